From an optimization exercise on the open Yosys and OpenROAD flow, aimed at small area, a short achievable clock period and few clock cycles; shortcuts taken in it are not production practice. The RTL was checked by simulation tests, not by an equivalence proof against the original design. The runs stand in the order in which they began. Some may have run side by side, so a run need not build on the results above it, and the first need not be the original design. The series may have gaps, and a smaller design here may also do less where the tests do not look. Power is estimated from default activity; no workload was simulated.

File: design/flow/config.mk
export PLATFORM = sky130hd
export DESIGN_NAME = render_accelerator_module
export DESIGN_NICKNAME = render_accelerator_module
export VERILOG_FILES = /design/flow/design.v
export SDC_FILE = /design/flow/constraint.sdc
export NUM_CORES = 4
export LEC_CHECK = 0
export CAP_MARGIN = 20
export CORE_MARGIN = 2
export CORE_UTILIZATION = 40
export SLEW_MARGIN = 20
export SYNTH_MEMORY_MAX_BITS = 32768
File: design/flow/run.sh
#!/bin/bash
# synth_recipe.tcl (not shown) runs the flow's synth.tcl, then flattens the netlist and writes it again
# the make line also repeats each setting of config.mk as NAME=value (left out here)
make -C /OpenROAD-flow-scripts/flow DESIGN_CONFIG=/design/flow/config.mk WORK_HOME=/design/flow/orfs CLKGATE_MAP_FILE= SYNTH_SCRIPT=/design/flow/synth_recipe.tcl finish
File: design/flow/design.v
module dumb_cs(  
	input             clock_sink_clk,          
	input             reset_sink_reset,        
    input  [5:0]      select,
    output [15:0]     n0, n1, n2, n3, n4, n5, n6, n7, n8, n9, n10, n11, n12, n13, n14, n15, n16, n17, n18, n19, n20, n21, n22, n23
);
reg [15:0] num[23:0];
assign n0 = num[0];
assign n1 = num[1];
assign n2 = num[2];
assign n3 = num[3];
assign n4 = num[4];
assign n5 = num[5];
assign n6 = num[6];
assign n7 = num[7];
assign n8 = num[8];
assign n9 = num[9];
assign n10 = num[10];
assign n11 = num[11];
assign n12 = num[12];
assign n13 = num[13];
assign n14 = num[14];
assign n15 = num[15];
assign n16 = num[16];
assign n17 = num[17];
assign n18 = num[18];
assign n19 = num[19];
assign n20 = num[20];
assign n21 = num[21];
assign n22 = num[22];
assign n23 = num[23];
always @(posedge clock_sink_clk)begin
    if(reset_sink_reset)begin
                num[0]<=16'h0000;
                num[1]<=16'h0000;
                num[2]<=16'h0000;
                num[3]<=16'h0000;
                num[4]<=16'h0000;
                num[5]<=16'h0000;
                num[6]<=16'h0000;
                num[7]<=16'h0000;
                num[8]<=16'h0000;
                num[9]<=16'h0000;
                num[10]<=16'h0000;
                num[11]<=16'h0000;
                num[12]<=16'h0000;
                num[13]<=16'h0000;
                num[14]<=16'h0000;
                num[15]<=16'h0000;
                num[16]<=16'h0000;
                num[17]<=16'h0000;
                num[18]<=16'h0000;
                num[19]<=16'h0000;
                num[20]<=16'h0000;
                num[21]<=16'h0000;
                num[22]<=16'h0000;
                num[23]<=16'h0000;
    end else begin
        case (select)
            6'd0: begin
                num[0] <=16'h0000;
                num[1] <=16'h0000;
                num[2] <=16'h0000;
                num[3] <=16'h0000;
                num[4] <=16'h07E0;
                num[5] <=16'h0FF0;
                num[6] <=16'h1C38;
                num[7] <=16'h3C3C;
                num[8] <=16'h781C;
                num[9] <=16'h781E;
                num[10]<=16'h781E;
                num[11]<=16'h781E;
                num[12]<=16'h781E;
                num[13]<=16'h781E;
                num[14]<=16'h781E;
                num[15]<=16'h781E;
                num[16]<=16'h781E;
                num[17]<=16'h383C;
                num[18]<=16'h3C38;
                num[19]<=16'h1E78;
                num[20]<=16'h07E0;
                num[21]<=16'h0000;
                num[22]<=16'h0000;
                num[23]<=16'h0000;
            end
            6'd1: begin
                num[0] <=16'h0000;
                num[1] <=16'h0000;
                num[2] <=16'h0000;
                num[3] <=16'h0000;
                num[4] <=16'h00C0;
                num[5] <=16'h0FC0;
                num[6] <=16'h1FC0;
                num[7] <=16'h03C0;
                num[8] <=16'h03C0;
                num[9] <=16'h03C0;
                num[10]<=16'h03C0;
                num[11]<=16'h03C0;
                num[12]<=16'h03C0;
                num[13]<=16'h03C0;
                num[14]<=16'h03C0;
                num[15]<=16'h03C0;
                num[16]<=16'h03C0;
                num[17]<=16'h03C0;
                num[18]<=16'h03C0;
                num[19]<=16'h03E0;
                num[20]<=16'h1FFC;
                num[21]<=16'h0000;
                num[22]<=16'h0000;
                num[23]<=16'h0000;
            end
            6'd2:begin
                num[0] <=16'h0000;
                num[1] <=16'h0000;
                num[2] <=16'h0000;
                num[3] <=16'h0000;
                num[4] <=16'h07E0;
                num[5] <=16'h1EF8;
                num[6] <=16'h383C;
                num[7] <=16'h781C;
                num[8] <=16'h7C1C;
                num[9] <=16'h381C;
                num[10]<=16'h003C;
                num[11]<=16'h0038;
                num[12]<=16'h0070;
                num[13]<=16'h01E0;
                num[14]<=16'h0380;
                num[15]<=16'h0700;
                num[16]<=16'h0E06;
                num[17]<=16'h1C0E;
                num[18]<=16'h301C;
                num[19]<=16'h7FFC;
                num[20]<=16'h7FFC;
                num[21]<=16'h0000;
                num[22]<=16'h0000;
                num[23]<=16'h0000;
            end 
            6'd3:  begin
                num[0] <=16'h0000;
                num[1] <=16'h0000;
                num[2] <=16'h0000;
                num[3] <=16'h0000;
                num[4] <=16'h07E0;
                num[5] <=16'h1EF0;
                num[6] <=16'h3838;
                num[7] <=16'h383C;
                num[8] <=16'h383C;
                num[9] <=16'h003C;
                num[10]<=16'h0078;
                num[11]<=16'h03F0;
                num[12]<=16'h03F0;
                num[13]<=16'h0038;
                num[14]<=16'h001C;
                num[15]<=16'h001E;
                num[16]<=16'h381E;
                num[17]<=16'h781E;
                num[18]<=16'h783C;
                num[19]<=16'h3C78;
                num[20]<=16'h0FE0;
                num[21]<=16'h0000;
                num[22]<=16'h0000;
                num[23]<=16'h0000;
            end
            6'd4: begin
                num[0] <=16'h0000;
                num[1] <=16'h0000;
                num[2] <=16'h0000;
                num[3] <=16'h0000;
                num[4] <=16'h0070;
                num[5] <=16'h0070;
                num[6] <=16'h00F0;
                num[7] <=16'h01F0;
                num[8] <=16'h03F0;
                num[9] <=16'h0770;
                num[10]<=16'h0E70;
                num[11]<=16'h0C70;
                num[12]<=16'h1870;
                num[13]<=16'h3070;
                num[14]<=16'h7070;
                num[15]<=16'hFFFF;
                num[16]<=16'h0070;
                num[17]<=16'h0070;
                num[18]<=16'h0070;
                num[19]<=16'h00F8;
                num[20]<=16'h07FE;
                num[21]<=16'h0000;
                num[22]<=16'h0000;
                num[23]<=16'h0000;
            end
            6'd5: begin
                num[0] <=16'h0000;
                num[1] <=16'h0000;
                num[2] <=16'h0000;
                num[3] <=16'h0000;
                num[4] <=16'h1FFC;
                num[5] <=16'h1FFC;
                num[6] <=16'h3800;
                num[7] <=16'h3800;
                num[8] <=16'h3800;
                num[9] <=16'h3800;
                num[10]<=16'h3FF0;
                num[11]<=16'h3FF8;
                num[12]<=16'h383C;
                num[13]<=16'h101C;
                num[14]<=16'h001E;
                num[15]<=16'h001E;
                num[16]<=16'h381E;
                num[17]<=16'h781C;
                num[18]<=16'h783C;
                num[19]<=16'h3C78;
                num[20]<=16'h0FF0;
                num[21]<=16'h0000;
                num[22]<=16'h0000;
                num[23]<=16'h0000;
            end
            6'd6:begin
                num[0] <=16'h0000;
                num[1] <=16'h0000;
                num[2] <=16'h0000;
                num[3] <=16'h0000;
                num[4] <=16'h03F0;
                num[5] <=16'h0F38;
                num[6] <=16'h1C3C;
                num[7] <=16'h383C;
                num[8] <=16'h3800;
                num[9] <=16'h7800;
                num[10]<=16'h7BF0;
                num[11]<=16'h7FF8;
                num[12]<=16'h7C3C;
                num[13]<=16'h781E;
                num[14]<=16'h781E;
                num[15]<=16'h781E;
                num[16]<=16'h781E;
                num[17]<=16'h381E;
                num[18]<=16'h3C1C;
                num[19]<=16'h1E38;
                num[20]<=16'h07F0;
                num[21]<=16'h0000;
                num[22]<=16'h0000;
                num[23]<=16'h0000;
            end
            6'd7: begin
                num[0] <=16'h0000;
                num[1] <=16'h0000;
                num[2] <=16'h0000;
                num[3] <=16'h0000;
                num[4] <=16'h3FFE;
                num[5] <=16'h3FFE;
                num[6] <=16'h381C;
                num[7] <=16'h7018;
                num[8] <=16'h7030;
                num[9] <=16'h0070;
                num[10]<=16'h00E0;
                num[11]<=16'h00E0;
                num[12]<=16'h01C0;
                num[13]<=16'h01C0;
                num[14]<=16'h0380;
                num[15]<=16'h0380;
                num[16]<=16'h0780;
                num[17]<=16'h0780;
                num[18]<=16'h0780;
                num[19]<=16'h0780;
                num[20]<=16'h0780;
                num[21]<=16'h0000;
                num[22]<=16'h0000;
                num[23]<=16'h0000;
            end
            6'd8: begin
                num[0] <=16'h0000;
                num[1] <=16'h0000;
                num[2] <=16'h0000;
                num[3] <=16'h0000;
                num[4] <=16'h07E0;
                num[5] <=16'h1E78;
                num[6] <=16'h381C;
                num[7] <=16'h701E;
                num[8] <=16'h701E;
                num[9] <=16'h781C;
                num[10]<=16'h3E3C;
                num[11]<=16'h1FF0;
                num[12]<=16'h1FF0;
                num[13]<=16'h3CF8;
                num[14]<=16'h783C;
                num[15]<=16'h701E;
                num[16]<=16'h701E;
                num[17]<=16'h701E;
                num[18]<=16'h701C;
                num[19]<=16'h3C38;
                num[20]<=16'h0FF0;
                num[21]<=16'h0000;
                num[22]<=16'h0000;
                num[23]<=16'h0000;
            end
            6'd9: begin
                num[0] <=16'h0000;
                num[1] <=16'h0000;
                num[2] <=16'h0000;
                num[3] <=16'h0000;
                num[4] <=16'h0FE0;
                num[5] <=16'h1EF8;
                num[6] <=16'h3838;
                num[7] <=16'h781C;
                num[8] <=16'h701E;
                num[9] <=16'h701E;
                num[10]<=16'h701E;
                num[11]<=16'h781E;
                num[12]<=16'h783E;
                num[13]<=16'h3FFE;
                num[14]<=16'h0FDE;
                num[15]<=16'h001C;
                num[16]<=16'h003C;
                num[17]<=16'h1838;
                num[18]<=16'h3C78;
                num[19]<=16'h3CF0;
                num[20]<=16'h1FC0;
                num[21]<=16'h0000;
                num[22]<=16'h0000;
                num[23]<=16'h0000;
            end                      
            6'd10: begin             
                num[0] <=16'h0000;
                num[1] <=16'h0000;
                num[2] <=16'h0000;
                num[3] <=16'h0000;
                num[4] <=16'h03C0;
                num[5] <=16'h03C0;
                num[6] <=16'h03C0;
                num[7] <=16'h07E0;
                num[8] <=16'h07E0;
                num[9] <=16'h0EE0;
                num[10]<=16'h0EF0;
                num[11]<=16'h0CF0;
                num[12]<=16'h1C70;
                num[13]<=16'h1C70;
                num[14]<=16'h1FF8;
                num[15]<=16'h3838;
                num[16]<=16'h3838;
                num[17]<=16'h303C;
                num[18]<=16'h701C;
                num[19]<=16'h701E;
                num[20]<=16'hFC7F;
                num[21]<=16'h0000;
                num[22]<=16'h0000;
                num[23]<=16'h0000;
            end
            6'd11: begin             
                num[0] <=16'h0000;
                num[1] <=16'h0000;
                num[2] <=16'h0000;
                num[3] <=16'h0000;
                num[4] <=16'hFFE0;
                num[5] <=16'h7FF8;
                num[6] <=16'h383C;
                num[7] <=16'h381E;
                num[8] <=16'h381E;
                num[9] <=16'h381C;
                num[10]<=16'h383C;
                num[11]<=16'h3FF8;
                num[12]<=16'h3FF8;
                num[13]<=16'h381C;
                num[14]<=16'h381E;
                num[15]<=16'h380F;
                num[16]<=16'h380F;
                num[17]<=16'h380E;
                num[18]<=16'h381E;
                num[19]<=16'h387C;
                num[20]<=16'hFFF0;
                num[21]<=16'h0000;
                num[22]<=16'h0000;
                num[23]<=16'h0000;
            end
            6'd12: begin             
                num[0] <=16'h0000;
                num[1] <=16'h0000;
                num[2] <=16'h0000;
                num[3] <=16'h0000;
                num[4] <=16'h03FE;
                num[5] <=16'h0F3E;
                num[6] <=16'h1C0E;
                num[7] <=16'h3806;
                num[8] <=16'h7807;
                num[9] <=16'h7800;
                num[10]<=16'hF000;
                num[11]<=16'hF000;
                num[12]<=16'hF000;
                num[13]<=16'hF000;
                num[14]<=16'hF000;
                num[15]<=16'h7000;
                num[16]<=16'h7807;
                num[17]<=16'h7806;
                num[18]<=16'h3C0C;
                num[19]<=16'h1F3C;
                num[20]<=16'h07F0;
                num[21]<=16'h0000;
                num[22]<=16'h0000;
                num[23]<=16'h0000;
            end
            6'd13: begin             
                num[0] <=16'h0000;
                num[1] <=16'h0000;
                num[2] <=16'h0000;
                num[3] <=16'h0000;
                num[4] <=16'hFF80;
                num[5] <=16'h7FF0;
                num[6] <=16'h3838;
                num[7] <=16'h381C;
                num[8] <=16'h381E;
                num[9] <=16'h381E;
                num[10]<=16'h380E;
                num[11]<=16'h380F;
                num[12]<=16'h380F;
                num[13]<=16'h380F;
                num[14]<=16'h380E;
                num[15]<=16'h381E;
                num[16]<=16'h381E;
                num[17]<=16'h381C;
                num[18]<=16'h383C;
                num[19]<=16'h38F0;
                num[20]<=16'hFFC0;
                num[21]<=16'h0000;
                num[22]<=16'h0000;
                num[23]<=16'h0000;
            end
            6'd14: begin             
                num[0] <=16'h0000;
                num[1] <=16'h0000;
                num[2] <=16'h0000;
                num[3] <=16'h0000;
                num[4] <=16'hFFFC;
                num[5] <=16'h7FFC;
                num[6] <=16'h3C0E;
                num[7] <=16'h3C06;
                num[8] <=16'h3C00;
                num[9] <=16'h3C30;
                num[10]<=16'h3C30;
                num[11]<=16'h3FF0;
                num[12]<=16'h3FF0;
                num[13]<=16'h3C30;
                num[14]<=16'h3C30;
                num[15]<=16'h3C00;
                num[16]<=16'h3C00;
                num[17]<=16'h3C07;
                num[18]<=16'h3C0E;
                num[19]<=16'h3C1E;
                num[20]<=16'hFFFC;
                num[21]<=16'h0000;
                num[22]<=16'h0000;
                num[23]<=16'h0000;
            end
            6'd15: begin             
                num[0] <=16'h0000;
                num[1] <=16'h0000;
                num[2] <=16'h0000;
                num[3] <=16'h0000;
                num[4] <=16'hFFFE;
                num[5] <=16'h7FFE;
                num[6] <=16'h3C0E;
                num[7] <=16'h3C07;
                num[8] <=16'h3C00;
                num[9] <=16'h3C18;
                num[10]<=16'h3C38;
                num[11]<=16'h3C78;
                num[12]<=16'h3FF8;
                num[13]<=16'h3C38;
                num[14]<=16'h3C38;
                num[15]<=16'h3C00;
                num[16]<=16'h3C00;
                num[17]<=16'h3C00;
                num[18]<=16'h3C00;
                num[19]<=16'h3C00;
                num[20]<=16'hFF00;
                num[21]<=16'h0000;
                num[22]<=16'h0000;
                num[23]<=16'h0000;
            end
            6'd16: begin             
                num[0] <=16'h0000;
                num[1] <=16'h0000;
                num[2] <=16'h0000;
                num[3] <=16'h0000;
                num[4] <=16'h07F8;
                num[5] <=16'h0F7C;
                num[6] <=16'h1C1C;
                num[7] <=16'h381C;
                num[8] <=16'h780C;
                num[9] <=16'h7000;
                num[10]<=16'hF000;
                num[11]<=16'hF000;
                num[12]<=16'hF000;
                num[13]<=16'hF07F;
                num[14]<=16'hF07E;
                num[15]<=16'hF01C;
                num[16]<=16'h701C;
                num[17]<=16'h781C;
                num[18]<=16'h381C;
                num[19]<=16'h1E3C;
                num[20]<=16'h0FF0;
                num[21]<=16'h0000;
                num[22]<=16'h0000;
                num[23]<=16'h0000;
            end
            6'd17: begin             
                num[0] <=16'h0000;
                num[1] <=16'h0000;
                num[2] <=16'h0000;
                num[3] <=16'h0000;
                num[4] <=16'hFC7F;
                num[5] <=16'h7C3E;
                num[6] <=16'h781C;
                num[7] <=16'h781C;
                num[8] <=16'h781C;
                num[9] <=16'h781C;
                num[10]<=16'h781C;
                num[11]<=16'h781C;
                num[12]<=16'h7FFC;
                num[13]<=16'h781C;
                num[14]<=16'h781C;
                num[15]<=16'h781C;
                num[16]<=16'h781C;
                num[17]<=16'h781C;
                num[18]<=16'h781C;
                num[19]<=16'h781C;
                num[20]<=16'hFE7F;
                num[21]<=16'h0000;
                num[22]<=16'h0000;
                num[23]<=16'h0000;
            end
            6'd18: begin             
                num[0] <=16'h0000;
                num[1] <=16'h0000;
                num[2] <=16'h0000;
                num[3] <=16'h0000;
                num[4] <=16'h3FFC;
                num[5] <=16'h1FF8;
                num[6] <=16'h03C0;
                num[7] <=16'h03C0;
                num[8] <=16'h03C0;
                num[9] <=16'h03C0;
                num[10]<=16'h03C0;
                num[11]<=16'h03C0;
                num[12]<=16'h03C0;
                num[13]<=16'h03C0;
                num[14]<=16'h03C0;
                num[15]<=16'h03C0;
                num[16]<=16'h03C0;
                num[17]<=16'h03C0;
                num[18]<=16'h03C0;
                num[19]<=16'h03C0;
                num[20]<=16'h3FFC;
                num[21]<=16'h0000;
                num[22]<=16'h0000;
                num[23]<=16'h0000;
            end
            6'd19: begin             
                num[0] <=16'h0000;
                num[1] <=16'h0000;
                num[2] <=16'h0000;
                num[3] <=16'h0000;
                num[4] <=16'h0FFF;
                num[5] <=16'h07FE;
                num[6] <=16'h00F0;
                num[7] <=16'h00F0;
                num[8] <=16'h00F0;
                num[9] <=16'h00F0;
                num[10]<=16'h00F0;
                num[11]<=16'h00F0;
                num[12]<=16'h00F0;
                num[13]<=16'h00F0;
                num[14]<=16'h00F0;
                num[15]<=16'h00F0;
                num[16]<=16'h00F0;
                num[17]<=16'h00F0;
                num[18]<=16'h00F0;
                num[19]<=16'h00F0;
                num[20]<=16'h70F0;
                num[21]<=16'hF8E0;
                num[22]<=16'h7BC0;
                num[23]<=16'h3F00;
            end
            6'd20: begin             
                num[0] <=16'h0000;
                num[1] <=16'h0000;
                num[2] <=16'h0000;
                num[3] <=16'h0000;
                num[4] <=16'hFE7E;
                num[5] <=16'h7E7E;
                num[6] <=16'h3838;
                num[7] <=16'h3860;
                num[8] <=16'h38E0;
                num[9] <=16'h39C0;
                num[10]<=16'h3B80;
                num[11]<=16'h3F80;
                num[12]<=16'h3FC0;
                num[13]<=16'h3DE0;
                num[14]<=16'h38E0;
                num[15]<=16'h38F0;
                num[16]<=16'h3870;
                num[17]<=16'h3878;
                num[18]<=16'h383C;
                num[19]<=16'h383E;
                num[20]<=16'hFE7F;
                num[21]<=16'h0000;
                num[22]<=16'h0000;
                num[23]<=16'h0000;
            end
            6'd21: begin             
                num[0] <=16'h0000;
                num[1] <=16'h0000;
                num[2] <=16'h0000;
                num[3] <=16'h0000;
                num[4] <=16'h7F00;
                num[5] <=16'h7E00;
                num[6] <=16'h3C00;
                num[7] <=16'h3C00;
                num[8] <=16'h3C00;
                num[9] <=16'h3C00;
                num[10]<=16'h3C00;
                num[11]<=16'h3C00;
                num[12]<=16'h3C00;
                num[13]<=16'h3C00;
                num[14]<=16'h3C00;
                num[15]<=16'h3C00;
                num[16]<=16'h3C00;
                num[17]<=16'h3C07;
                num[18]<=16'h3C06;
                num[19]<=16'h3C1E;
                num[20]<=16'hFFFE;
                num[21]<=16'h0000;
                num[22]<=16'h0000;
                num[23]<=16'h0000;
            end
            6'd22: begin             
                num[0] <=16'h0000;
                num[1] <=16'h0000;
                num[2] <=16'h0000;
                num[3] <=16'h0000;
                num[4] <=16'hF01F;
                num[5] <=16'hF81F;
                num[6] <=16'h783E;
                num[7] <=16'h783E;
                num[8] <=16'h7C3E;
                num[9] <=16'h7C7E;
                num[10]<=16'h7C7E;
                num[11]<=16'h7E7E;
                num[12]<=16'h6EFE;
                num[13]<=16'h6EDE;
                num[14]<=16'h6EDE;
                num[15]<=16'h67DE;
                num[16]<=16'h67DE;
                num[17]<=16'h679E;
                num[18]<=16'h679E;
                num[19]<=16'h639E;
                num[20]<=16'hFB7F;
                num[21]<=16'h0000;
                num[22]<=16'h0000;
                num[23]<=16'h0000;
            end
            6'd23: begin             
                num[0] <=16'h0000;
                num[1] <=16'h0000;
                num[2] <=16'h0000;
                num[3] <=16'h0000;
                num[4] <=16'hF83F;
                num[5] <=16'hFC1F;
                num[6] <=16'h3C0C;
                num[7] <=16'h3E0C;
                num[8] <=16'h3F0C;
                num[9] <=16'h370C;
                num[10]<=16'h378C;
                num[11]<=16'h33CC;
                num[12]<=16'h31CC;
                num[13]<=16'h31EC;
                num[14]<=16'h30FC;
                num[15]<=16'h307C;
                num[16]<=16'h307C;
                num[17]<=16'h303C;
                num[18]<=16'h301C;
                num[19]<=16'h301C;
                num[20]<=16'hFC0C;
                num[21]<=16'h0000;
                num[22]<=16'h0000;
                num[23]<=16'h0000;
            end
            6'd24: begin             
                num[0] <=16'h0000;
                num[1] <=16'h0000;
                num[2] <=16'h0000;
                num[3] <=16'h0000;
                num[4] <=16'h07E0;
                num[5] <=16'h1F78;
                num[6] <=16'h3C1C;
                num[7] <=16'h381C;
                num[8] <=16'h781E;
                num[9] <=16'h780E;
                num[10]<=16'h700F;
                num[11]<=16'hF00F;
                num[12]<=16'hF00F;
                num[13]<=16'hF00F;
                num[14]<=16'h700F;
                num[15]<=16'h700F;
                num[16]<=16'h780E;
                num[17]<=16'h381E;
                num[18]<=16'h3C1C;
                num[19]<=16'h1E78;
                num[20]<=16'h07F0;
                num[21]<=16'h0000;
                num[22]<=16'h0000;
                num[23]<=16'h0000;
            end
            6'd25: begin             
                num[0] <=16'h0000;
                num[1] <=16'h0000;
                num[2] <=16'h0000;
                num[3] <=16'h0000;
                num[4] <=16'hFFE0;
                num[5] <=16'h7FFC;
                num[6] <=16'h3C1E;
                num[7] <=16'h3C0E;
                num[8] <=16'h3C0E;
                num[9] <=16'h3C0E;
                num[10]<=16'h3C0E;
                num[11]<=16'h3C3C;
                num[12]<=16'h3FF8;
                num[13]<=16'h3F80;
                num[14]<=16'h3C00;
                num[15]<=16'h3C00;
                num[16]<=16'h3C00;
                num[17]<=16'h3C00;
                num[18]<=16'h3C00;
                num[19]<=16'h3C00;
                num[20]<=16'hFF00;
                num[21]<=16'h0000;
                num[22]<=16'h0000;
                num[23]<=16'h0000;
            end
            6'd26: begin             
                num[0] <=16'h0000;
                num[1] <=16'h0000;
                num[2] <=16'h0000;
                num[3] <=16'h0000;
                num[4] <=16'h07E0;
                num[5] <=16'h1E78;
                num[6] <=16'h3C3C;
                num[7] <=16'h781E;
                num[8] <=16'h781E;
                num[9] <=16'h700E;
                num[10]<=16'hF00F;
                num[11]<=16'hF00F;
                num[12]<=16'hF00F;
                num[13]<=16'hF00F;
                num[14]<=16'hF00F;
                num[15]<=16'h730E;
                num[16]<=16'h7FCE;
                num[17]<=16'h7DFE;
                num[18]<=16'h3CFC;
                num[19]<=16'h1EF8;
                num[20]<=16'h07F6;
                num[21]<=16'h007E;
                num[22]<=16'h003C;
                num[23]<=16'h0000;
            end
            6'd27: begin             
                num[0] <=16'h0000;
                num[1] <=16'h0000;
                num[2] <=16'h0000;
                num[3] <=16'h0000;
                num[4] <=16'hFFE0;
                num[5] <=16'h7FF8;
                num[6] <=16'h3C1C;
                num[7] <=16'h3C1E;
                num[8] <=16'h3C1E;
                num[9] <=16'h3C1E;
                num[10]<=16'h3C1C;
                num[11]<=16'h3C78;
                num[12]<=16'h3FE0;
                num[13]<=16'h3DE0;
                num[14]<=16'h3CE0;
                num[15]<=16'h3C70;
                num[16]<=16'h3C78;
                num[17]<=16'h3C38;
                num[18]<=16'h3C3C;
                num[19]<=16'h3C1C;
                num[20]<=16'hFF1F;
                num[21]<=16'h0000;
                num[22]<=16'h0000;
                num[23]<=16'h0000;
            end
            6'd28: begin             
                num[0] <=16'h0000;
                num[1] <=16'h0000;
                num[2] <=16'h0000;
                num[3] <=16'h0000;
                num[4] <=16'h0FE8;
                num[5] <=16'h1EFC;
                num[6] <=16'h383C;
                num[7] <=16'h701C;
                num[8] <=16'h700C;
                num[9] <=16'h7800;
                num[10]<=16'h3E00;
                num[11]<=16'h1F80;
                num[12]<=16'h07F0;
                num[13]<=16'h00F8;
                num[14]<=16'h003C;
                num[15]<=16'h001E;
                num[16]<=16'h600E;
                num[17]<=16'h700E;
                num[18]<=16'h701C;
                num[19]<=16'h7C38;
                num[20]<=16'h3FF0;
                num[21]<=16'h0000;
                num[22]<=16'h0000;
                num[23]<=16'h0000; 
            end
            6'd29: begin             
                num[0] <=16'h0000;
                num[1] <=16'h0000;
                num[2] <=16'h0000;
                num[3] <=16'h0000;
                num[4] <=16'h7FFC;
                num[5] <=16'h7FFE;
                num[6] <=16'h63C6;
                num[7] <=16'hE3C6;
                num[8] <=16'h43C0;
                num[9] <=16'h03C0;
                num[10]<=16'h03C0;
                num[11]<=16'h03C0;
                num[12]<=16'h03C0;
                num[13]<=16'h03C0;
                num[14]<=16'h03C0;
                num[15]<=16'h03C0;
                num[16]<=16'h03C0;
                num[17]<=16'h03C0;
                num[18]<=16'h03C0;
                num[19]<=16'h03C0;
                num[20]<=16'h0FF0;
                num[21]<=16'h0000;
                num[22]<=16'h0000;
                num[23]<=16'h0000;
            end
            6'd30: begin             
                num[0] <=16'h0000;
                num[1] <=16'h0000;
                num[2] <=16'h0000;
                num[3] <=16'h0000;
                num[4] <=16'hFE3F;
                num[5] <=16'hFC1E;
                num[6] <=16'h780C;
                num[7] <=16'h780C;
                num[8] <=16'h780C;
                num[9] <=16'h780C;
                num[10]<=16'h780C;
                num[11]<=16'h780C;
                num[12]<=16'h780C;
                num[13]<=16'h780C;
                num[14]<=16'h780C;
                num[15]<=16'h780C;
                num[16]<=16'h780C;
                num[17]<=16'h380C;
                num[18]<=16'h381C;
                num[19]<=16'h1E78;
                num[20]<=16'h0FE0;
                num[21]<=16'h0000;
                num[22]<=16'h0000;
                num[23]<=16'h0000;
            end
            6'd31: begin             
                num[0] <=16'h0000;
                num[1] <=16'h0000;
                num[2] <=16'h0000;
                num[3] <=16'h0000;
                num[4] <=16'hFC3F;
                num[5] <=16'hFC1E;
                num[6] <=16'h381C;
                num[7] <=16'h3C18;
                num[8] <=16'h3C18;
                num[9] <=16'h1C38;
                num[10]<=16'h1E30;
                num[11]<=16'h1E70;
                num[12]<=16'h0E70;
                num[13]<=16'h0F60;
                num[14]<=16'h0FE0;
                num[15]<=16'h07C0;
                num[16]<=16'h07C0;
                num[17]<=16'h07C0;
                num[18]<=16'h0380;
                num[19]<=16'h0380;
                num[20]<=16'h0380;
                num[21]<=16'h0000;
                num[22]<=16'h0000;
                num[23]<=16'h0000;
            end
            6'd32: begin             
                num[0] <=16'h0000;
                num[1] <=16'h0000;
                num[2] <=16'h0000;
                num[3] <=16'h0000;
                num[4] <=16'hFFFF;
                num[5] <=16'hFBCF;
                num[6] <=16'h71C6;
                num[7] <=16'h71CE;
                num[8] <=16'h79CC;
                num[9] <=16'h79CC;
                num[10]<=16'h3BEC;
                num[11]<=16'h3BFC;
                num[12]<=16'h3BFC;
                num[13]<=16'h3FF8;
                num[14]<=16'h1FF8;
                num[15]<=16'h1EF8;
                num[16]<=16'h1E78;
                num[17]<=16'h1E70;
                num[18]<=16'h1E70;
                num[19]<=16'h0C70;
                num[20]<=16'h0C70;
                num[21]<=16'h0000;
                num[22]<=16'h0000;
                num[23]<=16'h0000;   
            end
            6'd33: begin             
                num[0] <=16'h0000;
                num[1] <=16'h0000;
                num[2] <=16'h0000;
                num[3] <=16'h0000;
                num[4] <=16'h7E7E;
                num[5] <=16'h7C3E;
                num[6] <=16'h1C38;
                num[7] <=16'h1E30;
                num[8] <=16'h0E70;
                num[9] <=16'h0760;
                num[10]<=16'h07C0;
                num[11]<=16'h03C0;
                num[12]<=16'h03C0;
                num[13]<=16'h03C0;
                num[14]<=16'h07E0;
                num[15]<=16'h06F0;
                num[16]<=16'h0E70;
                num[17]<=16'h0C78;
                num[18]<=16'h183C;
                num[19]<=16'h383C;
                num[20]<=16'hFC7F;
                num[21]<=16'h0000;
                num[22]<=16'h0000;
                num[23]<=16'h0000;
            end
            6'd34: begin             
                num[0] <=16'h0000;
                num[1] <=16'h0000;
                num[2] <=16'h0000;
                num[3] <=16'h0000;
                num[4] <=16'hFE3F;
                num[5] <=16'h7C3E;
                num[6] <=16'h3C18;
                num[7] <=16'h1C18;
                num[8] <=16'h1E30;
                num[9] <=16'h0E30;
                num[10]<=16'h0F60;
                num[11]<=16'h07E0;
                num[12]<=16'h07C0;
                num[13]<=16'h03C0;
                num[14]<=16'h03C0;
                num[15]<=16'h03C0;
                num[16]<=16'h03C0;
                num[17]<=16'h03C0;
                num[18]<=16'h03C0;
                num[19]<=16'h03C0;
                num[20]<=16'h0FF0;
                num[21]<=16'h0000;
                num[22]<=16'h0000;
                num[23]<=16'h0000;
            end
            6'd35: begin             
                num[0] <=16'h0000;
                num[1] <=16'h0000;
                num[2] <=16'h0000;
                num[3] <=16'h0000;
                num[4] <=16'h1FFE;
                num[5] <=16'h3FFE;
                num[6] <=16'h383C;
                num[7] <=16'h7038;
                num[8] <=16'h0078;
                num[9] <=16'h00F0;
                num[10]<=16'h00E0;
                num[11]<=16'h01C0;
                num[12]<=16'h03C0;
                num[13]<=16'h0780;
                num[14]<=16'h0700;
                num[15]<=16'h0F00;
                num[16]<=16'h1E00;
                num[17]<=16'h1C06;
                num[18]<=16'h380E;
                num[19]<=16'h783C;
                num[20]<=16'h7FFC;
                num[21]<=16'h0000;
                num[22]<=16'h0000;
                num[23]<=16'h0000;
            end
            6'd36: begin             
                num[0] <=16'h0000;
                num[1] <=16'h0000;
                num[2] <=16'h0000;
                num[3] <=16'h0000;
                num[4] <=16'h0000;
                num[5] <=16'h0000;
                num[6] <=16'h0000;
                num[7] <=16'h0000;
                num[8] <=16'h0000;
                num[9] <=16'h0000;
                num[10]<=16'h0000;
                num[11]<=16'h0000;
                num[12]<=16'h0000;
                num[13]<=16'h0000;
                num[14]<=16'h0000;
                num[15]<=16'h0000;
                num[16]<=16'h0000;
                num[17]<=16'h0000;
                num[18]<=16'h3C00;
                num[19]<=16'h7E00;
                num[20]<=16'h3C00;
                num[21]<=16'h0000;
                num[22]<=16'h0000;
                num[23]<=16'h0000;
            end
            6'd37: begin             
                num[0] <=16'h0000;
                num[1] <=16'h0000;
                num[2] <=16'h0000;
                num[3] <=16'h0000;
                num[4] <=16'h0000;
                num[5] <=16'h0000;
                num[6] <=16'h0000;
                num[7] <=16'h0000;
                num[8] <=16'h0000;
                num[9] <=16'h0380;
                num[10]<=16'h07C0;
                num[11]<=16'h03C0;
                num[12]<=16'h0000;
                num[13]<=16'h0000;
                num[14]<=16'h0000;
                num[15]<=16'h0000;
                num[16]<=16'h0000;
                num[17]<=16'h0000;
                num[18]<=16'h03C0;
                num[19]<=16'h07C0;
                num[20]<=16'h03C0;
                num[21]<=16'h0000;
                num[22]<=16'h0000;
                num[23]<=16'h0000;
            end
            6'd38: begin             
                num[0] <=16'h0000;
                num[1] <=16'h0000;
                num[2] <=16'h0000;
                num[3] <=16'h0000;
                num[4] <=16'h03C0;
                num[5] <=16'h03C0;
                num[6] <=16'h03C0;
                num[7] <=16'h03C0;
                num[8] <=16'h03C0;
                num[9] <=16'h03C0;
                num[10]<=16'h0380;
                num[11]<=16'h0380;
                num[12]<=16'h0180;
                num[13]<=16'h0180;
                num[14]<=16'h0180;
                num[15]<=16'h0180;
                num[16]<=16'h0000;
                num[17]<=16'h0000;
                num[18]<=16'h03C0;
                num[19]<=16'h07C0;
                num[20]<=16'h03C0;
                num[21]<=16'h0000;
                num[22]<=16'h0000;
                num[23]<=16'h0000;
            end
            default: begin
                num[0] <=16'h0000;
                num[1] <=16'h0000;
                num[2] <=16'h0000;
                num[3] <=16'h0000;
                num[4] <=16'h0000;
                num[5] <=16'h0000;
                num[6] <=16'h0000;
                num[7] <=16'h0000;
                num[8] <=16'h0000;
                num[9] <=16'h0000;
                num[10]<=16'h0000;
                num[11]<=16'h0000;
                num[12]<=16'h0000;
                num[13]<=16'h0000;
                num[14]<=16'h0000;
                num[15]<=16'h0000;
                num[16]<=16'h0000;
                num[17]<=16'h0000;
                num[18]<=16'h0000;
                num[19]<=16'h0000;
                num[20]<=16'h0000;
                num[21]<=16'h0000;
                num[22]<=16'h0000;
                num[23]<=16'h0000;
            end
        endcase
    end
end
endmodule
module render_accelerator_module (
		input         clock_sink_clk,          
		input         reset_sink_reset,        
		output    [17:0]   avalon_master_mem_address,   
		output reg             avalon_master_mem_write,     
		output reg    [7:0]    avalon_master_mem_writedata,     
        input              avalon_master_waitrequest,
        input 		[7:0]  avalon_slave_hps_addr,        
		input              avalon_slave_hps_write,       
		input       [31:0] avalon_slave_hps_writedata,   
        input              avalon_slave_hps_read,        
        output reg      [31:0] avalon_slave_hps_readdata     
	);
    reg         ready_flag;         
    reg         start_flag;         
    reg [3:0]   mode_reg;            
    reg [31:0]  control_reg_1;       
    reg [31:0]  control_reg_2;       
    always @(posedge clock_sink_clk) begin
        if(reset_sink_reset) begin
            start_flag <= 1'b0;
        end
        else if(avalon_slave_hps_write) begin
            case (avalon_slave_hps_addr)
                8'h01   :    begin
                    mode_reg <= avalon_slave_hps_writedata[4:1];
                    start_flag <= avalon_slave_hps_writedata[0];
                end
                8'h02   :    control_reg_1 <= avalon_slave_hps_writedata;
                8'h03   :    control_reg_2 <= avalon_slave_hps_writedata; 
                default :    ; 
            endcase
        end
        else if (avalon_slave_hps_read) begin
            case (avalon_slave_hps_addr)
                8'h00   :   avalon_slave_hps_readdata <= {31'b0, ready_flag};
                8'h01   :   avalon_slave_hps_readdata <= {27'b0, mode_reg, start_flag};
                8'h02   :   avalon_slave_hps_readdata <= control_reg_1;
                8'h03   :   avalon_slave_hps_readdata <= control_reg_2;
                default :   avalon_slave_hps_readdata <= 32'b0;   
            endcase
        end
    end
    reg [4:0] state;
    reg [8:0] x_counter;
    reg [7:0] y_counter;
    wire [8:0] x_coord   = control_reg_1[8:0];
    wire [7:0] y_coord   = control_reg_1[16:9];
    wire [7:0] color     = control_reg_1[24:17];
    reg [8:0] width;     
    reg [7:0] height;
    wire [15:0] char_data[23:0];
    wire [8:0] char_select = control_reg_2[8:0];  
    wire [15:0] n0, n1, n2, n3, n4, n5, n6, n7, n8, n9, n10, n11, n12, n13, n14, n15, n16, n17, n18, n19, n20, n21, n22, n23;
    assign char_data[0]  = n0;
    assign char_data[1]  = n1;
    assign char_data[2]  = n2;
    assign char_data[3]  = n3;
    assign char_data[4]  = n4;
    assign char_data[5]  = n5;
    assign char_data[6]  = n6;
    assign char_data[7]  = n7;
    assign char_data[8]  = n8;
    assign char_data[9]  = n9;
    assign char_data[10] = n10;
    assign char_data[11] = n11;
    assign char_data[12] = n12;
    assign char_data[13] = n13;
    assign char_data[14] = n14;
    assign char_data[15] = n15;
    assign char_data[16] = n16;
    assign char_data[17] = n17;
    assign char_data[18] = n18;
    assign char_data[19] = n19;
    assign char_data[20] = n20;
    assign char_data[21] = n21;
    assign char_data[22] = n22;
    assign char_data[23] = n23;
    parameter char_width = 9'd16;
    parameter char_height = 8'd24;
    dumb_cs cs_bitmap(  
        .clock_sink_clk(clock_sink_clk),          
        .reset_sink_reset(reset_sink_reset),        
        .select(char_select[5:0]),
        .n0(n0), 
        .n1(n1), 
        .n2(n2), 
        .n3(n3), 
        .n4(n4), 
        .n5(n5), 
        .n6(n6), 
        .n7(n7), 
        .n8(n8), 
        .n9(n9), 
        .n10(n10), 
        .n11(n11), 
        .n12(n12), 
        .n13(n13), 
        .n14(n14), 
        .n15(n15), 
        .n16(n16), 
        .n17(n17), 
        .n18(n18), 
        .n19(n19), 
        .n20(n20), 
        .n21(n21), 
        .n22(n22), 
        .n23(n23)
    );
    always @(*) begin
        case (mode_reg)
            4'b0000: begin
                width     = control_reg_2[8:0];
                height    = control_reg_2[16:9];
                avalon_master_mem_write      = state[4];  
                avalon_master_mem_writedata  = color[7:0];  
            end
            4'b0001: begin
                width     = char_width;
                height    = char_height;
                avalon_master_mem_write = state[4] & char_data[y_counter][width - x_counter - 1];
                avalon_master_mem_writedata = char_data[y_counter][width - x_counter - 1] ? color[7:0]: 8'b0;
            end
            default: begin
                width     = 9'd320;  
                height    = 9'd240;
                avalon_master_mem_write     = 1'b0;
                avalon_master_mem_writedata = 8'b0;
            end
        endcase
    end
    wire [8:0] x_pos     = x_coord + x_counter;
    wire [7:0] y_pos     = y_coord + y_counter;   
    parameter idle      = 5'b00000;
    parameter inc_x     = 5'b10001;
    parameter inc_y     = 5'b10010;
    parameter finish    = 5'b00011;
    parameter square    = 4'b0000;
    parameter character = 4'b0001;
    always @(posedge clock_sink_clk) begin
        if(reset_sink_reset) begin
            state <= idle;
            ready_flag <= 1'b1;
        end else begin
            case (state)
                idle    : begin
                    if(start_flag && ( (mode_reg == 4'b0000) || (mode_reg == 4'b0001) ) )begin
                        state       <= inc_x;
                        ready_flag  <= 1'b0;
                        x_counter   <= 9'b0;
                        y_counter   <= 9'b0; 
                    end
                    else begin
                        ready_flag  <= 1'b1;
                        state       <= idle;
                    end
                end
                inc_x   : begin
                    if (x_counter == (width - 1) && y_counter == (height - 1)) begin
                        state       <= finish;
                    end
                    else if (x_counter == (width - 1)) begin
                        state       <= inc_y;
                        x_counter   <= 9'b0;
                    end
                    else begin
                        state       <= inc_x;
                        x_counter   <= x_counter + 1;
                    end
                end
                inc_y   : begin
                    state   <=  inc_x;
                    y_counter <= y_counter + 1;
                end
                finish  : state <= idle;
                default : state <= idle;
            endcase
        end
    end
    assign avalon_master_mem_address = {1'b0, y_pos[7:0], x_pos[8:0]};
endmodule
File: design/flow/constraint.sdc
create_clock -name core_clock -period 10.0 [get_ports {clock_sink_clk}]
set_input_delay 2.0000 -clock core_clock [delete_from_list [all_inputs] [get_ports {clock_sink_clk}]]
set_output_delay 2.0000 -clock core_clock [all_outputs]
set_load 0.01 [all_outputs]
==> impl_metrics.py, run 1 <==
metrics = {
    "worst_setup_path": {
        "r2r-end": "cs_bitmap.num[7][7]",
        "cp.required_ns": 8.00,
        "start_kind": "flop",
        "r2r-start": "control_reg_2[1]",
        "path_max_fanout": 17,
        "r2r_slack_ns": 5.60,
        "cp-end-kind": "output pin",
        "reg2regPathDepth": 8,
        "crit_arrival_ns": 5.33,
        "path_class": "reg -> out",
    },
    "run": {
        "drv_cap": 0,
    },
    "synthesis": {
        "synth.area.top_cells": "dfxtp_1, edfxtp_1, o21ai_0",
        "syn_area_mm2": 0.0188,
        "synth_fa_ha_area_share_pct": 2.87,
        "synthDistinctLibCells": 80,
        "synth_xor_area_share_pct": 1.96,
        "syn-num-nets": 2298,
        "synth_top_family_by_area": "compound AO/OA/AOI/OAI gates",
        "synth_ff_type": "dfxtp_1",
        "synth.area.mux_share_pct": 1.52,
        "synth-compound-area-share_pct": 25.5,
        "synthCells": 2211,
        "synth.avg_cell_area_um2": 8.51,
        "synth_top_area_share_pct": 26.3,
        "yosysSeqAreaShare_pct": 45.0,
        "synth_edf_count": 117,
        "synth_seq_cells": 364,
        "synth.largest_area_cell": "dfxtp_1",
        "synth-async-reset-ratio_pct": 0,
        "synth_simple_gate_area_share_pct": 18.8,
        "synth_warnings": 3,
    },
    "detailed_routing": {
        "via_per_inst": 7.06,
        "drc": 0,
        "num_vias": 20500,
        "drt_first_pass_iters": 8,
        "detail-route-antenna-nets": 0,
        "drt_iter0_drc": 3923,
        "post_drt_wl_per_cell_um": 38.4,
        "routed_wl_um": 112000,
    },
    "clocking": {
        "cts-root-buf": "clkbuf_16",
        "cts_tree": "built",
        "clock_latency_ns": 0.61,
        "cts_inserted_buffers": 42,
        "clockBufferDepth": 3,
        "cts_sinks": 364,
        "post_cts_buffers": 0,
        "cts_hold_buf": 0,
        "htreeDepth": 2,
        "clkSlewWorstSetupHoldPaths_ns": 0.06,
        "post_cts_resized": 0,
    },
    "power_and_ir_drop": {
        "leakage_nw": 8.51,
        "power_density_mw_per_mm2": 149,
        "ir_drop_mv": 0.146,
    },
    "status": {
        "status": "timing/DRC/antenna clean",
    },
    "timing": {
        "fin_crit_ns": 7.33,
        "setup_violations": 0,
        "fin_tns_setup_ns": 0,
        "clock_skew_ns": 0.0303,
        "final-max-slew-violation-count": 0,
        "worst_pin_slew_ns": 1.32,
        "rsz0062_at_grt": "false",
        "fmax_mhz": 136,
        "final.period_utilization_pct": 73.3,
        "hold_viol_final": 0,
        "relSlewSlack_pct": 11.2,
    },
    "placement": {
        "hpwl_um": 78800,
        "dp_cells": 2830,
        "portBuffers": 101,
        "gp_congestion": 1.09,
    },
    "hold_path": {
        "hold_depth": 1,
        "hp-start": "state[1]",
        "hold_path.class": "reg -> reg",
        "hold_end": "state[1]",
    },
    "die": {
        "initial_core_util_pct": 40.5,
        "core_area_mm2": 0.0465,
        "rows": 79,
        "die_w_um": 221,
        "dieArea_mm2": 0.0488,
        "io_pins": 104,
        "die_height_um": 221,
    },
    "cells_and_area": {
        "instances_no_fill": 2909,
        "final_cell_mix": "nand2_1, dfxtp_1, o21ai_0, nor2_1, a21oi_1",
        "final_common_cell": "nand2_1",
        "drive_above_1_share_pct": 9.53,
        "final_util_pct": 47.9,
        "fin_nets": 2355,
        "largest_reg_flops": 242,
        "areaGrowthSynthToFinish_pct": 18.2,
        "top_register": "cs_bitmap.num",
        "fill_cells": 4537,
    },
    "global_routing": {
        "antenna_found_initial": 4,
        "grt_max_degree": 111,
        "grt_pass1_vias": 18900,
        "grt_pass1_wl_um": 152000,
        "grt_use_total_pct": 44.1,
        "gr-total-overflow": 0,
    },
}
[synthesized netlist by cell type, types with 16 or more instances]
master    number
o211ai_1      30
nand4_1       18
edfxtp_1     117
and3_1        16
buf_1         33
nor3_1        36
nand2b_1      17
inv_1         37
xnor2_1       27
a21oi_1      184
a221oi_1      19
nor2_1       215
a32oi_1       22
mux2_2        18
a22o_1        37
nand2_1      270
dfxtp_1      247
ha_1          40
o21ai_0      225
a31oi_1       32
nand3_1       85
a22oi_1       72
nor2b_1       21
clkbuf_1     134
[cells by family (layout without fill, tap and decap cells)]
| logic type | Yosys count | in the layout |
|---|---|---|
| buffers and inverters | 217 | 305 |
| AND/OR/NAND/NOR | 765 | 765 |
| multiplexers | 25 | 25 |
| other | 1 | 4 |
| AO/OA/AOI/OAI | 755 | 755 |
| flip-flops | 364 | 364 |
| adder cells (fa/ha/maj) | 42 | 42 |
| XOR/XNOR | 42 | 42 |
[report_power, final]
group	internal (mW)	switching, mW	total, mW
combinational	0.0283	0.0476	0.0758
sequential	1.54	0.00776	1.54
clock	0.990	0.695	1.69
total	2.55	0.750	3.30
[layer usage]
metal | GRT usage (%) | share of wire, %
met1 | 58.9 | 39
met2 | 58.3 | 38
met3 | 20.6 | 16
met4 | 23.6 | 6.7
met5 | 0 | 0.045
[through the flow]
step | hold slack [ns] | instance area (µm²) | power (mW) | setup WS [ns]
6_report | 0.508 | 22200 | 3.30 | 2.67
5_1_grt | 0.530 | 22200 | 3.35 | 2.63
4_1_cts | 0.506 | 22200 | 3.29 | 2.89
3_5_place_dp | 0.492 | 20700 | 1.65 | 3.50
3_3_place_gp | 0.454 | 20700 | 1.65 | 3.56
2_1_floorplan | 0.445 | 18800 | 1.60 | 4.54
[critical path, cell delays in order, from the launching register on]
cell and delay [ns]:
edfxtp_1 0.98, clkinv_1 0.53, ha_1 0.35, buf_4 0.23, a221oi_1 0.28, nand2_1 0.10
nor4_1 0.68, a311oi_1 0.26, o211ai_1 0.25, and4_1 0.46, nor2_1 0.11, clkdlybuf4s50_1 0.50
[worst max-delay path by stage]
stage	slack, ns	start	endpoint
5_1_grt	2.63	y_counter[4]	avalon_master_mem_writedata[6]
4_1_cts	2.89	y_counter[4]	avalon_master_mem_writedata[0]
6_report	2.67	y_counter[4]	avalon_master_mem_writedata[0]
3_3_place_gp	3.56	y_counter[4]	avalon_master_mem_writedata[3]
2_1_floorplan	4.54	reset_sink_reset	avalon_slave_hps_readdata[0]
3_5_place_dp	3.50	y_counter[4]	avalon_master_mem_write
[area by class of cell]
class	instances	area (µm²)	area share [%]
Antenna cell	3	7.51	0.0338
Clock buffer	54	1180	5.29
Clock inverter	21	299	1.35
Inverter	41	154	0.692
Multi-Input combinational cell	1630	9670	43.5
Sequential cell	364	8460	38.0
Tap cell	607	759	3.42
Timing Repair Buffer	189	1700	7.67
Testbench counts, summed over its fixed seeds: cycles 433,180.
==> run 2: changes to the inputs <==
==> design/flow/design.v (replaced) <==
module dumb_cs(
    input  [5:0]  select,
    input  [4:0]  k,
    output reg [15:0] q
);
always @(*) begin
    case ({select, k})
        11'd0: q = 16'h07E0;
        11'd1: q = 16'h0FF0;
        11'd2: q = 16'h1C38;
        11'd3: q = 16'h3C3C;
        11'd4: q = 16'h381E;
        11'd5: q = 16'h781E;
        11'd6: q = 16'h781E;
        11'd7: q = 16'h781E;
        11'd8: q = 16'h781E;
        11'd9: q = 16'h781E;
        11'd10: q = 16'h781E;
        11'd11: q = 16'h781E;
        11'd12: q = 16'h781E;
        11'd13: q = 16'h3C1C;
        11'd14: q = 16'h1C3C;
        11'd15: q = 16'h1E78;
        11'd16: q = 16'h07E0;
        11'd32: q = 16'h0300;
        11'd33: q = 16'h03F0;
        11'd34: q = 16'h03F8;
        11'd35: q = 16'h03C0;
        11'd36: q = 16'h03C0;
        11'd37: q = 16'h03C0;
        11'd38: q = 16'h03C0;
        11'd39: q = 16'h03C0;
        11'd40: q = 16'h03C0;
        11'd41: q = 16'h03C0;
        11'd42: q = 16'h03C0;
        11'd43: q = 16'h03C0;
        11'd44: q = 16'h03C0;
        11'd45: q = 16'h03C0;
        11'd46: q = 16'h03C0;
        11'd47: q = 16'h07C0;
        11'd48: q = 16'h3FF8;
        11'd64: q = 16'h07E0;
        11'd65: q = 16'h1F78;
        11'd66: q = 16'h3C1C;
        11'd67: q = 16'h381E;
        11'd68: q = 16'h383E;
        11'd69: q = 16'h381C;
        11'd70: q = 16'h3C00;
        11'd71: q = 16'h1C00;
        11'd72: q = 16'h0E00;
        11'd73: q = 16'h0780;
        11'd74: q = 16'h01C0;
        11'd75: q = 16'h00E0;
        11'd76: q = 16'h6070;
        11'd77: q = 16'h7038;
        11'd78: q = 16'h380C;
        11'd79: q = 16'h3FFE;
        11'd80: q = 16'h3FFE;
        11'd96: q = 16'h07E0;
        11'd97: q = 16'h0F78;
        11'd98: q = 16'h1C1C;
        11'd99: q = 16'h3C1C;
        11'd100: q = 16'h3C1C;
        11'd101: q = 16'h3C00;
        11'd102: q = 16'h1E00;
        11'd103: q = 16'h0FC0;
        11'd104: q = 16'h0FC0;
        11'd105: q = 16'h1C00;
        11'd106: q = 16'h3800;
        11'd107: q = 16'h7800;
        11'd108: q = 16'h781C;
        11'd109: q = 16'h781E;
        11'd110: q = 16'h3C1E;
        11'd111: q = 16'h1E3C;
        11'd112: q = 16'h07F0;
        11'd128: q = 16'h0E00;
        11'd129: q = 16'h0E00;
        11'd130: q = 16'h0F00;
        11'd131: q = 16'h0F80;
        11'd132: q = 16'h0FC0;
        11'd133: q = 16'h0EE0;
        11'd134: q = 16'h0E70;
        11'd135: q = 16'h0E30;
        11'd136: q = 16'h0E18;
        11'd137: q = 16'h0E0C;
        11'd138: q = 16'h0E0E;
        11'd139: q = 16'hFFFF;
        11'd140: q = 16'h0E00;
        11'd141: q = 16'h0E00;
        11'd142: q = 16'h0E00;
        11'd143: q = 16'h1F00;
        11'd144: q = 16'h7FE0;
        11'd160: q = 16'h3FF8;
        11'd161: q = 16'h3FF8;
        11'd162: q = 16'h001C;
        11'd163: q = 16'h001C;
        11'd164: q = 16'h001C;
        11'd165: q = 16'h001C;
        11'd166: q = 16'h0FFC;
        11'd167: q = 16'h1FFC;
        11'd168: q = 16'h3C1C;
        11'd169: q = 16'h3808;
        11'd170: q = 16'h7800;
        11'd171: q = 16'h7800;
        11'd172: q = 16'h781C;
        11'd173: q = 16'h381E;
        11'd174: q = 16'h3C1E;
        11'd175: q = 16'h1E3C;
        11'd176: q = 16'h0FF0;
        11'd192: q = 16'h0FC0;
        11'd193: q = 16'h1CF0;
        11'd194: q = 16'h3C38;
        11'd195: q = 16'h3C1C;
        11'd196: q = 16'h001C;
        11'd197: q = 16'h001E;
        11'd198: q = 16'h0FDE;
        11'd199: q = 16'h1FFE;
        11'd200: q = 16'h3C3E;
        11'd201: q = 16'h781E;
        11'd202: q = 16'h781E;
        11'd203: q = 16'h781E;
        11'd204: q = 16'h781E;
        11'd205: q = 16'h781C;
        11'd206: q = 16'h383C;
        11'd207: q = 16'h1C78;
        11'd208: q = 16'h0FE0;
        11'd224: q = 16'h7FFC;
        11'd225: q = 16'h7FFC;
        11'd226: q = 16'h381C;
        11'd227: q = 16'h180E;
        11'd228: q = 16'h0C0E;
        11'd229: q = 16'h0E00;
        11'd230: q = 16'h0700;
        11'd231: q = 16'h0700;
        11'd232: q = 16'h0380;
        11'd233: q = 16'h0380;
        11'd234: q = 16'h01C0;
        11'd235: q = 16'h01C0;
        11'd236: q = 16'h01E0;
        11'd237: q = 16'h01E0;
        11'd238: q = 16'h01E0;
        11'd239: q = 16'h01E0;
        11'd240: q = 16'h01E0;
        11'd256: q = 16'h07E0;
        11'd257: q = 16'h1E78;
        11'd258: q = 16'h381C;
        11'd259: q = 16'h780E;
        11'd260: q = 16'h780E;
        11'd261: q = 16'h381E;
        11'd262: q = 16'h3C7C;
        11'd263: q = 16'h0FF8;
        11'd264: q = 16'h0FF8;
        11'd265: q = 16'h1F3C;
        11'd266: q = 16'h3C1E;
        11'd267: q = 16'h780E;
        11'd268: q = 16'h780E;
        11'd269: q = 16'h780E;
        11'd270: q = 16'h380E;
        11'd271: q = 16'h1C3C;
        11'd272: q = 16'h0FF0;
        11'd288: q = 16'h07F0;
        11'd289: q = 16'h1F78;
        11'd290: q = 16'h1C1C;
        11'd291: q = 16'h381E;
        11'd292: q = 16'h780E;
        11'd293: q = 16'h780E;
        11'd294: q = 16'h780E;
        11'd295: q = 16'h781E;
        11'd296: q = 16'h7C1E;
        11'd297: q = 16'h7FFC;
        11'd298: q = 16'h7BF0;
        11'd299: q = 16'h3800;
        11'd300: q = 16'h3C00;
        11'd301: q = 16'h1C18;
        11'd302: q = 16'h1E3C;
        11'd303: q = 16'h0F3C;
        11'd304: q = 16'h03F8;
        11'd320: q = 16'h03C0;
        11'd321: q = 16'h03C0;
        11'd322: q = 16'h03C0;
        11'd323: q = 16'h07E0;
        11'd324: q = 16'h07E0;
        11'd325: q = 16'h0770;
        11'd326: q = 16'h0F70;
        11'd327: q = 16'h0F30;
        11'd328: q = 16'h0E38;
        11'd329: q = 16'h0E38;
        11'd330: q = 16'h1FF8;
        11'd331: q = 16'h1C1C;
        11'd332: q = 16'h1C1C;
        11'd333: q = 16'h3C0C;
        11'd334: q = 16'h380E;
        11'd335: q = 16'h780E;
        11'd336: q = 16'hFE3F;
        11'd352: q = 16'h07FF;
        11'd353: q = 16'h1FFE;
        11'd354: q = 16'h3C1C;
        11'd355: q = 16'h781C;
        11'd356: q = 16'h781C;
        11'd357: q = 16'h381C;
        11'd358: q = 16'h3C1C;
        11'd359: q = 16'h1FFC;
        11'd360: q = 16'h1FFC;
        11'd361: q = 16'h381C;
        11'd362: q = 16'h781C;
        11'd363: q = 16'hF01C;
        11'd364: q = 16'hF01C;
        11'd365: q = 16'h701C;
        11'd366: q = 16'h781C;
        11'd367: q = 16'h3E1C;
        11'd368: q = 16'h0FFF;
        11'd384: q = 16'h7FC0;
        11'd385: q = 16'h7CF0;
        11'd386: q = 16'h7038;
        11'd387: q = 16'h601C;
        11'd388: q = 16'hE01E;
        11'd389: q = 16'h001E;
        11'd390: q = 16'h000F;
        11'd391: q = 16'h000F;
        11'd392: q = 16'h000F;
        11'd393: q = 16'h000F;
        11'd394: q = 16'h000F;
        11'd395: q = 16'h000E;
        11'd396: q = 16'hE01E;
        11'd397: q = 16'h601E;
        11'd398: q = 16'h303C;
        11'd399: q = 16'h3CF8;
        11'd400: q = 16'h0FE0;
        11'd416: q = 16'h01FF;
        11'd417: q = 16'h0FFE;
        11'd418: q = 16'h1C1C;
        11'd419: q = 16'h381C;
        11'd420: q = 16'h781C;
        11'd421: q = 16'h781C;
        11'd422: q = 16'h701C;
        11'd423: q = 16'hF01C;
        11'd424: q = 16'hF01C;
        11'd425: q = 16'hF01C;
        11'd426: q = 16'h701C;
        11'd427: q = 16'h781C;
        11'd428: q = 16'h781C;
        11'd429: q = 16'h381C;
        11'd430: q = 16'h3C1C;
        11'd431: q = 16'h0F1C;
        11'd432: q = 16'h03FF;
        11'd448: q = 16'h3FFF;
        11'd449: q = 16'h3FFE;
        11'd450: q = 16'h703C;
        11'd451: q = 16'h603C;
        11'd452: q = 16'h003C;
        11'd453: q = 16'h0C3C;
        11'd454: q = 16'h0C3C;
        11'd455: q = 16'h0FFC;
        11'd456: q = 16'h0FFC;
        11'd457: q = 16'h0C3C;
        11'd458: q = 16'h0C3C;
        11'd459: q = 16'h003C;
        11'd460: q = 16'h003C;
        11'd461: q = 16'hE03C;
        11'd462: q = 16'h703C;
        11'd463: q = 16'h783C;
        11'd464: q = 16'h3FFF;
        11'd480: q = 16'h7FFF;
        11'd481: q = 16'h7FFE;
        11'd482: q = 16'h703C;
        11'd483: q = 16'hE03C;
        11'd484: q = 16'h003C;
        11'd485: q = 16'h183C;
        11'd486: q = 16'h1C3C;
        11'd487: q = 16'h1E3C;
        11'd488: q = 16'h1FFC;
        11'd489: q = 16'h1C3C;
        11'd490: q = 16'h1C3C;
        11'd491: q = 16'h003C;
        11'd492: q = 16'h003C;
        11'd493: q = 16'h003C;
        11'd494: q = 16'h003C;
        11'd495: q = 16'h003C;
        11'd496: q = 16'h00FF;
        11'd512: q = 16'h1FE0;
        11'd513: q = 16'h3EF0;
        11'd514: q = 16'h3838;
        11'd515: q = 16'h381C;
        11'd516: q = 16'h301E;
        11'd517: q = 16'h000E;
        11'd518: q = 16'h000F;
        11'd519: q = 16'h000F;
        11'd520: q = 16'h000F;
        11'd521: q = 16'hFE0F;
        11'd522: q = 16'h7E0F;
        11'd523: q = 16'h380F;
        11'd524: q = 16'h380E;
        11'd525: q = 16'h381E;
        11'd526: q = 16'h381C;
        11'd527: q = 16'h3C78;
        11'd528: q = 16'h0FF0;
        11'd544: q = 16'hFE3F;
        11'd545: q = 16'h7C3E;
        11'd546: q = 16'h381E;
        11'd547: q = 16'h381E;
        11'd548: q = 16'h381E;
        11'd549: q = 16'h381E;
        11'd550: q = 16'h381E;
        11'd551: q = 16'h381E;
        11'd552: q = 16'h3FFE;
        11'd553: q = 16'h381E;
        11'd554: q = 16'h381E;
        11'd555: q = 16'h381E;
        11'd556: q = 16'h381E;
        11'd557: q = 16'h381E;
        11'd558: q = 16'h381E;
        11'd559: q = 16'h381E;
        11'd560: q = 16'hFE7F;
        11'd576: q = 16'h3FFC;
        11'd577: q = 16'h1FF8;
        11'd578: q = 16'h03C0;
        11'd579: q = 16'h03C0;
        11'd580: q = 16'h03C0;
        11'd581: q = 16'h03C0;
        11'd582: q = 16'h03C0;
        11'd583: q = 16'h03C0;
        11'd584: q = 16'h03C0;
        11'd585: q = 16'h03C0;
        11'd586: q = 16'h03C0;
        11'd587: q = 16'h03C0;
        11'd588: q = 16'h03C0;
        11'd589: q = 16'h03C0;
        11'd590: q = 16'h03C0;
        11'd591: q = 16'h03C0;
        11'd592: q = 16'h3FFC;
        11'd608: q = 16'hFFF0;
        11'd609: q = 16'h7FE0;
        11'd610: q = 16'h0F00;
        11'd611: q = 16'h0F00;
        11'd612: q = 16'h0F00;
        11'd613: q = 16'h0F00;
        11'd614: q = 16'h0F00;
        11'd615: q = 16'h0F00;
        11'd616: q = 16'h0F00;
        11'd617: q = 16'h0F00;
        11'd618: q = 16'h0F00;
        11'd619: q = 16'h0F00;
        11'd620: q = 16'h0F00;
        11'd621: q = 16'h0F00;
        11'd622: q = 16'h0F00;
        11'd623: q = 16'h0F00;
        11'd624: q = 16'h0F0E;
        11'd625: q = 16'h071F;
        11'd626: q = 16'h03DE;
        11'd627: q = 16'h00FC;
        11'd640: q = 16'h7E7F;
        11'd641: q = 16'h7E7E;
        11'd642: q = 16'h1C1C;
        11'd643: q = 16'h061C;
        11'd644: q = 16'h071C;
        11'd645: q = 16'h039C;
        11'd646: q = 16'h01DC;
        11'd647: q = 16'h01FC;
        11'd648: q = 16'h03FC;
        11'd649: q = 16'h07BC;
        11'd650: q = 16'h071C;
        11'd651: q = 16'h0F1C;
        11'd652: q = 16'h0E1C;
        11'd653: q = 16'h1E1C;
        11'd654: q = 16'h3C1C;
        11'd655: q = 16'h7C1C;
        11'd656: q = 16'hFE7F;
        11'd672: q = 16'h00FE;
        11'd673: q = 16'h007E;
        11'd674: q = 16'h003C;
        11'd675: q = 16'h003C;
        11'd676: q = 16'h003C;
        11'd677: q = 16'h003C;
        11'd678: q = 16'h003C;
        11'd679: q = 16'h003C;
        11'd680: q = 16'h003C;
        11'd681: q = 16'h003C;
        11'd682: q = 16'h003C;
        11'd683: q = 16'h003C;
        11'd684: q = 16'h003C;
        11'd685: q = 16'hE03C;
        11'd686: q = 16'h603C;
        11'd687: q = 16'h783C;
        11'd688: q = 16'h7FFF;
        11'd704: q = 16'hF80F;
        11'd705: q = 16'hF81F;
        11'd706: q = 16'h7C1E;
        11'd707: q = 16'h7C1E;
        11'd708: q = 16'h7C3E;
        11'd709: q = 16'h7E3E;
        11'd710: q = 16'h7E3E;
        11'd711: q = 16'h7E7E;
        11'd712: q = 16'h7F76;
        11'd713: q = 16'h7B76;
        11'd714: q = 16'h7B76;
        11'd715: q = 16'h7BE6;
        11'd716: q = 16'h7BE6;
        11'd717: q = 16'h79E6;
        11'd718: q = 16'h79E6;
        11'd719: q = 16'h79C6;
        11'd720: q = 16'hFEDF;
        11'd736: q = 16'hFC1F;
        11'd737: q = 16'hF83F;
        11'd738: q = 16'h303C;
        11'd739: q = 16'h307C;
        11'd740: q = 16'h30FC;
        11'd741: q = 16'h30EC;
        11'd742: q = 16'h31EC;
        11'd743: q = 16'h33CC;
        11'd744: q = 16'h338C;
        11'd745: q = 16'h378C;
        11'd746: q = 16'h3F0C;
        11'd747: q = 16'h3E0C;
        11'd748: q = 16'h3E0C;
        11'd749: q = 16'h3C0C;
        11'd750: q = 16'h380C;
        11'd751: q = 16'h380C;
        11'd752: q = 16'h303F;
        11'd768: q = 16'h07E0;
        11'd769: q = 16'h1EF8;
        11'd770: q = 16'h383C;
        11'd771: q = 16'h381C;
        11'd772: q = 16'h781E;
        11'd773: q = 16'h701E;
        11'd774: q = 16'hF00E;
        11'd775: q = 16'hF00F;
        11'd776: q = 16'hF00F;
        11'd777: q = 16'hF00F;
        11'd778: q = 16'hF00E;
        11'd779: q = 16'hF00E;
        11'd780: q = 16'h701E;
        11'd781: q = 16'h781C;
        11'd782: q = 16'h383C;
        11'd783: q = 16'h1E78;
        11'd784: q = 16'h0FE0;
        11'd800: q = 16'h07FF;
        11'd801: q = 16'h3FFE;
        11'd802: q = 16'h783C;
        11'd803: q = 16'h703C;
        11'd804: q = 16'h703C;
        11'd805: q = 16'h703C;
        11'd806: q = 16'h703C;
        11'd807: q = 16'h3C3C;
        11'd808: q = 16'h1FFC;
        11'd809: q = 16'h01FC;
        11'd810: q = 16'h003C;
        11'd811: q = 16'h003C;
        11'd812: q = 16'h003C;
        11'd813: q = 16'h003C;
        11'd814: q = 16'h003C;
        11'd815: q = 16'h003C;
        11'd816: q = 16'h00FF;
        11'd832: q = 16'h07E0;
        11'd833: q = 16'h1E78;
        11'd834: q = 16'h3C3C;
        11'd835: q = 16'h781E;
        11'd836: q = 16'h781E;
        11'd837: q = 16'h700E;
        11'd838: q = 16'hF00F;
        11'd839: q = 16'hF00F;
        11'd840: q = 16'hF00F;
        11'd841: q = 16'hF00F;
        11'd842: q = 16'hF00F;
        11'd843: q = 16'h70CE;
        11'd844: q = 16'h73FE;
        11'd845: q = 16'h7FBE;
        11'd846: q = 16'h3F3C;
        11'd847: q = 16'h1F78;
        11'd848: q = 16'h6FE0;
        11'd849: q = 16'h7E00;
        11'd850: q = 16'h3C00;
        11'd864: q = 16'h07FF;
        11'd865: q = 16'h1FFE;
        11'd866: q = 16'h383C;
        11'd867: q = 16'h783C;
        11'd868: q = 16'h783C;
        11'd869: q = 16'h783C;
        11'd870: q = 16'h383C;
        11'd871: q = 16'h1E3C;
        11'd872: q = 16'h07FC;
        11'd873: q = 16'h07BC;
        11'd874: q = 16'h073C;
        11'd875: q = 16'h0E3C;
        11'd876: q = 16'h1E3C;
        11'd877: q = 16'h1C3C;
        11'd878: q = 16'h3C3C;
        11'd879: q = 16'h383C;
        11'd880: q = 16'hF8FF;
        11'd896: q = 16'h17F0;
        11'd897: q = 16'h3F78;
        11'd898: q = 16'h3C1C;
        11'd899: q = 16'h380E;
        11'd900: q = 16'h300E;
        11'd901: q = 16'h001E;
        11'd902: q = 16'h007C;
        11'd903: q = 16'h01F8;
        11'd904: q = 16'h0FE0;
        11'd905: q = 16'h1F00;
        11'd906: q = 16'h3C00;
        11'd907: q = 16'h7800;
        11'd908: q = 16'h7006;
        11'd909: q = 16'h700E;
        11'd910: q = 16'h380E;
        11'd911: q = 16'h1C3E;
        11'd912: q = 16'h0FFC;
        11'd928: q = 16'h3FFE;
        11'd929: q = 16'h7FFE;
        11'd930: q = 16'h63C6;
        11'd931: q = 16'h63C7;
        11'd932: q = 16'h03C2;
        11'd933: q = 16'h03C0;
        11'd934: q = 16'h03C0;
        11'd935: q = 16'h03C0;
        11'd936: q = 16'h03C0;
        11'd937: q = 16'h03C0;
        11'd938: q = 16'h03C0;
        11'd939: q = 16'h03C0;
        11'd940: q = 16'h03C0;
        11'd941: q = 16'h03C0;
        11'd942: q = 16'h03C0;
        11'd943: q = 16'h03C0;
        11'd944: q = 16'h0FF0;
        11'd960: q = 16'hFC7F;
        11'd961: q = 16'h783F;
        11'd962: q = 16'h301E;
        11'd963: q = 16'h301E;
        11'd964: q = 16'h301E;
        11'd965: q = 16'h301E;
        11'd966: q = 16'h301E;
        11'd967: q = 16'h301E;
        11'd968: q = 16'h301E;
        11'd969: q = 16'h301E;
        11'd970: q = 16'h301E;
        11'd971: q = 16'h301E;
        11'd972: q = 16'h301E;
        11'd973: q = 16'h301C;
        11'd974: q = 16'h381C;
        11'd975: q = 16'h1E78;
        11'd976: q = 16'h07F0;
        11'd992: q = 16'hFC3F;
        11'd993: q = 16'h783F;
        11'd994: q = 16'h381C;
        11'd995: q = 16'h183C;
        11'd996: q = 16'h183C;
        11'd997: q = 16'h1C38;
        11'd998: q = 16'h0C78;
        11'd999: q = 16'h0E78;
        11'd1000: q = 16'h0E70;
        11'd1001: q = 16'h06F0;
        11'd1002: q = 16'h07F0;
        11'd1003: q = 16'h03E0;
        11'd1004: q = 16'h03E0;
        11'd1005: q = 16'h03E0;
        11'd1006: q = 16'h01C0;
        11'd1007: q = 16'h01C0;
        11'd1008: q = 16'h01C0;
        11'd1024: q = 16'hFFFF;
        11'd1025: q = 16'hF3DF;
        11'd1026: q = 16'h638E;
        11'd1027: q = 16'h738E;
        11'd1028: q = 16'h339E;
        11'd1029: q = 16'h339E;
        11'd1030: q = 16'h37DC;
        11'd1031: q = 16'h3FDC;
        11'd1032: q = 16'h3FDC;
        11'd1033: q = 16'h1FFC;
        11'd1034: q = 16'h1FF8;
        11'd1035: q = 16'h1F78;
        11'd1036: q = 16'h1E78;
        11'd1037: q = 16'h0E78;
        11'd1038: q = 16'h0E78;
        11'd1039: q = 16'h0E30;
        11'd1040: q = 16'h0E30;
        11'd1056: q = 16'h7E7E;
        11'd1057: q = 16'h7C3E;
        11'd1058: q = 16'h1C38;
        11'd1059: q = 16'h0C78;
        11'd1060: q = 16'h0E70;
        11'd1061: q = 16'h06E0;
        11'd1062: q = 16'h03E0;
        11'd1063: q = 16'h03C0;
        11'd1064: q = 16'h03C0;
        11'd1065: q = 16'h03C0;
        11'd1066: q = 16'h07E0;
        11'd1067: q = 16'h0F60;
        11'd1068: q = 16'h0E70;
        11'd1069: q = 16'h1E30;
        11'd1070: q = 16'h3C18;
        11'd1071: q = 16'h3C1C;
        11'd1072: q = 16'hFE3F;
        11'd1088: q = 16'hFC7F;
        11'd1089: q = 16'h7C3E;
        11'd1090: q = 16'h183C;
        11'd1091: q = 16'h1838;
        11'd1092: q = 16'h0C78;
        11'd1093: q = 16'h0C70;
        11'd1094: q = 16'h06F0;
        11'd1095: q = 16'h07E0;
        11'd1096: q = 16'h03E0;
        11'd1097: q = 16'h03C0;
        11'd1098: q = 16'h03C0;
        11'd1099: q = 16'h03C0;
        11'd1100: q = 16'h03C0;
        11'd1101: q = 16'h03C0;
        11'd1102: q = 16'h03C0;
        11'd1103: q = 16'h03C0;
        11'd1104: q = 16'h0FF0;
        11'd1120: q = 16'h7FF8;
        11'd1121: q = 16'h7FFC;
        11'd1122: q = 16'h3C1C;
        11'd1123: q = 16'h1C0E;
        11'd1124: q = 16'h1E00;
        11'd1125: q = 16'h0F00;
        11'd1126: q = 16'h0700;
        11'd1127: q = 16'h0380;
        11'd1128: q = 16'h03C0;
        11'd1129: q = 16'h01E0;
        11'd1130: q = 16'h00E0;
        11'd1131: q = 16'h00F0;
        11'd1132: q = 16'h0078;
        11'd1133: q = 16'h6038;
        11'd1134: q = 16'h701C;
        11'd1135: q = 16'h3C1E;
        11'd1136: q = 16'h3FFE;
        11'd1166: q = 16'h003C;
        11'd1167: q = 16'h007E;
        11'd1168: q = 16'h003C;
        11'd1189: q = 16'h01C0;
        11'd1190: q = 16'h03E0;
        11'd1191: q = 16'h03C0;
        11'd1198: q = 16'h03C0;
        11'd1199: q = 16'h03E0;
        11'd1200: q = 16'h03C0;
        11'd1216: q = 16'h03C0;
        11'd1217: q = 16'h03C0;
        11'd1218: q = 16'h03C0;
        11'd1219: q = 16'h03C0;
        11'd1220: q = 16'h03C0;
        11'd1221: q = 16'h03C0;
        11'd1222: q = 16'h01C0;
        11'd1223: q = 16'h01C0;
        11'd1224: q = 16'h0180;
        11'd1225: q = 16'h0180;
        11'd1226: q = 16'h0180;
        11'd1227: q = 16'h0180;
        11'd1230: q = 16'h03C0;
        11'd1231: q = 16'h03E0;
        11'd1232: q = 16'h03C0;
        default: q = 16'h0000;
    endcase
end
endmodule
module render_accelerator_module (
		input         clock_sink_clk,          
		input         reset_sink_reset,        
		output    [17:0]   avalon_master_mem_address,   
		output             avalon_master_mem_write,     
		output    [7:0]    avalon_master_mem_writedata,     
        input              avalon_master_waitrequest,
        input 		[7:0]  avalon_slave_hps_addr,        
		input              avalon_slave_hps_write,       
		input       [31:0] avalon_slave_hps_writedata,   
        input              avalon_slave_hps_read,        
        output reg      [31:0] avalon_slave_hps_readdata     
	);
    reg         start_flag;         
    reg [3:0]   mode_reg;            
    reg [31:0]  control_reg_1;       
    reg [31:0]  control_reg_2;       
    wire [8:0] x_coord = control_reg_1[8:0];
    wire [7:0] y_coord = control_reg_1[16:9];
    wire [7:0] color   = control_reg_1[24:17];
    wire [8:0] width   = control_reg_2[8:0];
    wire [7:0] height  = control_reg_2[16:9];
    wire [5:0] glyph   = control_reg_2[5:0];
    reg        busy;         
    reg        char_mode;    
    reg        wr;           
    reg [8:0]  px;           
    reg [7:0]  py;           
    reg [8:0]  col_left;     
    reg [7:0]  row_left;     
    reg [15:0] mask;         
    reg [7:0]  mask_y;       
    reg [4:0]  fetch_k;      
    wire [3:0] mode_in = avalon_slave_hps_writedata[4:1];
    wire start_ev = avalon_slave_hps_write && (avalon_slave_hps_addr == 8'h01) &&
                    avalon_slave_hps_writedata[0] && !busy;
    wire rect_last = col_left == 9'd0 && row_left == 8'd0;
    wire ready = !busy || (!char_mode && rect_last);
    always @(posedge clock_sink_clk) begin
        if(reset_sink_reset) begin
            start_flag <= 1'b0;
        end
        else if(avalon_slave_hps_write) begin
            case (avalon_slave_hps_addr)
                8'h01   :    begin
                    mode_reg <= avalon_slave_hps_writedata[4:1];
                    start_flag <= avalon_slave_hps_writedata[0];
                end
                8'h02   :    control_reg_1 <= avalon_slave_hps_writedata;
                8'h03   :    control_reg_2 <= avalon_slave_hps_writedata;
                default :    ; 
            endcase
        end
        else if (avalon_slave_hps_read) begin
            case (avalon_slave_hps_addr)
                8'h00   :   avalon_slave_hps_readdata <= {31'b0, ready};
                8'h01   :   avalon_slave_hps_readdata <= {27'b0, mode_reg, start_flag};
                8'h02   :   avalon_slave_hps_readdata <= control_reg_1;
                8'h03   :   avalon_slave_hps_readdata <= control_reg_2;
                default :   avalon_slave_hps_readdata <= 32'b0;   
            endcase
        end
    end
    wire [15:0] rom_q;
    dumb_cs cs_bitmap(
        .select(glyph),
        .k(fetch_k),
        .q(rom_q)
    );
    reg [3:0]  first;
    reg [15:0] below;        
    integer i;
    always @(*) begin
        first = 4'd0;
        for (i = 15; i >= 0; i = i - 1)
            if (mask[i]) first = i[3:0];
        below[0] = 1'b0;
        for (i = 1; i < 16; i = i + 1)
            below[i] = below[i-1] | mask[i-1];
    end
    wire [15:0] mask_rest = mask & below;
    wire        row_done  = mask_rest == 16'd0;            
    wire [4:0]  end_k     = (glyph == 6'd19) ? 5'd20 : (glyph == 6'd26) ? 5'd19 : 5'd17;
    wire        glyph_end = fetch_k == end_k;
    assign avalon_master_mem_write     = wr;
    assign avalon_master_mem_writedata = color;
    assign avalon_master_mem_address   = {1'b0, py, px};
    always @(posedge clock_sink_clk) begin
        if (reset_sink_reset) begin
            busy    <= 1'b0;
            wr      <= 1'b0;
            fetch_k <= 5'd0;
        end else if (!busy) begin
            char_mode <= mode_in[0];
            busy      <= start_ev && (mode_in[3:1] == 3'b000);
            wr        <= start_ev && (mode_in == 4'd0);
            px        <= x_coord;
            py        <= y_coord;
            col_left  <= width - 9'd1;
            row_left  <= height - 8'd1;
            mask      <= rom_q;
            mask_y    <= y_coord + 8'd4;
            fetch_k   <= {4'd0, start_ev};
        end else if (!char_mode) begin
            if (rect_last) begin
                busy <= 1'b0;
                wr   <= 1'b0;
            end else if (col_left == 9'd0) begin
                px       <= x_coord;
                py       <= py + 8'd1;
                col_left <= width - 9'd1;
                row_left <= row_left - 8'd1;
            end else begin
                px       <= px + 9'd1;
                col_left <= col_left - 9'd1;
            end
        end else begin
            wr <= mask != 16'd0;
            px <= x_coord + {5'd0, first};
            py <= mask_y;
            if (row_done) begin
                mask    <= rom_q;
                mask_y  <= mask_y + 8'd1;
                fetch_k <= fetch_k + 5'd1;
                if (glyph_end) begin
                    busy    <= 1'b0;
                    fetch_k <= 5'd0;
                end
            end else begin
                mask <= mask_rest;
            end
        end
    end
endmodule
==> run 2 against run 1 <==
  * Cell count decreased by 23%
  * Area after synthesis decreased by 22%
  * Clock skew decreased by 0.020 ns
  * Non-clock buffer count decreased by 25
  * Global-route usage decreased by 4.4 points
  * Worst setup slack improved by 2.0 ns
  * Sequential share of layout area decreased by 8.4 points
  * Via count decreased by 22%
==> impl_metrics.py, run 2 <==
metrics = {
    "run": {
        "drv_cap": 0,
    },
    "die": {
        "die_w_um": 196,
        "dieArea_mm2": 0.0383,
        "die_height_um": 196,
        "rows": 70,
        "initial_core_util_pct": 40.4,
        "io_pins": 104,
        "core_area_mm2": 0.0364,
    },
    "timing": {
        "setup_violations": 0,
        "worst_pin_slew_ns": 1.27,
        "rsz0062_at_grt": "false",
        "final.period_utilization_pct": 53.1,
        "fin_crit_ns": 5.31,
        "hold_viol_final": 0,
        "relSlewSlack_pct": 13.1,
        "clock_skew_ns": 0.0105,
        "final-max-slew-violation-count": 0,
        "fmax_mhz": 188,
        "fin_tns_setup_ns": 0,
    },
    "cells_and_area": {
        "final_area_mm2": 0.0167,
        "final_util_pct": 45.8,
        "fin_nets": 1860,
        "fill_cells": 3611,
        "final_common_cell": "edfxtp_1",
        "instances_no_fill": 2243,
        "drive_above_1_share_pct": 8.91,
        "largestRegisters": "avalon_slave_hps_readdata: 32 flops, control_reg_1: 32 flops, control_reg_2: 32 flops",
        "final_cell_mix": "edfxtp_1, nand2_1, a21oi_1, nor2_1, o21ai_0",
        "areaGrowthSynthToFinish_pct": 13.4,
    },
    "synthesis": {
        "synthCells": 1754,
        "syn-num-nets": 1854,
        "synthTopCellsByCount": "edfxtp_1, nand2_1, a21oi_1, nor2_1, o21ai_0",
        "yosysSeqAreaShare_pct": 33.6,
        "syn_area_mm2": 0.0147,
        "synthDistinctLibCells": 89,
        "synth_edf_count": 159,
        "synth.avg_cell_area_um2": 8.38,
        "synth_warnings": 2,
        "synth_ff_type": "edfxtp_1",
        "yosys.cell_count.top_type": "edfxtp_1",
        "synth.largest_area_cell": "edfxtp_1",
        "synth_seq_cells": 167,
        "synth.area.top_cells": "edfxtp_1, a21oi_1, ha_1",
        "synth-async-reset-ratio_pct": 0,
        "synth_top_area_share_pct": 32.5,
    },
    "placement": {
        "dp_cells": 2209,
        "portBuffers": 101,
        "gp_congestion": 1.08,
        "postPlaceCellArea_mm2": 0.0161,
        "hpwl_um": 53900,
    },
    "global_routing": {
        "met1_usage_pct": 53.3,
        "grt_pass1_wl_um": 109000,
        "gr-total-overflow": 0,
        "grt_pass1_vias": 15000,
        "grt_max_degree": 121,
        "grt_use_total_pct": 39.7,
        "antenna_found_initial": 2,
        "grtUsageMet2_pct": 56.5,
        "top_usage_layer": "met2",
        "grtUsageMet3_pct": 13.5,
    },
    "power_and_ir_drop": {
        "ir_drop_mv": 0.112,
        "total_power_mw": 1.51,
        "power_density_mw_per_mm2": 90.7,
        "leakage_nw": 5.68,
    },
    "detailed_routing": {
        "drt_first_pass_iters": 8,
        "drc": 0,
        "routed_wl_um": 77200,
        "via_per_inst": 7.10,
        "detail-route-antenna-nets": 0,
        "num_vias": 15900,
        "drt_iter0_drc": 2543,
        "post_drt_wl_per_cell_um": 34.4,
    },
    "worst_setup_path": {
        "path_delay_family": "compound AO/OA/AOI/OAI gates",
        "cp-end-kind": "flop",
        "crit_path_top_delay_cell": "a311oi_1",
        "path_max_fanout": 22,
        "start_kind": "flop",
        "crit_buf_inv": 3,
        "worstPathCellList": "inv_1 -> ha_1 -> ha_1 -> buf_4 -> nand4bb_1 -> buf_4 -> nand2_1 -> a211oi_1 -> a221oi_1 -> a311o_1 -> a311oi_1 -> o21ai_1",
        "path_class": "reg -> reg",
        "slowest_delay_ns": 0.77,
        "crit_arrival_ns": 5.47,
        "cp.required_ns": 10.16,
    },
    "hold_path": {
        "hold_path.class": "reg -> reg",
    },
    "clocking": {
        "cts_sinks": 167,
        "clockBufferDepth": 2,
        "clock_latency_ns": 0.44,
        "clkSlewWorstSetupHoldPaths_ns": 0.07,
        "post_cts_resized": 0,
        "post_cts_buffers": 0,
        "cts-root-buf": "clkbuf_16",
        "cts_hold_buf": 0,
        "cts_tree": "built",
        "cts_inserted_buffers": 17,
        "htreeDepth": 4,
    },
    "status": {
        "status": "timing/DRC/antenna clean",
    },
}
-- run 2: changes by cell type after synthesis, moves of 18 or more --
cell      before  now
nor2_1       215  147
dfxtp_1      247    8
clkbuf_1     134  100
buf_1         33   15
nand2_1      270  149
buf_2          8   47
nand3_1       85   67
a21oi_1      184  147
edfxtp_1     117  159
a22oi_1       72   17
o21ai_0      225  128
a32oi_1       22    2
mux2i_1        6   32
-- run 2: cell families (layout without fill, tap and decap cells) --
logic type	after synthesis	in the layout	synth area share (%)
other cells	1	3	0.0255
buf+inv	211	230	6.17
fa+ha+maj	56	56	4.80
xor+xnor	44	44	2.62
flops	167	167	33.6
simple gates	571	571	18.9
mux	50	50	3.71
compound gates	654	654	30.2
-- run 2: area by class of cell --
type	count	area, µm²	area share [%]
Clock inverter	15	165	0.991
Inverter	34	128	0.765
Antenna cell	2	5.00	0.0300
Timing Repair Buffer	164	1510	9.05
Clock buffer	17	425	2.55
Tap cell	468	586	3.51
Multi-Input combinational cell	1376	8910	53.4
Sequential cell	167	4940	29.7
-- run 2: final timing paths --
check	from	endpoint	slack [ns]	cells after the start
worst max-delay path	fetch_k[1]	mask[12]	4.69	12
worst min-delay path	start_flag	start_flag	0.51	2
worst max register to register	fetch_k[1]	mask[12]	4.69	12
worst min register to register	start_flag	start_flag	0.51	2
-- run 2: tightest hold or removal path: stages, from the launching register on --
cell and delay (ns):
dfxtp_1 0.34, mux2i_1 0.07, nor2_1 0.07
-- run 2: power by group --
part | internal (mW) | total, mW | leakage (nW) | switching, mW
Combinational | 0.0337 | 0.0693 | 3.77 | 0.0356
Clock | 0.354 | 0.662 | 0.286 | 0.308
Sequential | 0.771 | 0.780 | 1.62 | 0.00935
Total | 1.16 | 1.51 | 5.68 | 0.353
-- run 2: routing by layer --
metal / part of all wire, % / vias up
met4: 5.9 / 2
li1: - / 6720
met1: 41 / 7745
met3: 13 / 286
met2: 41 / 1173
met5: 0.019 / -
-- run 2: per-stage QoR --
step | hold WS [ns] | worst slack [ns]
after floorplan | 0.455 | 4.85
after global placement | 0.487 | 4.98
after detailed placement | 0.488 | 5.03
after CTS | 0.513 | 5.03
after global routing | 0.555 | 4.77
final | 0.511 | 4.69
Testbench counts for the RTL of run 2, summed over its fixed seeds: cycles 227,741.

re-timing with driven ports:
Ports are ideal in the flow. The routed layouts listed here were re-timed in OpenROAD. Step 1: set_driving_cell puts a clkbuf_16 on clock_sink_clk and a buf_2 on each other input, an assumption about the parent block. Step 2 also shifts input and output timing later by t, the mid clock arrival at the registers, as if the neighbouring blocks saw the same clock. a / b / c = no drivers / after step 1 / after step 2; a / b = the first two.
run | t, ns | setup slack, ns | worst setup path after step 2 | clock arrival spread, ns
run 1 | 0.641 | 2.673 / 2.621 / 3.262 | register to output | 0.048 / 0.048
run 2 | 0.487 | 4.688 / 4.688 / 4.688 | register to register | 0.011 / 0.010
After both steps setup and hold are still met in every run listed.
